From an optimization exercise on the open Yosys and OpenROAD flow, aimed at small area and a short achievable clock period; shortcuts taken in it are not production practice.
Where RTL was checked, it was by simulation tests only, not by an equivalence proof against the original.
The runs stand in the order in which they began. Some may have run side by side, so a run need not build on the results above it, and the first need not be the original design.
The series may have gaps, and a smaller design here may also do less where the tests do not look.
The RTL of run 2 was laid out without a check of its function.
No activity file was given, so power comes from the tool's default toggle rates.

**flow/config.mk**
```make
export PLATFORM = sky130hd
export DESIGN_NAME = RegisterUnit
export DESIGN_NICKNAME = RegisterUnit
export VERILOG_FILES = /design/flow/design.v
export SDC_FILE = /design/flow/constraint.sdc
export NUM_CORES = 4
export LEC_CHECK = 0
export CAP_MARGIN = 20
export CORE_MARGIN = 2
export CORE_UTILIZATION = 30
export SLEW_MARGIN = 20
```
**flow/constraint.sdc**
```tcl
create_clock -name core_clock -period 8.0 [get_ports {clock_i}]
set_input_delay 1.6000 -clock core_clock [delete_from_list [all_inputs] [get_ports {clock_i}]]
set_output_delay 1.6000 -clock core_clock [all_outputs]
set_load 0.01 [all_outputs]
```
**flow/run.sh**
```bash
#!/bin/bash
# synth_recipe.tcl (not shown) runs the flow's synth.tcl, then flattens the netlist and writes it again
# the make line also repeats each setting of config.mk as NAME=value (left out here)
make -C /OpenROAD-flow-scripts/flow DESIGN_CONFIG=/design/flow/config.mk WORK_HOME=/design/flow/orfs CLKGATE_MAP_FILE= SYNTH_SCRIPT=/design/flow/synth_recipe.tcl finish
```
**flow/design.v**
```verilog
`timescale 1ns / 1ps
module RegisterUnit(
   input wire clock_i, reset_i,
   input wire enableA_i, enableB_i,
	input wire pwriteA_i, preadA_i, sreadA_i, pwriteB_i, preadB_i, sreadB_i,
	input wire[1:0] functionTypeA_i, functionTypeB_i,
	input wire [6:0] opcodeA_i, opcodeB_i,
	input wire[4:0] primOperandA_i, primOperandB_i,
	input wire [15:0] secOperandA_i, secOperandB_i,
	input wire flushBack_i, 
	output reg enableA_o, enableB_o,
	output reg wbA_o, wbB_o, 
	output reg [6:0] opCodeA_o, opCodeB_o,
	output reg [4:0] regAddrA_o, regAddrB_o,
	output reg [15:0] primOperandA_o, primOperandB_o, 
	output reg [15:0] secOperandA_o, secOperandB_o,
	output reg [1:0] functionTypeA_o, functionTypeB_o,
	output reg [1:0] operationStatusA_o, operationStatusB_o,
	input wire wbA_i, wbB_i,
	input wire [4:0] wbAddrA_i, wbAddrB_i,
	input wire [15:0] wbValA_i, wbVAlB_i,
	input wire [1:0] operationStatusA_i, operationStatusB_i
    );
	parameter NUM_REGISTERS_PER_BANK = 32, NUM_REG_BANKS = 1;
	reg [15:0] regFile [(NUM_REGISTERS_PER_BANK * NUM_REG_BANKS)-1:0]; 
	reg [1:0] operationStatusA, operationStatusB; 
	reg [5:0] bankSelect;
	integer i;	
	reg enableA_ib, enableB_ib;
	reg pwriteA_ib, preadA_ib, sreadA_ib, pwriteB_ib, preadB_ib, sreadB_ib;
	reg [1:0] functionTypeA_ib, functionTypeB_ib;
	reg [6:0] opcodeA_ib, opcodeB_ib;
	reg [4:0] primOperandA_ib, primOperandB_ib;
	reg [15:0] secOperandA_ib, secOperandB_ib;
	reg wbA_ib, wbB_ib;
	reg [4:0] wbAddrA_ib, wbAddrB_ib;
	reg [15:0] wbValA_ib, wbVAlB_ib;
	reg [1:0] operationStatusA_ib, operationStatusB_ib;
	reg enableA_ob, enableB_ob;
	reg wbA_ob, wbB_ob;
	reg [6:0] opCodeA_ob, opCodeB_ob;
	reg [4:0] regAddrA_ob, regAddrB_ob;
	reg [15:0] primOperandA_ob, primOperandB_ob;
	reg [15:0] secOperandA_ob, secOperandB_ob;
	reg [1:0] functionTypeA_ob, functionTypeB_ob;
	always @(posedge clock_i)
	begin
		enableA_ib <= enableA_i; enableB_ib <= enableB_i;
		pwriteA_ib <= pwriteA_i; preadA_ib <= preadA_i; sreadA_ib <= sreadA_i; pwriteB_ib <= pwriteB_i; preadB_ib <= preadB_i; sreadB_ib <= sreadB_i;
		functionTypeA_ib <= functionTypeA_i; functionTypeB_ib <= functionTypeB_i;
		opcodeA_ib <= opcodeA_i; opcodeB_ib <= opcodeB_i;
		primOperandA_ib <= primOperandA_i; primOperandB_ib <= primOperandB_i;
		secOperandA_ib <= secOperandA_i; secOperandB_ib <= secOperandB_i;
		wbA_ib <= wbA_i; wbB_ib <= wbB_i;
		wbAddrA_ib <= wbAddrA_i; wbAddrB_ib <= wbAddrB_i;		
		wbValA_ib <= wbValA_i; wbVAlB_ib <= wbVAlB_i;
		operationStatusA_ib <= operationStatusA_i; operationStatusB_ib <= operationStatusB_i;
		if(reset_i == 1)
		begin
			bankSelect <= 0;
			for(i = 0; i < NUM_REGISTERS_PER_BANK * NUM_REG_BANKS; i = i + 1)
				regFile[i] <= 0;
		end
		if(wbA_ib) 
		begin
			regFile[wbAddrA_ib + (bankSelect * NUM_REGISTERS_PER_BANK)] <= wbValA_ib;
			operationStatusA <= operationStatusA_ib;
		end
		if(enableA_ib == 1) 
		begin
			if(functionTypeA_ib == 3 && opcodeA_ib == 20) 
			begin
				bankSelect <= bankSelect + 1; 
				enableA_ob <= 0; 
			end
			else if(functionTypeA_ib == 3 && opcodeA_ib == 21) 
			begin
				bankSelect <= bankSelect - 1; 
				enableA_ob <= 0; 
			end
			else if(functionTypeA_ib == 3 && opcodeA_ib == 24) 
			begin
				bankSelect <= secOperandA_ib;
				enableA_ob <= 0; 
			end
			else if(functionTypeA_ib == 1 && (opcodeA_ib == 10 || opcodeA_ib == 0) && pwriteA_ib)
			begin
				if(sreadA_ib) 
					regFile[primOperandA_ib + (bankSelect * NUM_REGISTERS_PER_BANK)] <= regFile[secOperandA_ib + (bankSelect * NUM_REGISTERS_PER_BANK)];
				else
					regFile[primOperandA_ib + (bankSelect * NUM_REGISTERS_PER_BANK)] <= secOperandA_ib;
				enableA_ob <= 0; 
			end
			else
			begin		
				if(preadA_ib) 
					primOperandA_ob <= regFile[primOperandA_ib + (bankSelect * NUM_REGISTERS_PER_BANK)];
				if(sreadA_ib) 
					secOperandA_ob <= regFile[secOperandA_ib + (bankSelect * NUM_REGISTERS_PER_BANK)];
				else if(sreadA_ib == 0) 
					secOperandA_ob <= secOperandA_ib;
				enableA_ob <= 1;
			end
		end
		if(wbB_ib) 
			regFile[wbAddrB_ib + (bankSelect * NUM_REGISTERS_PER_BANK)] <= wbVAlB_ib;
			operationStatusB <= operationStatusB_ib;
		if(enableB_ib == 1) 
		begin
			if(functionTypeB_ib == 3 && opcodeB_ib == 20) 
			begin
				bankSelect <= bankSelect + 1; 
				enableB_ob <= 0; 
			end
			else if(functionTypeB_ib == 3 && opcodeB_ib == 21) 
			begin
				bankSelect <= bankSelect - 1; 
				enableB_ob <= 0; 
			end
			else if(functionTypeB_ib == 3 && opcodeB_ib == 24) 
			begin
				bankSelect <= secOperandB_ib;
				enableB_ob <= 0; 
			end
			else if(functionTypeB_ib == 1 && (opcodeB_ib == 10 || opcodeB_ib == 0) && pwriteB_ib)
			begin
				if(sreadB_ib) 
					regFile[primOperandB_ib + (bankSelect * NUM_REGISTERS_PER_BANK)] <= regFile[secOperandB_ib + (bankSelect * NUM_REGISTERS_PER_BANK)];
				else
					regFile[primOperandB_ib + (bankSelect * NUM_REGISTERS_PER_BANK)] <= secOperandB_ib;
				enableB_ob <= 0; 
			end
			else
			begin		
				if(preadB_ib) 
					primOperandB_ob <= regFile[primOperandB_ib + (bankSelect * NUM_REGISTERS_PER_BANK)];
				if(sreadB_ib) 
					secOperandB_ob <= regFile[secOperandB_ib + (bankSelect * NUM_REGISTERS_PER_BANK)];
				else if(sreadB_ib == 0) 
					secOperandB_ob <= secOperandB_ib;
				enableB_ob <= 1;
			end			
		end
		wbA_ob <= pwriteA_ib; wbB_ob <= pwriteB_ib;
		opCodeA_ob <= opcodeA_ib; opCodeB_ob <= opcodeB_ib;	
		regAddrA_ob <= primOperandA_ib; regAddrB_ob <= primOperandB_ib;
		functionTypeA_ob <= functionTypeA_ib; functionTypeB_ob <= functionTypeB_ib;	
		enableA_o <= enableA_ob; enableB_o <= enableB_ob;
		wbA_o <= wbA_ob; wbB_o <= wbB_ob;
		opCodeA_o <= opCodeA_ob; opCodeB_o <= opCodeB_ob;
		regAddrA_o <= regAddrA_ob; regAddrB_o <= regAddrB_ob;
		primOperandA_o <= primOperandA_ob; primOperandB_o <= primOperandB_ob;
		secOperandA_o <= secOperandA_ob; secOperandB_o <= secOperandB_ob;
		functionTypeA_o <= functionTypeA_ob; functionTypeB_o <= functionTypeB_ob;
		operationStatusA_o <= operationStatusA; operationStatusB_o <= operationStatusB;
	end
endmodule
```
==> out/summary.txt, run 1 <==
status: finished clean
routability cong.: 1.13
Filler Cells Inserted: 19000
DRT met1 WL: 111000 um
sequential cell area fraction in the yosys report: 0.387
RSZ-0062 raised after global routing: false
CP delay by family, top: compound AO/OA/AOI/OAI gates
FF-to-FF path depth: 8
CP endpoint kind: flip-flop
overall routing resource usage: 0.321
core area: 192000 sq um
R2R Setup Slk: 2920 ps
initial antenna violation count: 22
commonest non-fill, non-tap cell in the layout: edfxtp_1
Clock Latency Late Sink: 820 ps
adder-cell share of the synthesized area: 0
largest family of logic cells by synthesized area: compound AO/OA/AOI/OAI gates
Detail Route met3 WL: 49600 um
crit path buf inv count: 1
number of routed nets with antenna violations: 0
CP Max Fanout: 30
Top Layer Used: met5
cts hold-fix bufs: 0
Die H: 443 um
min Tclk post-route: 5080 ps
root buf cell: clkbuf_16
nets: 5308
Die Wd: 443 um
Power Density: 186 nW/um^2
Via-to-Cell Ratio: 7.38
Iteration-0 DRC Markers: 12700
Async SR Flop Fraction: 0
post-synthesis xor/xnor area fraction: 0.000303
Critical R2R Launch: secOperandB_ib[1]
Final period util: 0.635
syn nets: 5468
fraction of layout cells with a size suffix above 1: 0.212
total CTS buffers: 103
Starting Density: 0.301
CTS Sinks: 828
clock-pin slew on the worst setup and hold paths: 60 ps
DRC: 0
pre-CTS WS: 3110 ps
Max-cap violations: 0
f_max: 0.197 GHz
max_slew headroom: 0.151
Final HPWL DP: 237000 um
H-tree levels: 3
IO buf count: 217
final setup fails: 0
synthesized cell area: 57800 sq um
num rows: 161
CTS Buffer Depth: 3
io pins: 219
Compound-Gate Fraction of Synth Area: 0.256
hold path startpoint: opCodeA_ob[1]
multiplexer share of the synthesized area: 0.213
Critical Path Source Type: flip-flop
Cell Chain, Critical Path: buf_4 -> mux4_2 -> mux2i_1 -> o22ai_1 -> a311oi_1 -> a21o_1 -> a2bb2oi_1 -> nand3_1
count of final hold-check violations: 0
Setup Buffers After CTS: 0
Setup TNS Final: 0 ps
hold depth: 0
simple-gate area share of the yosys netlist: 0.0880
Slowest-stage cell, CP: a311oi_1
fin worst setup slack: 2920 ps
PostCTS Resize Cnt: 0
synthesis-to-layout area growth: 13.9%
Min-Delay Endpoint: opCodeA_o[1]
DRT Wirelength: 327000 um
Slew Limit Fails: 0
Worst VDD drop: 0.000165 V
Yosys reg bits: 828
Least-Margin Pin Slew: 1270 ps
Top FF cell, synth: edfxtp_1
CTS tree: yes
CP peak stage delay: 940 ps
syn_area_per_cell: 10.8 sq um
vias in the first global route: 52100
Final Skew: 57.7 ps
largest net degree at the start of global routing: 80
DR pass1 iterations: 14
distinct cell type count after synthesis: 90
CP arrival: 5510 ps
Crit Reg-Reg Endpoint: regFile[2][8]
vias: 57700
Hold WC Path Type: flip-flop to flip-flop
met2 WL: 132000 um
Cells after Synth: 5349
P_leak: 22.1 nW
crit path kind: flip-flop to flip-flop
EDFF count, synth: 580
first-pass GRT wire length: 441000 um
grt total ovfl: 0
post-DR wirelength/cell: 41.8 um
Critical Path RT: 8430 ps
commonest cells after routing, fill and taps aside: 580 x edfxtp_1, 449 x mux4_2, 359 x a21oi_1
Die ar.: 196000 sq um
warning count from the yosys run: 1
## worst reg2reg max path, stage by stage, from the launching register on
cell	delay [ps]
dfxtp_4	720
buf_4	630
mux4_2	620
mux2i_1	330
o22ai_1	250
a311oi_1	940
a21o_1	650
a2bb2oi_1	270
nand3_1	330
## how the worst max path moves through the flow
| stage | start | end | depth (start not counted) |
|---|---|---|---|
| after floorplan | reset_i | regFile[10][0] | 2 |
| after global placement | secOperandB_ib[0] | regFile[0][8] | 7 |
| after detailed placement | secOperandB_ib[0] | regFile[0][8] | 7 |
| after CTS | secOperandB_ib[0] | regFile[0][8] | 7 |
| after global routing | secOperandB_ib[0] | regFile[2][8] | 8 |
| final | secOperandB_ib[1] | regFile[2][8] | 8 |
## metrics by stage
stage                     area (sq um)   util  hold slack [ps]  power, mW  instances
after global placement           62200  0.324              310       7.14       7606
final                            65900  0.343              321       12.2       7818
after detailed placement         62200  0.324              312       7.17       7607
after CTS                        65700  0.342              322       12.1       7802
after global routing             65800  0.343              330       12.4       7807
after floorplan                  57800      -              310       6.16       5349
## metal layers
metal  vias up  global-route usage
met3      1545               0.111
met5         -             0.00269
met1     28000               0.393
li1      21800                   -
met4        16               0.256
met2      6285               0.455
## area by class of cell
type / instances / area (sq um) / share of cell area
inverter: 15 / 56.3 / 0.000855
sequential: 828 / 22400 / 0.341
timing repair buffer: 456 / 4040 / 0.0614
antenna: 13 / 32.5 / 0.000494
clock inverter: 61 / 583 / 0.00885
multi-input combinational: 3785 / 32600 / 0.495
clock buffer: 134 / 2960 / 0.0449
tap: 2526 / 3160 / 0.0480
## kinds of logic (layout without fill, tap and decap cells)
family | after synthesis | after routing
AOI/OAI and AO/OA | 2078 | 2078
xor gates and xnor gates | 2 | 2
buffers and inverters | 736 | 666
DFF | 828 | 828
muxes | 663 | 663
other | 0 | 13
and+or+nand+nor | 1042 | 1042
## Yosys cell counts, drive strengths merged, types with 7 or more instances
cell | count | area, sq um
mux2 | 62 | 698
a221oi | 196 | 1790
nand4 | 38 | 244
o221ai | 15 | 163
o22ai | 336 | 2100
and4 | 7 | 61.3
dfxtp | 248 | 4960
or3 | 14 | 87.6
a211oi | 76 | 583
nor3 | 150 | 902
a22o | 32 | 280
nor2b | 9 | 56.3
a21oi | 361 | 1820
and2 | 71 | 444
nand3 | 51 | 255
a21o | 64 | 480
edfxtp | 580 | 17400
a22oi | 152 | 1150
buf | 253 | 1400
nor2 | 332 | 1260
a311oi | 19 | 179
o31ai | 34 | 260
o31a | 19 | 166
and3 | 18 | 113
or4 | 32 | 240
or2 | 14 | 87.6
nor3b | 7 | 62.6
inv | 15 | 56.3
a32oi | 8 | 70.1
nand3b | 10 | 75.1
nand2 | 265 | 995
o21bai | 8 | 60.1
a221o | 273 | 2730
mux4 | 449 | 10100
o32ai | 41 | 359
o21ai | 340 | 1700
a2bb2oi | 12 | 105
mux2i | 152 | 1520
clkbuf | 468 | 1760
o211ai | 46 | 345
## power by group
part / switching, mW / total [mW] / internal (mW)
clock: 2.23 / 5.01 / 2.78
sequential: 0.317 / 5.13 / 4.81
combinational: 1.39 / 2.08 / 0.695
total: 3.93 / 12.2 / 8.29
## registers in the layout (all words and copies together), names as in the netlist, 16 cells and up
signal	flops
secOperandA_ob	16
wbVAlB_ib	16
primOperandA_o	16
primOperandB_o	16
secOperandA_o	16
secOperandB_ib	16
primOperandA_ob	16
secOperandB_ob	16
secOperandA_ib	16
primOperandB_ob	16
secOperandB_o	16
regFile	512
wbValA_ib	16
==> run 2: changes to the inputs <==
==> flow/design.v (replaced) <==
`timescale 1ns / 1ps
module RegisterUnit(
   input wire clock_i, reset_i,
   input wire enableA_i, enableB_i,
   input wire pwriteA_i, preadA_i, sreadA_i, pwriteB_i, preadB_i, sreadB_i,
   input wire [1:0] functionTypeA_i, functionTypeB_i,
   input wire [6:0] opcodeA_i, opcodeB_i,
   input wire [4:0] primOperandA_i, primOperandB_i,
   input wire [15:0] secOperandA_i, secOperandB_i,
   input wire flushBack_i,
   output reg enableA_o, enableB_o,
   output reg wbA_o, wbB_o,
   output reg [6:0] opCodeA_o, opCodeB_o,
   output reg [4:0] regAddrA_o, regAddrB_o,
   output reg [15:0] primOperandA_o, primOperandB_o,
   output reg [15:0] secOperandA_o, secOperandB_o,
   output reg [1:0] functionTypeA_o, functionTypeB_o,
   output reg [1:0] operationStatusA_o, operationStatusB_o,
   input wire wbA_i, wbB_i,
   input wire [4:0] wbAddrA_i, wbAddrB_i,
   input wire [15:0] wbValA_i, wbVAlB_i,
   input wire [1:0] operationStatusA_i, operationStatusB_i
   );
   reg enableA_ib, enableB_ib;
   reg pwriteA_ib, preadA_ib, sreadA_ib, pwriteB_ib, preadB_ib, sreadB_ib;
   reg [1:0] functionTypeA_ib, functionTypeB_ib;
   reg [6:0] opcodeA_ib, opcodeB_ib;
   reg [4:0] primOperandA_ib, primOperandB_ib;
   reg [15:0] secOperandA_ib, secOperandB_ib;
   reg wbA_ib, wbB_ib;
   reg [4:0] wbAddrA_ib, wbAddrB_ib;
   reg [15:0] wbValA_ib, wbVAlB_ib;
   reg [1:0] operationStatusA_ib, operationStatusB_ib;
   reg enableA_ob, enableB_ob;
   reg wbA_ob, wbB_ob;
   reg [6:0] opCodeA_ob, opCodeB_ob;
   reg [4:0] regAddrA_ob, regAddrB_ob;
   reg [15:0] primOperandA_ob, primOperandB_ob;
   reg [15:0] secOperandA_ob, secOperandB_ob;
   reg [1:0] functionTypeA_ob, functionTypeB_ob;
   reg [1:0] operationStatusA, operationStatusB;
   reg [15:0] regFile [0:31];
   wire frameA = functionTypeA_ib == 2'd3 &&
                 (opcodeA_ib == 7'd20 || opcodeA_ib == 7'd21 || opcodeA_ib == 7'd24);
   wire frameB = functionTypeB_ib == 2'd3 &&
                 (opcodeB_ib == 7'd20 || opcodeB_ib == 7'd21 || opcodeB_ib == 7'd24);
   wire moveA = enableA_ib && functionTypeA_ib == 2'd1 &&
                (opcodeA_ib == 7'd10 || opcodeA_ib == 7'd0) && pwriteA_ib;
   wire moveB = enableB_ib && functionTypeB_ib == 2'd1 &&
                (opcodeB_ib == 7'd10 || opcodeB_ib == 7'd0) && pwriteB_ib;
   wire normA = !frameA && !moveA;
   wire normB = !frameB && !moveB;
   wire [31:0] selPA, selSA, selPB, selSB;
   wire [15:0] rdPA, rdSA, rdPB, rdSB;
   genvar g, b;
   generate
      for (g = 0; g < 32; g = g + 1) begin : dec
         assign selPA[g] = primOperandA_ib == g;
         assign selSA[g] = sreadA_ib && secOperandA_ib[4:0] == g;
         assign selPB[g] = primOperandB_ib == g;
         assign selSB[g] = sreadB_ib && secOperandB_ib[4:0] == g;
      end
      for (b = 0; b < 16; b = b + 1) begin : col
         wire [31:0] c;
         for (g = 0; g < 32; g = g + 1) begin : cg
            assign c[g] = regFile[g][b];
         end
         ReadColumn uPA (.sel(selPA), .d(c), .y(rdPA[b]));
         ReadColumnX uSA (.sel(selSA), .d(c), .xs(!sreadA_ib), .x(secOperandA_ib[b]), .y(rdSA[b]));
         ReadColumn uPB (.sel(selPB), .d(c), .y(rdPB[b]));
         ReadColumnX uSB (.sel(selSB), .d(c), .xs(!sreadB_ib), .x(secOperandB_ib[b]), .y(rdSB[b]));
      end
   endgenerate
   wire [15:0] secValA = rdSA;
   wire [15:0] secValB = rdSB;
   generate
      for (g = 0; g < 32; g = g + 1) begin : row
         wire hWA = wbA_ib && wbAddrA_ib == g;
         wire hMA = moveA && primOperandA_ib == g;
         wire hWB = wbB_ib && wbAddrB_ib == g;
         wire hMB = moveB && primOperandB_ib == g;
         wire sMB = hMB;
         wire sWB = hWB && !hMB;
         wire sMA = hMA && !hWB && !hMB;
         wire sWA = hWA && !hMA && !hWB && !hMB;
         wire sH = !hWA && !hMA && !hWB && !hMB && !reset_i;
         wire [15:0] nxt;
         for (b = 0; b < 16; b = b + 1) begin : wbit
            WriteBit u (.s0(sWA), .d0(wbValA_ib[b]), .s1(sMA), .d1(secValA[b]),
                        .s2(sWB), .d2(wbVAlB_ib[b]), .s3(sMB), .d3(secValB[b]),
                        .s4(sH), .d4(regFile[g][b]), .y(nxt[b]));
         end
         always @(posedge clock_i)
            regFile[g] <= nxt;
      end
   endgenerate
   always @(posedge clock_i) begin
      enableA_ib <= enableA_i; enableB_ib <= enableB_i;
      pwriteA_ib <= pwriteA_i; preadA_ib <= preadA_i; sreadA_ib <= sreadA_i;
      pwriteB_ib <= pwriteB_i; preadB_ib <= preadB_i; sreadB_ib <= sreadB_i;
      functionTypeA_ib <= functionTypeA_i; functionTypeB_ib <= functionTypeB_i;
      opcodeA_ib <= opcodeA_i; opcodeB_ib <= opcodeB_i;
      primOperandA_ib <= primOperandA_i; primOperandB_ib <= primOperandB_i;
      secOperandA_ib <= secOperandA_i; secOperandB_ib <= secOperandB_i;
      wbA_ib <= wbA_i; wbB_ib <= wbB_i;
      wbAddrA_ib <= wbAddrA_i; wbAddrB_ib <= wbAddrB_i;
      wbValA_ib <= wbValA_i; wbVAlB_ib <= wbVAlB_i;
      operationStatusA_ib <= operationStatusA_i; operationStatusB_ib <= operationStatusB_i;
      if (wbA_ib) operationStatusA <= operationStatusA_ib;
      operationStatusB <= operationStatusB_ib;
      if (enableA_ib) begin
         enableA_ob <= normA;
         if (normA) begin
            if (preadA_ib) primOperandA_ob <= rdPA;
            secOperandA_ob <= secValA;
         end
      end
      if (enableB_ib) begin
         enableB_ob <= normB;
         if (normB) begin
            if (preadB_ib) primOperandB_ob <= rdPB;
            secOperandB_ob <= secValB;
         end
      end
      wbA_ob <= pwriteA_ib; wbB_ob <= pwriteB_ib;
      opCodeA_ob <= opcodeA_ib; opCodeB_ob <= opcodeB_ib;
      regAddrA_ob <= primOperandA_ib; regAddrB_ob <= primOperandB_ib;
      functionTypeA_ob <= functionTypeA_ib; functionTypeB_ob <= functionTypeB_ib;
      enableA_o <= enableA_ob; enableB_o <= enableB_ob;
      wbA_o <= wbA_ob; wbB_o <= wbB_ob;
      opCodeA_o <= opCodeA_ob; opCodeB_o <= opCodeB_ob;
      regAddrA_o <= regAddrA_ob; regAddrB_o <= regAddrB_ob;
      primOperandA_o <= primOperandA_ob; primOperandB_o <= primOperandB_ob;
      secOperandA_o <= secOperandA_ob; secOperandB_o <= secOperandB_ob;
      functionTypeA_o <= functionTypeA_ob; functionTypeB_o <= functionTypeB_ob;
      operationStatusA_o <= operationStatusA; operationStatusB_o <= operationStatusB;
   end
endmodule
module ReadColumn(input wire [31:0] sel, input wire [31:0] d, output wire y);
   wire [10:0] t;
   genvar i;
   generate
      for (i = 0; i < 10; i = i + 1) begin : g3
         AndOr3N u (.a0(d[3*i]), .s0(sel[3*i]), .a1(d[3*i+1]), .s1(sel[3*i+1]),
                    .a2(d[3*i+2]), .s2(sel[3*i+2]), .y(t[i]));
      end
   endgenerate
   assign t[10] = ~((d[30] & sel[30]) | (d[31] & sel[31]));
   assign y = ~(&t);
endmodule
module ReadColumnX(input wire [31:0] sel, input wire [31:0] d, input wire xs, x,
                  output wire y);
   wire [10:0] t;
   genvar i;
   generate
      for (i = 0; i < 10; i = i + 1) begin : g3
         AndOr3N u (.a0(d[3*i]), .s0(sel[3*i]), .a1(d[3*i+1]), .s1(sel[3*i+1]),
                    .a2(d[3*i+2]), .s2(sel[3*i+2]), .y(t[i]));
      end
   endgenerate
   AndOr3N u10 (.a0(d[30]), .s0(sel[30]), .a1(d[31]), .s1(sel[31]),
                .a2(x), .s2(xs), .y(t[10]));
   assign y = ~(&t);
endmodule
module AndOr3N(input wire a0, s0, a1, s1, a2, s2, output wire y);
   assign y = ~((a0 & s0) | (a1 & s1) | (a2 & s2));
endmodule
module WriteBit(input wire s0, d0, s1, d1, s2, d2, s3, d3, s4, d4, output wire y);
   assign y = (s0 & d0) | (s1 & d1) | (s2 & d2) | (s3 & d3) | (s4 & d4);
endmodule
==> flow/flow/run.sh (new file) <==
#!/bin/bash
# Standard ORFS layout with small port buffers and a clock tree without dummy loads.
# Each make run's output goes to a log of its own in this folder; ORFS's per-step
# logs are under orfs/logs/.
set -euo pipefail
bash standard.sh \
  "BUFFER_PORTS_ARGS=-buffer_cell sky130_fd_sc_hd__buf_1" \
  "CTS_ARGS=-sink_clustering_enable -repair_clock_nets -dont_use_dummy_load -sink_clustering_size 30 -sink_clustering_max_diameter 80" \
  finish > make_finish.log 2>&1
==> flow/standard.sh (new file) <==
#!/bin/bash
# synth_recipe.tcl (not shown) runs the flow's synth.tcl, then flattens the netlist and writes it again
# the make line also repeats each setting of config.mk as NAME=value (left out here)
make -C /OpenROAD-flow-scripts/flow DESIGN_CONFIG=/design/flow/config.mk WORK_HOME=/design/flow/orfs CLKGATE_MAP_FILE= SYNTH_SCRIPT=/design/flow/synth_recipe.tcl "${@:-finish}"
==> flow/config.mk (replaced) <==
export PLATFORM = sky130hd
export DESIGN_NAME = RegisterUnit
export DESIGN_NICKNAME = RegisterUnit
export VERILOG_FILES = /design/flow/design.v
export SDC_FILE = /design/flow/constraint.sdc
export NUM_CORES = 4
export LEC_CHECK = 0
export CAP_MARGIN = 0
export CORE_MARGIN = 2
export CORE_UTILIZATION = 50
export SETUP_SLACK_MARGIN = 5
export SLEW_MARGIN = 0
export SYNTH_HIERARCHICAL = 1
removed: flow/run.sh
==> out/summary.txt, run 2 <==
sequential cell area fraction in the yosys report: 0.431 (+0.0439)
Area after DPL: 44700 sq um (-28%)
Starting Density: 0.506 (+0.205)
cts hold-fix bufs: 0 (unchanged)
CTS Buffer Depth: 3 (unchanged)
Die Wd: 287 um (-35%)
Synth top area share: 0.380 (+0.0787)
syn nets: 4079 (-25%)
Top FF cell, synth: dfxtp_1
Exit stage: global routing
Async SR Flop Fraction: 0 (unchanged)
distinct cell type count after synthesis: 51 (-43%)
synthesized cell area: 40000 sq um (-31%)
overall routing resource usage: 0.769
Die H: 287 um (-35%)
Cells after Synth: 3960 (-26%)
simple-gate area share of the yosys netlist: 0.156 (+0.0682)
status: aborted with a tool error
largest net degree at the start of global routing: 33
largest family of logic cells by synthesized area: compound AO/OA/AOI/OAI gates
grt total ovfl: 7
Yosys reg bits: 828 (unchanged)
CTS Sinks: 828 (unchanged)
total CTS buffers: 46 (-55%)
Area contributors post-synth: dfxtp_1 38%, a222oi_1 30%, a22oi_1 9.6%
Final HPWL DP: 186000 um (-21%)
Err: [ERROR GRT-0232] Routing congestion too high. Check the congestion heatmap in the GUI.
root buf cell: clkbuf_16
IO buf count: 217 (unchanged)
syn_area_per_cell: 10.1 sq um (-6.5%)
num rows: 103 (-36%)
H-tree levels: 2 (-1)
routability cong.: 1.20 (+6.0%)
Compound-Gate Fraction of Synth Area: 0.407 (+0.151)
multiplexer share of the synthesized area: 0 (-0.213)
warning count from the yosys run: 9 (+8)
post-placement cell count: 5452 (-28%)
Synth area leader: dfxtp_1
post-synthesis xor/xnor area fraction: 0.000625 (+0.000322)
adder-cell share of the synthesized area: 0 (unchanged)
EDFF count, synth: 68 (-88%)
top cells by instance count after synthesis: 1184 x a222oi_1, 760 x dfxtp_1, 609 x nand2_1
io pins: 219 (unchanged)
pre-CTS WS: 3160 ps (+49.3 ps)
count leader, synth: a222oi_1
[run 2: Yosys stat by module (local to each module, per instance)]
| module | flops+latches | cells |
|---|---|---|
| RegisterUnit | 828 | 1464 |
| ReadColumn | 0 | 5 |
| ReadColumnX | 0 | 4 |
| WriteBit | 0 | 3 |
| AndOr3N | 0 | 1 |
[run 2: per-stage QoR]
step | hold slack (ps) | utilization
2_1_floorplan | 310 | -
3_3_place_gp | 310 | 0.565
3_5_place_dp | 313 | 0.565
4_1_cts | 337 | 0.651
[run 2: per-layer routing]
layer,GRT overflow,global-route usage
met5,0,0.495
met4,0,0.696
met3,1,0.658
met2,4,0.890
met1,2,0.791
[run 2: power groups by stage]
| stage | sequential [mW] | clock, mW | combinational (mW) |
|---|---|---|---|
| floorplan | 4.58 | 0 | 0.328 |
| global placement | 4.68 | 0 | 0.799 |
| detailed placement | 4.69 | 0 | 0.811 |
| CTS | 4.59 | 2.43 | 1.16 |
[run 2: how the worst min path moves through the flow]
stage | from | to | slack (ps) | depth (start not counted)
2_1_floorplan | functionTypeA_ob[0] | functionTypeA_o[0] | 310 | 0
3_3_place_gp | operationStatusB_ib[1] | operationStatusB[1] | 310 | 0
3_5_place_dp | regAddrA_ob[1] | regAddrA_o[1] | 310 | 0
4_1_cts | regAddrB_ob[1] | regAddrB_o[1] | 340 | 0
[run 2: repair_timing]
| item | CTS |
|---|---|
| pin swaps | 303 |
| setup endpoints to repair | 576 |
| resized for setup | 519 |
| gates cloned | 52 |
| setup buffers | 311 |
[run 2: cell families after synthesis]
family / count (synthesis)
compound gates: 1776
simple gates: 1301
buf+inv: 53
xor+xnor: 2
flops: 828
==> run 3: changes to the inputs <==
--- a/flow/design.v
+++ b/flow/design.v
@@ -31,6 +31,8 @@
    reg [4:0] wbAddrA_ib, wbAddrB_ib;
    reg [15:0] wbValA_ib, wbVAlB_ib;
    reg [1:0] operationStatusA_ib, operationStatusB_ib;
+   reg [3:0] secLoA_ib, secLoB_ib;
+   reg [7:0] secHiA_ib, secHiB_ib;
    reg enableA_ob, enableB_ob;
    reg wbA_ob, wbB_ob;
    reg [6:0] opCodeA_ob, opCodeB_ob;
@@ -50,24 +52,26 @@
                 (opcodeB_ib == 7'd10 || opcodeB_ib == 7'd0) && pwriteB_ib;
    wire normA = !frameA && !moveA;
    wire normB = !frameB && !moveB;
+   wire loadPA = enableA_ib && normA && preadA_ib;
+   wire loadPB = enableB_ib && normB && preadB_ib;
    wire [31:0] selPA, selSA, selPB, selSB;
    wire [15:0] rdPA, rdSA, rdPB, rdSB;
    genvar g, b;
    generate
       for (g = 0; g < 32; g = g + 1) begin : dec
-         assign selPA[g] = primOperandA_ib == g;
-         assign selSA[g] = sreadA_ib && secOperandA_ib[4:0] == g;
-         assign selPB[g] = primOperandB_ib == g;
-         assign selSB[g] = sreadB_ib && secOperandB_ib[4:0] == g;
+         assign selPA[g] = loadPA && primOperandA_ib == g;
+         assign selSA[g] = secLoA_ib[g % 4] && secHiA_ib[g / 4];
+         assign selPB[g] = loadPB && primOperandB_ib == g;
+         assign selSB[g] = secLoB_ib[g % 4] && secHiB_ib[g / 4];
       end
       for (b = 0; b < 16; b = b + 1) begin : col
          wire [31:0] c;
          for (g = 0; g < 32; g = g + 1) begin : cg
             assign c[g] = regFile[g][b];
          end
-         ReadColumn uPA (.sel(selPA), .d(c), .y(rdPA[b]));
+         ReadColumnX uPA (.sel(selPA), .d(c), .xs(!loadPA), .x(primOperandA_ob[b]), .y(rdPA[b]));
          ReadColumnX uSA (.sel(selSA), .d(c), .xs(!sreadA_ib), .x(secOperandA_ib[b]), .y(rdSA[b]));
-         ReadColumn uPB (.sel(selPB), .d(c), .y(rdPB[b]));
+         ReadColumnX uPB (.sel(selPB), .d(c), .xs(!loadPB), .x(primOperandB_ob[b]), .y(rdPB[b]));
          ReadColumnX uSB (.sel(selSB), .d(c), .xs(!sreadB_ib), .x(secOperandB_ib[b]), .y(rdSB[b]));
       end
    endgenerate
@@ -102,6 +106,10 @@
       opcodeA_ib <= opcodeA_i; opcodeB_ib <= opcodeB_i;
       primOperandA_ib <= primOperandA_i; primOperandB_ib <= primOperandB_i;
       secOperandA_ib <= secOperandA_i; secOperandB_ib <= secOperandB_i;
+      secLoA_ib <= 4'd1 << secOperandA_i[1:0];
+      secLoB_ib <= 4'd1 << secOperandB_i[1:0];
+      secHiA_ib <= sreadA_i ? 8'd1 << secOperandA_i[4:2] : 8'd0;
+      secHiB_ib <= sreadB_i ? 8'd1 << secOperandB_i[4:2] : 8'd0;
       wbA_ib <= wbA_i; wbB_ib <= wbB_i;
       wbAddrA_ib <= wbAddrA_i; wbAddrB_ib <= wbAddrB_i;
       wbValA_ib <= wbValA_i; wbVAlB_ib <= wbVAlB_i;
@@ -111,14 +119,12 @@
       if (enableA_ib) begin
          enableA_ob <= normA;
          if (normA) begin
-            if (preadA_ib) primOperandA_ob <= rdPA;
             secOperandA_ob <= secValA;
          end
       end
       if (enableB_ib) begin
          enableB_ob <= normB;
          if (normB) begin
-            if (preadB_ib) primOperandB_ob <= rdPB;
             secOperandB_ob <= secValB;
          end
       end
@@ -126,6 +132,7 @@
       opCodeA_ob <= opcodeA_ib; opCodeB_ob <= opcodeB_ib;
       regAddrA_ob <= primOperandA_ib; regAddrB_ob <= primOperandB_ib;
       functionTypeA_ob <= functionTypeA_ib; functionTypeB_ob <= functionTypeB_ib;
+      primOperandA_ob <= rdPA; primOperandB_ob <= rdPB;
       enableA_o <= enableA_ob; enableB_o <= enableB_ob;
       wbA_o <= wbA_ob; wbB_o <= wbB_ob;
       opCodeA_o <= opCodeA_ob; opCodeB_o <= opCodeB_ob;
@@ -136,31 +143,34 @@
       operationStatusA_o <= operationStatusA; operationStatusB_o <= operationStatusB;
    end
 endmodule
-module ReadColumn(input wire [31:0] sel, input wire [31:0] d, output wire y);
-   wire [10:0] t;
+module ReadColumnX(input wire [31:0] sel, input wire [31:0] d, input wire xs, x,
+                   output wire y);
+   wire [7:0] t;
+   wire [3:0] n;
    genvar i;
    generate
-      for (i = 0; i < 10; i = i + 1) begin : g3
-         AndOr3N u (.a0(d[3*i]), .s0(sel[3*i]), .a1(d[3*i+1]), .s1(sel[3*i+1]),
-                    .a2(d[3*i+2]), .s2(sel[3*i+2]), .y(t[i]));
+      for (i = 0; i < 7; i = i + 1) begin : g4
+         AndOr4 u (.d(d[4*i+3:4*i]), .s(sel[4*i+3:4*i]), .y(t[i]));
+      end
+      for (i = 0; i < 4; i = i + 1) begin : g2
+         Nor2 u (.a(t[2*i]), .b(t[2*i+1]), .y(n[i]));
       end
    endgenerate
-   assign t[10] = ~((d[30] & sel[30]) | (d[31] & sel[31]));
-   assign y = ~(&t);
+   AndOr4X u7 (.d(d[31:28]), .s(sel[31:28]), .x(x), .xs(xs), .y(t[7]));
+   Nand4 uy (.a(n), .y(y));
 endmodule
-module ReadColumnX(input wire [31:0] sel, input wire [31:0] d, input wire xs, x,
-                  output wire y);
-   wire [10:0] t;
-   genvar i;
-   generate
-      for (i = 0; i < 10; i = i + 1) begin : g3
-         AndOr3N u (.a0(d[3*i]), .s0(sel[3*i]), .a1(d[3*i+1]), .s1(sel[3*i+1]),
-                    .a2(d[3*i+2]), .s2(sel[3*i+2]), .y(t[i]));
-      end
-   endgenerate
-   AndOr3N u10 (.a0(d[30]), .s0(sel[30]), .a1(d[31]), .s1(sel[31]),
-                .a2(x), .s2(xs), .y(t[10]));
-   assign y = ~(&t);
+module AndOr4(input wire [3:0] d, s, output wire y);
+   assign y = ~(~((d[0] & s[0]) | (d[1] & s[1])) & ~((d[2] & s[2]) | (d[3] & s[3])));
+endmodule
+module AndOr4X(input wire [3:0] d, s, input wire x, xs, output wire y);
+   assign y = ~(~((d[0] & s[0]) | (d[1] & s[1])) & ~((d[2] & s[2]) | (d[3] & s[3])) &
+                ~(x & xs));
+endmodule
+module Nor2(input wire a, b, output wire y);
+   assign y = ~(a | b);
+endmodule
+module Nand4(input wire [3:0] a, output wire y);
+   assign y = ~(&a);
 endmodule
 module AndOr3N(input wire a0, s0, a1, s1, a2, s2, output wire y);
    assign y = ~((a0 & s0) | (a1 & s1) | (a2 & s2));
--- a/flow/config.mk
+++ b/flow/config.mk
@@ -6,8 +6,11 @@
 export NUM_CORES = 4
 export LEC_CHECK = 0
 export CAP_MARGIN = 0
+export CELL_PAD_IN_SITES_DETAIL_PLACEMENT = 1
+export CELL_PAD_IN_SITES_GLOBAL_PLACEMENT = 1
 export CORE_MARGIN = 2
-export CORE_UTILIZATION = 50
+export CORE_UTILIZATION = 33
+export PLACE_DENSITY = 0.42
 export SETUP_SLACK_MARGIN = 5
 export SLEW_MARGIN = 0
 export SYNTH_HIERARCHICAL = 1
==> out/summary.txt, run 3 <==
commonest cells after routing, fill and taps aside: 1472 x a22oi_1, 1083 x nand2_1, 769 x dfxtp_1
count leader, synth: a22oi_1
Final Skew: 108 ps
core area: 129000 sq um
CP peak stage delay: 510 ps
fin worst setup slack: 4900 ps
Final period util: 0.388
Hold WC Path Type: flip-flop to flip-flop
Compound-Gate Fraction of Synth Area: 0.397 (-0.00959)
Critical R2R Launch: secLoA_ib[3]
Max-cap violations: 0
CTS tree: yes
hold depth: 0
Critical Path Source Type: flip-flop
cts hold-fix bufs: 0 (unchanged)
Min-Delay Endpoint: secOperandB_o[1]
CP delay by family, top: simple AND/OR/NAND/NOR gates
post-placement cell count: 7102 (+30%)
overall routing resource usage: 0.493
max_slew headroom: 0.152
syn_area_per_cell: 8.81 sq um (-13%)
distinct cell type count after synthesis: 47 (-7.8%)
Async SR Flop Fraction: 0 (unchanged)
fraction of layout cells with a size suffix above 1: 0.165
initial antenna violation count: 38
count of final hold-check violations: 0
Synth area leader: dfxtp_1
CTS Sinks: 852 (+2.9%)
EDFF count, synth: 36 (-47%)
io pins: 219 (unchanged)
synthesis-to-layout area growth: 23.0%
Slew Limit Fails: 0
Crit Reg-Reg Endpoint: regFile[5][8]
hold path startpoint: secOperandB_ob[1]
vias in the first global route: 51800
Via-to-Cell Ratio: 7.65
CP endpoint kind: flip-flop
Setup TNS Final: 0 ps
Top FF cell, synth: dfxtp_1
cell count along the critical path: 9
commonest non-fill, non-tap cell in the layout: a22oi_1
pre-CTS WS: 3550 ps (+389 ps)
most flop-heavy register: regFile
RSZ-0062 raised after global routing: true
register area: 17500 sq um
largest net degree at the start of global routing: 34
P_leak: 21.1 nW
Starting Density: 0.332 (-0.174)
syn nets: 4997 (+23%)
final setup fails: 0
R2R Setup Slk: 4900 ps
crit path kind: flip-flop to flip-flop
Die ar.: 133000 sq um
adder-cell share of the synthesized area: 0 (unchanged)
Slowest-stage cell, CP: nor2_1
post-DR wirelength/cell: 47.2 um
Non-Filler Instances: 7267
status: finished clean
post-synthesis xor/xnor area fraction: 0.000582 (-0.0000423)
root buf cell: clkbuf_16
Largest register FFs: 512
nets: 5631
IO buf count: 217 (unchanged)
number of routed nets with antenna violations: 0
Yosys reg bits: 852 (+2.9%)
grt total ovfl: 0
Synth top area share: 0.380 (about the same)
top cells by instance count after synthesis: 1472 x a22oi_1, 1094 x nand2_1, 816 x dfxtp_1
DR pass1 iterations: 11
Critical Path RT: 8570 ps
Die H: 365 um (+27%)
Cell Chain, Critical Path: and2_1 -> buf_4 -> a22oi_1 -> nand2_1 -> nor2_1 -> nand4_1 -> buf_4 -> a22oi_1 -> nand2_1
Power Density: 165 nW/um^2
Least-Margin Pin Slew: 1270 ps
Die Wd: 365 um (+27%)
first-pass GRT wire length: 453000 um
Filler Cells Inserted: 15000
CP arrival: 3680 ps
num rows: 132 (+28%)
f_max: 0.322 GHz
DRC: 0
FF-to-FF path depth: 9
multiplexer share of the synthesized area: 0 (unchanged)
Clock Latency Late Sink: 780 ps
total CTS buffers: 60 (+30%)
DRT Wirelength: 343000 um
CP Max Fanout: 25
CTS Buffer Depth: 3 (unchanged)
vias: 55600
simple-gate area share of the yosys netlist: 0.191 (+0.0348)
Worst VDD drop: 0.000212 V
Cells after Synth: 4878 (+23%)
crit path buf inv count: 2
routability cong.: 1.06 (-11%)
H-tree levels: 2 (unchanged)
largest family of logic cells by synthesized area: compound AO/OA/AOI/OAI gates
min Tclk post-route: 3100 ps
synthesized cell area: 43000 sq um (+7.3%)
clock-pin slew on the worst setup and hold paths: 110 ps
Area contributors post-synth: dfxtp_1 38%, a22oi_1 26%, a222oi_1 13%
sequential cell area fraction in the yosys report: 0.405 (-0.0255)
Final HPWL DP: 225000 um (+21%)
Multi-input gate area: 27400 sq um
Iteration-0 DRC Markers: 12500
warning count from the yosys run: 9 (unchanged)
## run 3: cell count changes after synthesis, sizes merged, moves of 32 or more
cell and change:
nor2 +122, a22oi +960, and2 +63, edfxtp -32, a22o -32, or3 -36
or4 -32, nor3 +76, nand4 -73, nand2 +485, a222oi -608, dfxtp +56
nand3 -34
## run 3: Yosys stat by module, one instance, submodules excluded, excerpt
module,times used,cells inside,flops+latches
AndOr4X,64,3,0
Nor2,256,1,0
WriteBit,512,3,0
Nand4,64,1,0
RegisterUnit,1,1486,852
AndOr4,448,3,0
## run 3: what timing repair did
| item | in CTS | in global routing |
|---|---|---|
| hold endpoints to repair | 0 | 0 |
| setup endpoints to repair | 577 | 516 |
| cloned | 1 | 1 |
| gates resized for setup | 200 | 119 |
| setup buffers | 66 | 22 |
| pin swaps | 49 | 18 |
## run 3: cells by family (layout without fill, tap and decap cells)
logic type | count (synthesis) | in the layout
compound gates | 2084 | 2084
xor+xnor | 2 | 2
buf+inv | 52 | 683
flops | 852 | 852
other cells | 0 | 15
simple gates | 1888 | 1889
## run 3: report_power, final
part | switching [mW] | leakage [nW] | internal (mW) | total, mW
combinational | 0.897 | 13.3 | 0.219 | 1.12
sequential | 0.223 | 7.05 | 4.44 | 4.66
clock | 1.65 | 0.739 | 1.31 | 2.96
total | 2.77 | 21.1 | 5.97 | 8.74
## run 3: through the flow
| stage | utilization | cell area [sq um] | hold WS [ps] | total power, mW |
|---|---|---|---|---|
| detailed placement | 0.381 | 49300 | 314 | 5.72 |
| global placement | 0.381 | 49300 | 310 | 5.70 |
| finish | 0.409 | 52900 | 293 | 8.74 |
| floorplan | - | 43000 | 310 | 4.99 |
| CTS | 0.403 | 52100 | 295 | 8.62 |
| global route | 0.409 | 52800 | 308 | 8.88 |
## run 3: worst max path at each step
stage / from / end / slack (ps)
final: secLoA_ib[3] / regFile[5][8] / 4900
after global routing: opcodeA_ib[1] / regFile[31][14] / 4970
after CTS: enableB_ib / primOperandB_ob[7] / 4870
after detailed placement: enableB_ib / primOperandB_ob[7] / 3550
after global placement: enableB_ib / primOperandB_ob[7] / 3630
after floorplan: reset_i / regFile[22][0] / 4600
## run 3: worst reg2reg max path: cells and delay by family (launching register included)
kind | cells | cell delay, ps
AO/OA/AOI/OAI | 2 | 530
buffers and inverters | 2 | 610
flip-flops | 1 | 490
AND/OR/NAND/NOR | 5 | 1320
## run 3: layer usage
layer  part of all wire  GRT usage
met5             0.0013     0.0171
met4              0.095      0.392
met3               0.15      0.198
met2               0.38      0.652
met1               0.37      0.624
## run 3: layout make-up
class                           count  share of cell area
Antenna cell                       15            0.000710
Clock buffer                       60              0.0284
Inverter                            6            0.000426
Multi-Input combinational cell   3975               0.518
Sequential cell                   852               0.331
Tap cell                         1742              0.0412
Timing Repair Buffer              617              0.0802
==> run 4: changes to the inputs <==
--- a/flow/design.v
+++ b/flow/design.v
@@ -42,18 +42,27 @@
    reg [1:0] functionTypeA_ob, functionTypeB_ob;
    reg [1:0] operationStatusA, operationStatusB;
    reg [15:0] regFile [0:31];
-   wire frameA = functionTypeA_ib == 2'd3 &&
-                 (opcodeA_ib == 7'd20 || opcodeA_ib == 7'd21 || opcodeA_ib == 7'd24);
-   wire frameB = functionTypeB_ib == 2'd3 &&
-                 (opcodeB_ib == 7'd20 || opcodeB_ib == 7'd21 || opcodeB_ib == 7'd24);
-   wire moveA = enableA_ib && functionTypeA_ib == 2'd1 &&
-                (opcodeA_ib == 7'd10 || opcodeA_ib == 7'd0) && pwriteA_ib;
-   wire moveB = enableB_ib && functionTypeB_ib == 2'd1 &&
-                (opcodeB_ib == 7'd10 || opcodeB_ib == 7'd0) && pwriteB_ib;
-   wire normA = !frameA && !moveA;
-   wire normB = !frameB && !moveB;
-   wire loadPA = enableA_ib && normA && preadA_ib;
-   wire loadPB = enableB_ib && normB && preadB_ib;
+   wire frameA_i = functionTypeA_i == 2'd3 &&
+                   (opcodeA_i == 7'd20 || opcodeA_i == 7'd21 || opcodeA_i == 7'd24);
+   wire frameB_i = functionTypeB_i == 2'd3 &&
+                   (opcodeB_i == 7'd20 || opcodeB_i == 7'd21 || opcodeB_i == 7'd24);
+   wire moveA_i = functionTypeA_i == 2'd1 && (opcodeA_i == 7'd10 || opcodeA_i == 7'd0) &&
+                  pwriteA_i;
+   wire moveB_i = functionTypeB_i == 2'd1 && (opcodeB_i == 7'd10 || opcodeB_i == 7'd0) &&
+                  pwriteB_i;
+   reg moveA, moveB;      
+   reg issueA, issueB;    
+   reg loadPA, loadPB;    
+   wire issueA_i = enableA_i && !frameA_i && !moveA_i;
+   wire issueB_i = enableB_i && !frameB_i && !moveB_i;
+   always @(posedge clock_i) begin
+      moveA <= enableA_i && moveA_i;
+      moveB <= enableB_i && moveB_i;
+      issueA <= issueA_i;
+      issueB <= issueB_i;
+      loadPA <= issueA_i && preadA_i;
+      loadPB <= issueB_i && preadB_i;
+   end
    wire [31:0] selPA, selSA, selPB, selSB;
    wire [15:0] rdPA, rdSA, rdPB, rdSB;
    genvar g, b;
@@ -116,18 +125,10 @@
       operationStatusA_ib <= operationStatusA_i; operationStatusB_ib <= operationStatusB_i;
       if (wbA_ib) operationStatusA <= operationStatusA_ib;
       operationStatusB <= operationStatusB_ib;
-      if (enableA_ib) begin
-         enableA_ob <= normA;
-         if (normA) begin
-            secOperandA_ob <= secValA;
-         end
-      end
-      if (enableB_ib) begin
-         enableB_ob <= normB;
-         if (normB) begin
-            secOperandB_ob <= secValB;
-         end
-      end
+      if (enableA_ib) enableA_ob <= issueA;
+      if (issueA) secOperandA_ob <= secValA;
+      if (enableB_ib) enableB_ob <= issueB;
+      if (issueB) secOperandB_ob <= secValB;
       wbA_ob <= pwriteA_ib; wbB_ob <= pwriteB_ib;
       opCodeA_ob <= opcodeA_ib; opCodeB_ob <= opcodeB_ib;
       regAddrA_ob <= primOperandA_ib; regAddrB_ob <= primOperandB_ib;
==> flow/flow/run.sh (replaced) <==
#!/bin/bash
# Standard ORFS layout with small port buffers, a clock tree without dummy loads,
# and timing repair aimed 5.3 ns below the clock period.
# The make run's output goes to make_finish.log in this folder; ORFS's per-step
# logs are under orfs/logs/.
set -euo pipefail
bash standard.sh \
  "BUFFER_PORTS_ARGS=-buffer_cell sky130_fd_sc_hd__buf_1" \
  "CTS_ARGS=-sink_clustering_enable -repair_clock_nets -dont_use_dummy_load -sink_clustering_size 22 -sink_clustering_max_diameter 60" \
  "SETUP_SLACK_MARGIN=5.3" \
  finish > make_finish.log 2>&1
==> flow/config.mk (replaced) <==
export PLATFORM = sky130hd
export DESIGN_NAME = RegisterUnit
export DESIGN_NICKNAME = RegisterUnit
export VERILOG_FILES = /design/flow/design.v
export SDC_FILE = /design/flow/constraint.sdc
export NUM_CORES = 4
export LEC_CHECK = 0
export CAP_MARGIN = 20
export CELL_PAD_IN_SITES_DETAIL_PLACEMENT = 1
export CELL_PAD_IN_SITES_GLOBAL_PLACEMENT = 1
export CORE_MARGIN = 2
export CORE_UTILIZATION = 33
export PLACE_DENSITY = 0.42
export SLEW_MARGIN = 20
export SYNTH_HIERARCHICAL = 1
==> out/summary.txt, run 4 <==
commonest cells after routing, fill and taps aside: 1454 x a22oi_1, 1023 x nand2_1, 715 x dfxtp_1
clock-pin slew on the worst setup and hold paths: 80 ps (-30 ps)
Final Skew: 109 ps (+1.42 ps)
Power Density: 176 nW/um^2 (+6.6%)
RSZ-0062 raised after global routing: true
crit path kind: flip-flop to flip-flop
CP arrival: 3540 ps (-140 ps)
DRT Wirelength: 344000 um (+0.46%)
routability cong.: 1.02 (-4.3%)
first-pass GRT wire length: 448000 um (-0.99%)
Least-Margin Pin Slew: 1300 ps (+29.2 ps)
Top FF cell, synth: dfxtp_1
crit path buf inv count: 3 (+1)
initial antenna violation count: 20 (-47%)
most flop-heavy register: regFile
synthesis-to-layout area growth: 32.2%
commonest non-fill, non-tap cell in the layout: a22oi_1
pre-CTS WS: 3600 ps (+49.9 ps)
fin util: 0.438 (+0.0296)
Setup TNS Final: 0 ps (unchanged)
Max-cap violations: 0 (unchanged)
nets: 5720 (+1.6%)
Critical Path RT: 8560 ps (about the same)
warning count from the yosys run: 9 (unchanged)
Cell Chain, Critical Path: and2_4 -> buf_12 -> a222oi_1 -> nand2_1 -> nor2_4 -> nand4_1 -> buf_12 -> buf_16 -> a222oi_1 -> nand2_1
total CTS buffers: 100 (+67%)
Die Wd: 364 um (-0.15%)
Hold WC Path Type: flip-flop to flip-flop
root buf cell: clkbuf_16
DR pass1 iterations: 12 (+1)
Final period util: 0.372 (-0.0155)
GRT busiest layer: met2
Slowest-stage cell, CP: a222oi_1
io pins: 219 (unchanged)
Iteration-0 DRC Markers: 12500 (+0.40%)
Slew Limit Fails: 0 (unchanged)
Worst VDD drop: 0.000195 V (-8.0%)
Synth area leader: dfxtp_1
core area: 129000 sq um (-0.13%)
grt total ovfl: 0 (unchanged)
status: finished clean
synthesized cell area: 42800 sq um (-0.29%)
Die ar.: 133000 sq um (-0.29%)
sequential cell area fraction in the yosys report: 0.408 (+0.00307)
max_slew headroom: 0.136 (-0.0164)
DRC: 0 (unchanged)
R2R Setup Slk: 5020 ps (+120 ps)
Area after DPL: 49200 sq um (-0.28%)
vias: 56300 (+1.2%)
Clock Latency Late Sink: 780 ps (about the same)
syn nets: 4966 (-0.62%)
cts hold-fix bufs: 0 (unchanged)
P_leak: 22.7 nW (+8.0%)
met1 Usage GRT: 0.583 (-0.0406)
post-DR wirelength/cell: 46.8 um (-0.72%)
Starting Density: 0.332 (-0.000554)
Final Power: 9.97 mW (+14%)
count leader, synth: a22oi_1
M3 GR Usage: 0.213 (+0.0153)
number of routed nets with antenna violations: 0 (unchanged)
distinct cell type count after synthesis: 38 (-19%)
fin worst setup slack: 5020 ps (+124 ps)
top cells by instance count after synthesis: 1472 x a22oi_1, 1038 x nand2_1, 820 x dfxtp_1
Final HPWL DP: 219000 um (-2.6%)
post-route cell area: 56600 sq um (+7.1%)
Die H: 364 um (-0.15%)
EDFF count, synth: 36 (unchanged)
CP delay by family, top: simple AND/OR/NAND/NOR gates
largest net degree at the start of global routing: 34 (unchanged)
num rows: 132 (unchanged)
Critical Path Source Type: flip-flop
CTS Buffer Depth: 3 (unchanged)
final setup fails: 0 (unchanged)
CP endpoint kind: flip-flop
Yosys reg bits: 856 (+0.47%)
syn_area_per_cell: 8.84 sq um (+0.34%)
Worst Setup SP: secLoB_ib[3]
fraction of layout cells with a size suffix above 1: 0.218 (+0.0529)
Cells after Synth: 4847 (-0.64%)
Area contributors post-synth: dfxtp_1 38%, a22oi_1 26%, a222oi_1 13%
Synth top area share: 0.383 (+0.00299)
count of final hold-check violations: 0 (unchanged)
vias in the first global route: 52400 (+1.1%)
CTS Sinks: 856 (+0.47%)
met2 Track Usage GR: 0.670 (+0.0176)
Filler Cells Inserted: 14700 (-1.9%)
min Tclk post-route: 2980 ps (-124 ps)
Via-to-Cell Ratio: 7.65 (about the same)
CP peak stage delay: 440 ps (-70 ps)
CTS tree: yes
overall routing resource usage: 0.486 (-0.00707)
hold path startpoint: opcodeA_ib[3]
IO buf count: 217 (unchanged)
Largest register FFs: 512 (unchanged)
H-tree levels: 3 (+1)
f_max: 0.336 GHz (+4.2%)
CP Max Fanout: 8 (-68%)
Critical R2R Launch: secLoB_ib[3]
Async SR Flop Fraction: 0 (unchanged)
## run 4: cell type report
cell class	count	area, sq um	share of cell area
multi-input cells	3914	27600	0.488
flip-flops and latches	856	17700	0.312
repair buffers	725	6590	0.116
clock buffers	100	2500	0.0442
well taps	1742	2180	0.0385
diodes	12	30.0	0.000530
inverters	4	15.0	0.000265
## run 4: per-layer routing
layer / vias up / part of all wire
met5: - / 0.0011
met4: 18 / 0.098
met3: 1221 / 0.15
met2: 4917 / 0.39
met1: 28200 / 0.36
li1: 21900 / -
## run 4: Yosys stat by module (local to each module, per instance), a selection
module        copies in the design  area [sq um]
Nand4                           64          6.26
Nor2                           256          3.75
AndOr4                         448          18.8
AndOr4X                         64          21.3
RegisterUnit                     1         20800
WriteBit                       512          21.3
## run 4: worst paths after layout
| check | end | cells past startpoint |
|---|---|---|
| hold / removal | opCodeA_ob[3] | 0 |
| setup / recovery | regFile[4][15] | 10 |
| hold reg to reg | opCodeA_ob[3] | 0 |
| setup reg to reg | regFile[4][15] | 10 |
## run 4: power breakdown
part	internal (mW)	switching (mW)
clock	2.17	1.83
sequential	4.46	0.236
combinational	0.340	0.934
total	6.97	3.00
## run 4: logic make-up after synthesis
logic type	count (synthesis)	share of synthesized area
compound gates	2082	0.399
buf+inv	77	0.00844
simple gates	1830	0.183
xor+xnor	2	0.000409
flops	856	0.408
## run 4: through the flow
step	hold slack [ps]	std cells
after floorplan	310	4847
after global placement	310	7032
after detailed placement	313	7035
after CTS	315	7255
after global routing	316	7345
final	316	7353
## run 4: timing repair
action,in CTS,in global routing
setup buffers,115,66
pin swaps,89,91
endpoints found under the setup margin,674,602
gates cloned,5,19
resized for setup,468,246
==> run 5: changes to the inputs <==
--- a/flow/design.v
+++ b/flow/design.v
@@ -78,9 +78,9 @@
          for (g = 0; g < 32; g = g + 1) begin : cg
             assign c[g] = regFile[g][b];
          end
-         ReadColumnX uPA (.sel(selPA), .d(c), .xs(!loadPA), .x(primOperandA_ob[b]), .y(rdPA[b]));
+         ReadColumnS uPA (.sel(selPA), .d(c), .xs(!loadPA), .x(primOperandA_ob[b]), .y(rdPA[b]));
          ReadColumnX uSA (.sel(selSA), .d(c), .xs(!sreadA_ib), .x(secOperandA_ib[b]), .y(rdSA[b]));
-         ReadColumnX uPB (.sel(selPB), .d(c), .xs(!loadPB), .x(primOperandB_ob[b]), .y(rdPB[b]));
+         ReadColumnS uPB (.sel(selPB), .d(c), .xs(!loadPB), .x(primOperandB_ob[b]), .y(rdPB[b]));
          ReadColumnX uSB (.sel(selSB), .d(c), .xs(!sreadB_ib), .x(secOperandB_ib[b]), .y(rdSB[b]));
       end
    endgenerate
@@ -173,6 +173,20 @@
 module Nand4(input wire [3:0] a, output wire y);
    assign y = ~(&a);
 endmodule
+module ReadColumnS(input wire [31:0] sel, input wire [31:0] d, input wire xs, x,
+                   output wire y);
+   wire [10:0] t;
+   genvar i;
+   generate
+      for (i = 0; i < 10; i = i + 1) begin : g3
+         AndOr3N u (.a0(d[3*i]), .s0(sel[3*i]), .a1(d[3*i+1]), .s1(sel[3*i+1]),
+                    .a2(d[3*i+2]), .s2(sel[3*i+2]), .y(t[i]));
+      end
+   endgenerate
+   AndOr3N u10 (.a0(d[30]), .s0(sel[30]), .a1(d[31]), .s1(sel[31]),
+                .a2(x), .s2(xs), .y(t[10]));
+   assign y = ~(&t);
+endmodule
 module AndOr3N(input wire a0, s0, a1, s1, a2, s2, output wire y);
    assign y = ~((a0 & s0) | (a1 & s1) | (a2 & s2));
 endmodule
==> flow/flow/run.sh (replaced) <==
#!/bin/bash
# Standard ORFS layout with small port buffers and a clock tree without dummy loads.
# Each make run's output goes to a log of its own in this folder; ORFS's per-step
# logs are under orfs/logs/.
set -euo pipefail
bash standard.sh \
  "BUFFER_PORTS_ARGS=-buffer_cell sky130_fd_sc_hd__buf_1" \
  "CTS_ARGS=-sink_clustering_enable -repair_clock_nets -dont_use_dummy_load -sink_clustering_size 24 -sink_clustering_max_diameter 70" \
  finish > make_finish.log 2>&1
--- a/flow/config.mk
+++ b/flow/config.mk
@@ -5,11 +5,12 @@
 export SDC_FILE = /design/flow/constraint.sdc
 export NUM_CORES = 4
 export LEC_CHECK = 0
-export CAP_MARGIN = 20
+export CAP_MARGIN = 10
 export CELL_PAD_IN_SITES_DETAIL_PLACEMENT = 1
 export CELL_PAD_IN_SITES_GLOBAL_PLACEMENT = 1
 export CORE_MARGIN = 2
 export CORE_UTILIZATION = 33
 export PLACE_DENSITY = 0.42
-export SLEW_MARGIN = 20
+export SETUP_SLACK_MARGIN = 5
+export SLEW_MARGIN = 10
 export SYNTH_HIERARCHICAL = 1
==> out/summary.txt, run 5 <==
overall routing resource usage: 0.518 (+0.0322)
DRT Wirelength: 356000 um (+3.3%)
DRC: 0 (unchanged)
nets: 5158 (-9.8%)
vias in the first global route: 50100 (-4.4%)
core area: 125000 sq um (-3.0%)
Iteration-0 DRC Markers: 16600 (+32%)
Setup TNS Final: 0 ps (unchanged)
EDFF count, synth: 36 (unchanged)
CTS Sinks: 856 (unchanged)
Final Skew: 85.5 ps (-24.0 ps)
first-pass GRT wire length: 460000 um (+2.6%)
syn nets: 4518 (-9.0%)
Synth area leader: dfxtp_1
routability cong.: 1.15 (+13%)
Yosys reg bits: 856 (unchanged)
Final HPWL DP: 239000 um (+9.1%)
vias: 55500 (-1.5%)
RSZ-0062 raised after global routing: true
io pins: 219 (unchanged)
CP Max Fanout: 7 (-1)
synthesized cell area: 41500 sq um (-3.0%)
Cell Chain, Critical Path: buf_12 -> or2_4 -> buf_12 -> or3_4 -> nor3_4 -> buf_6 -> a222oi_1 -> nand4_1 -> or3_1
Slew Limit Fails: 0 (unchanged)
grt total ovfl: 0 (unchanged)
syn_area_per_cell: 9.45 sq um (+6.9%)
Critical Path RT: 8580 ps (+20 ps)
warning count from the yosys run: 9 (unchanged)
min Tclk post-route: 3460 ps (+478 ps)
pre-CTS WS: 3830 ps (+230 ps)
distinct cell type count after synthesis: 38 (unchanged)
Least-Margin Pin Slew: 1410 ps (+111 ps)
Die H: 359 um (-1.5%)
count of final hold-check violations: 0 (unchanged)
f_max: 0.289 GHz (-14%)
Largest register FFs: 512 (unchanged)
Critical Path Source Type: flip-flop
crit path buf inv count: 3 (unchanged)
Worst VDD drop: 0.000231 V (+18%)
count leader, synth: a22oi_1
fin util: 0.410 (-0.0279)
Power Density: 182 nW/um^2 (+3.1%)
commonest non-fill, non-tap cell in the layout: a22oi_1
post-DR wirelength/cell: 53.0 um (+13%)
commonest cells after routing, fill and taps aside: 971 x a22oi_1, 896 x a222oi_1, 777 x nand2_1
num rows: 130 (-1.5%)
initial antenna violation count: 48 (+140%)
fin worst setup slack: 4540 ps (-478 ps)
Non-Filler Instances: 6711 (-8.7%)
number of routed nets with antenna violations: 0 (unchanged)
sequential cell area fraction in the yosys report: 0.421 (+0.0126)
status: finished clean
synthesis-to-layout area growth: 23.7%
Top FF cell, synth: dfxtp_1
Filler Cells Inserted: 14200 (-3.5%)
CP arrival: 4040 ps (+500 ps)
root buf cell: clkbuf_16
Final period util: 0.432 (+0.0598)
Slowest-stage cell, CP: a222oi_1
Async SR Flop Fraction: 0 (unchanged)
Synth top area share: 0.395 (+0.0118)
Starting Density: 0.332 (about the same)
Hold WC Path Type: flip-flop to flip-flop
fraction of layout cells with a size suffix above 1: 0.173 (-0.0452)
Area contributors post-synth: dfxtp_1 40%, a222oi_1 22%, a22oi_1 18%
most flop-heavy register: regFile
Max-cap violations: 0 (unchanged)
largest net degree at the start of global routing: 34 (unchanged)
IO buf count: 217 (unchanged)
most frequent CP cell: buf_12
final setup fails: 0 (unchanged)
post-placement cell count: 6467 (-8.1%)
P_leak: 19.5 nW (-14%)
max_slew headroom: 0.0621 (-0.0737)
CP peak stage delay: 790 ps (+350 ps)
DR pass1 iterations: 17 (+5)
CTS Buffer Depth: 3 (unchanged)
clock-pin slew on the worst setup and hold paths: 80 ps (about the same)
CTS tree: yes
Clock Latency Late Sink: 740 ps (-40 ps)
crit path kind: flip-flop to flip-flop
CP endpoint kind: flip-flop
Via-to-Cell Ratio: 8.26 (+8.0%)
Die ar.: 129000 sq um (-3.0%)
Cells after Synth: 4399 (-9.2%)
cts hold-fix bufs: 0 (unchanged)
Die Wd: 359 um (-1.5%)
CP delay by family, top: simple AND/OR/NAND/NOR gates
top cells by instance count after synthesis: 992 x a22oi_1, 896 x a222oi_1, 820 x dfxtp_1
total CTS buffers: 77 (-23%)
H-tree levels: 3 (unchanged)
[run 5: worst paths after layout]
path                                     startpoint                    end  slack [ps]  depth (start not counted)
worst max-delay path             primOperandA_ib[1]     primOperandA_ob[5]        4540                          9
worst max register to register   primOperandA_ib[1]     primOperandA_ob[5]        4540                          9
worst min-delay path            operationStatusB[0]  operationStatusB_o[0]         310                          0
worst min register to register  operationStatusB[0]  operationStatusB_o[0]         310                          0
[run 5: worst reg2reg max path: cells and delay by family, from the launching register on]
| family | cells | cell delay, ps |
|---|---|---|
| buf+inv | 3 | 410 |
| simple gates | 5 | 1790 |
| compound gates | 1 | 790 |
| flops | 1 | 350 |
[run 5: final cells by class]
class | instances | area (sq um) | area share
sequential | 856 | 17600 | 0.342
timing repair buffer | 633 | 4440 | 0.0865
tap | 1650 | 2060 | 0.0402
clock buffer | 77 | 1930 | 0.0375
inverter | 4 | 18.8 | 0.000365
multi-input combinational | 3467 | 25300 | 0.492
antenna | 24 | 60.1 | 0.00117
[run 5: cells by family after synthesis]
family | share of synthesized area
AO/OA/AOI/OAI | 0.402
AND/OR/NAND/NOR | 0.168
flip-flops | 0.421
buffers and inverters | 0.00864
XOR/XNOR | 0.000422
[run 5: stage by stage]
step | power, mW | instance area, sq um | hold slack (ps)
2_1_floorplan | 5.02 | 41600 | 310
6_report | 9.34 | 51400 | 314
4_1_cts | 9.16 | 50100 | 308
3_3_place_gp | 5.79 | 47000 | 310
3_5_place_dp | 5.80 | 47000 | 313
5_1_grt | 9.41 | 51400 | 322
[run 5: routing by layer]
metal  global-route usage  part of all wire
met5              0.00592           0.00069
met4                0.392              0.10
met3                0.223              0.15
met2                0.742              0.40
met1                0.610              0.34
[run 5: Yosys stat by module (local to each module, per instance), excerpt]
module,cells,cell area (sq um)
AndOr4X,3,21.3
Nand4,1,6.26
AndOr4,3,18.8
ReadColumnS,4,23.8
WriteBit,3,21.3
AndOr3N,1,10.0
RegisterUnit,1455,20800
Nor2,1,3.75
[run 5: power by group]
group | switching, mW | leakage [nW] | total (mW) | internal, mW
Clock | 1.74 | 0.949 | 3.42 | 1.69
Sequential | 0.252 | 7.08 | 4.71 | 4.46
Combinational | 0.962 | 11.5 | 1.20 | 0.240
[run 5: what timing repair did]
action                                  in CTS  in global routing
cloned                                       1                  8
endpoints found under the setup margin     568                519
hold endpoints to repair                     0                  0
resized for setup                          200                144
pin swaps                                   89                 88
buffers inserted                            56                 74
==> run 6: changes to the inputs <==
==> flow/design.v: back to that of run 3 <==
==> flow/flow/run.sh (replaced) <==
#!/bin/bash
# Standard ORFS layout with small port buffers, a clock tree without dummy loads,
# and timing repair aimed 5.1 ns below the clock period.
# The make run's output goes to make_finish.log in this folder; ORFS's per-step
# logs are under orfs/logs/.
set -euo pipefail
bash standard.sh \
  "BUFFER_PORTS_ARGS=-buffer_cell sky130_fd_sc_hd__buf_1" \
  "CTS_ARGS=-sink_clustering_enable -repair_clock_nets -dont_use_dummy_load -sink_clustering_size 24 -sink_clustering_max_diameter 70" \
  "SETUP_SLACK_MARGIN=5.1" \
  finish > make_finish.log 2>&1
--- a/flow/config.mk
+++ b/flow/config.mk
@@ -11,6 +11,5 @@
 export CORE_MARGIN = 2
 export CORE_UTILIZATION = 33
 export PLACE_DENSITY = 0.42
-export SETUP_SLACK_MARGIN = 5
 export SLEW_MARGIN = 10
 export SYNTH_HIERARCHICAL = 1
==> out/summary.txt, run 6 <==
crit path kind: flip-flop to flip-flop
post-placement cell count: 7130 (+10%)
num rows: 132 (+1.5%)
CTS tree: yes
overall routing resource usage: 0.509 (-0.00912)
Setup TNS Final: 0 ps (unchanged)
vias in the first global route: 52800 (+5.5%)
post-route cell area: 54200 sq um (+5.4%)
vias: 57300 (+3.3%)
post-DR wirelength/cell: 48.3 um (-9.0%)
CP delay by family, top: simple AND/OR/NAND/NOR gates
Least-Margin Pin Slew: 1070 ps (-332 ps)
clock-pin slew on the worst setup and hold paths: 80 ps (about the same)
RSZ-0062 raised after global routing: true
tightest hold margin: 316 ps (+2.13 ps)
Die ar.: 133000 sq um (+3.4%)
Via-to-Cell Ratio: 7.80 (-5.6%)
total CTS buffers: 90 (+17%)
count of final hold-check violations: 0 (unchanged)
number of routed nets with antenna violations: 0 (unchanged)
DR pass1 iterations: 14 (-3)
final setup fails: 0 (unchanged)
warning count from the yosys run: 9 (unchanged)
Clock Latency Late Sink: 770 ps (+30 ps)
Yosys reg bits: 852 (-0.47%)
most flop-heavy register: regFile
first-pass GRT wire length: 465000 um (+1.1%)
Die H: 365 um (+1.7%)
Die Wd: 365 um (+1.7%)
Final period util: 0.382 (-0.0500)
pre-CTS WS: 3750 ps (-74.5 ps)
fraction of layout cells with a size suffix above 1: 0.187 (+0.0136)
routability cong.: 1.12 (-2.4%)
Worst VDD drop: 0.000185 V (-20%)
synthesis-to-layout area growth: 26.1%
CTS Sinks: 852 (-0.47%)
fin util: 0.419 (+0.00863)
Final Power: 9.64 mW (+3.3%)
CP Max Fanout: 16 (+9)
Cells after Synth: 4878 (+11%)
Slowest-stage cell, CP: dfxtp_2
count leader, synth: a22oi_1
Area contributors post-synth: dfxtp_1 38%, a22oi_1 26%, a222oi_1 13%
io pins: 219 (unchanged)
Critical Path Source Type: flip-flop
P_leak: 21.7 nW (+11%)
syn nets: 4997 (+11%)
Area after DPL: 49400 sq um (+5.2%)
Non-Filler Instances: 7343 (+9.4%)
Starting Density: 0.332 (+0.000453)
Slew Limit Fails: 0 (unchanged)
root buf cell: clkbuf_16
DRC: 0 (unchanged)
EDFF count, synth: 36 (unchanged)
f_max: 0.327 GHz (+13%)
Cell Chain, Critical Path: and2b_1 -> and2_0 -> nor4b_2 -> buf_4 -> a22oi_1 -> nand2_1 -> nor2_1 -> nand4_1
Max-cap violations: 0 (unchanged)
distinct cell type count after synthesis: 47 (+24%)
Critical Path RT: 8550 ps (-30 ps)
initial antenna violation count: 33 (-31%)
largest net degree at the start of global routing: 36 (+5.9%)
grt total ovfl: 0 (unchanged)
CP endpoint kind: flip-flop
Largest register FFs: 512 (unchanged)
sequential cell area fraction in the yosys report: 0.405 (-0.0157)
crit path buf inv count: 1 (-2)
fin worst setup slack: 4940 ps (+400 ps)
Power Density: 178 nW/um^2 (-2.0%)
commonest cells after routing, fill and taps aside: 1463 x a22oi_1, 1073 x nand2_1, 758 x dfxtp_1
syn_area_per_cell: 8.81 sq um (-6.8%)
Final Skew: 115 ps (+29.9 ps)
synthesized cell area: 43000 sq um (+3.4%)
IO buf count: 217 (unchanged)
Hold WC Path Type: flip-flop to flip-flop
Synth area leader: dfxtp_1
DRT Wirelength: 354000 um (-0.41%)
max_slew headroom: 0.283 (+0.221)
CTS Buffer Depth: 3 (unchanged)
Async SR Flop Fraction: 0 (unchanged)
Iteration-0 DRC Markers: 13200 (-20%)
min Tclk post-route: 3060 ps (-400 ps)
nets: 5708 (+11%)
top cells by instance count after synthesis: 1472 x a22oi_1, 1094 x nand2_1, 816 x dfxtp_1
CP arrival: 3610 ps (-430 ps)
Filler Cells Inserted: 15000 (+5.9%)
Top FF cell, synth: dfxtp_1
Synth top area share: 0.380 (-0.0148)
status: finished clean
CP peak stage delay: 550 ps (-240 ps)
core area: 129000 sq um (+3.3%)
commonest non-fill, non-tap cell in the layout: a22oi_1
H-tree levels: 3 (unchanged)
Final HPWL DP: 232000 um (-2.9%)
==> run 6: cell count changes after synthesis, sizes merged, moves of 27 or more <==
cell and delta:
a22oi +480, a222oi -320, nand2 +312, nor2 +65
nor3 +36, or3 -36, nand4 -32, o21ai +32
o22ai -32, nor4 +27
==> run 6: path summary, 6_finish.rpt <==
check	end	startpoint	cells after the start	slack (ps)
min	opCodeB_o[4]	opCodeB_ob[4]	0	320
max reg2reg	primOperandA_ob[8]	primOperandA_ib[3]	8	4940
min reg2reg	opCodeB_o[4]	opCodeB_ob[4]	0	320
max	primOperandA_ob[8]	primOperandA_ib[3]	8	4940
==> run 6: metal layers <==
| layer | vias to the layer above | track usage | share of wire |
|---|---|---|---|
| met3 | 1279 | 0.227 | 0.15 |
| met4 | 28 | 0.395 | 0.097 |
| li1 | 22000 | - | - |
| met1 | 28700 | 0.636 | 0.37 |
| met5 | - | 0.00581 | 0.00079 |
| met2 | 5214 | 0.672 | 0.38 |
==> run 6: cell type report <==
type	count	area (sq um)	area share
Tap cell	1742	2180	0.0402
Clock buffer	90	2250	0.0416
Antenna cell	14	35.0	0.000647
Multi-Input combinational cell	3975	27600	0.508
Sequential cell	852	17500	0.324
Timing Repair Buffer	664	4600	0.0849
Inverter	6	22.5	0.000416
==> run 6: Yosys stat by module, one instance, submodules excluded, excerpt <==
module	cells	times used	flops+latches
Nand4	1	64	0
AndOr4X	3	64	0
WriteBit	3	512	0
RegisterUnit	1486	1	852
AndOr4	3	448	0
Nor2	1	256	0
==> run 6: power by group <==
group	internal, mW	switching, mW
sequential	4.44	0.339
combinational	0.228	0.851
clock	1.96	1.83
==> run 6: timing repair <==
item,in CTS,in global routing
setup endpoints to repair,571,502
gates cloned,3,7
resized for setup,212,206
pin swaps,44,49
setup buffers,55,44
hold buffers,0,0
==> run 6: worst register-to-register path, cell delays in order, from the launching register on <==
cell and delay, ps:
dfxtp_2 550, and2b_1 330, and2_0 300, nor4b_2 220, buf_4 240, a22oi_1 220, nand2_1 190, nor2_1 510
nand4_1 280
==> run 6: kinds of logic (layout without fill, tap and decap cells) <==
family,Yosys count,count (layout),synth area share
buffers and inverters,52,760,0.00594
xor gates and xnor gates,2,2,0.000583
and+or+nand+nor,1888,1889,0.191
other,0,14,0
DFF,852,852,0.405
AOI/OAI and AO/OA,2084,2084,0.397

re-timing with driven ports:
The results above use ideal ports. As a check the final layouts listed here were re-extracted and re-timed, cells and wires unchanged. Step 1 sets driving cells, clkbuf_16 on the clock port and buf_2 on the other inputs (assumed; they add their load-dependent delay and slew). Step 2 also shifts input and output timing later by t, the mid clock arrival at the registers, as if the neighbouring blocks saw the same clock. a / b / c = ideal ports / drivers / drivers and shift; a / b = the first two.
| run | t, ns | setup slack, ns | latest minus earliest clock arrival (ns) | worst register clock-pin slew, ns |
|---|---|---|---|---|
| run 1 | 0.884 | 2.920 / 2.920 / 2.920 | 0.058 / 0.058 | 0.07 / 0.07 |
| run 3 | 0.806 | 4.896 / 4.896 / 4.420 | 0.108 / 0.108 | 0.12 / 0.12 |
| run 4 | 0.811 | 5.020 / 5.020 / 4.586 | 0.109 / 0.110 | 0.08 / 0.08 |
| run 5 | 0.778 | 4.542 / 4.542 / 4.255 | 0.086 / 0.086 | 0.09 / 0.09 |
| run 6 | 0.797 | 4.943 / 4.943 / 4.451 | 0.115 / 0.116 | 0.09 / 0.09 |
After both steps every run listed still meets setup and hold. The setup slack of run 6, which loses most, moves by 0.000 ns with the drivers and by -0.492 ns with both steps.
